Background: an optimization exercise with open tools, aiming at a short achievable clock period and few clock cycles. Do not read the settings as production practice. RTL that was checked went through simulation tests only; none was proved equivalent to the original. Runs are listed by start time; runs that overlapped did not see each other's results, and the first one shown may already differ from the original design. Some runs may be left out. An edit can pass the tests and still lose a function that they never use. The RTL of run 1 was laid out without a check of its function. Power figures rest on the tool's default switching activity, not on a simulated workload.

==> flow/design.v <==
module riscvsingle(clk, reset,
                   PC,
                   Instr,
                   MemWrite,
                   ALUResult, WriteData,
                   ReadData);
input clk, reset;
output [63:0] PC;
input  [31:0] Instr;
output MemWrite;
output [63:0] ALUResult, WriteData;
input  [63:0] ReadData;
  wire       ALUSrc, RegWrite, Jump, Zero;
  wire [1:0] ResultSrc, ImmSrc;
  wire [2:0] ALUControl;
  controller c(Instr[6:0], Instr[14:12], Instr[30], Zero,
               ResultSrc, MemWrite, PCSrc,
               ALUSrc, RegWrite, Jump,
               ImmSrc, ALUControl);
  datapath dp(clk, reset, ResultSrc, PCSrc,
              ALUSrc, RegWrite,
              ImmSrc, ALUControl,
              Zero, PC, Instr,
              ALUResult, WriteData, ReadData);
endmodule
module controller(op,
                  funct3,
                  funct7b5,
                  Zero,
                  ResultSrc,
                  MemWrite,
                  PCSrc, ALUSrc,
                  RegWrite, Jump,
                  ImmSrc,
                  ALUControl);
  input  [6:0] op;
  input  [2:0] funct3;
  input  funct7b5;
  input  Zero;
  output [1:0] ResultSrc;
  output MemWrite;
  output PCSrc, ALUSrc;
  output RegWrite, Jump;
  output [1:0] ImmSrc;
  output [2:0] ALUControl;
  wire [1:0] ALUOp;
  wire       Branch;
  maindec md(op, ResultSrc, MemWrite, Branch,
             ALUSrc, RegWrite, Jump, ImmSrc, ALUOp);
  aludec  ad(op[5], funct3, funct7b5, ALUOp, ALUControl);
  assign PCSrc = Branch & Zero | Jump;
endmodule
module maindec(op,
               ResultSrc,
               MemWrite,
               Branch, ALUSrc,
               RegWrite, Jump,
               ImmSrc,
               ALUOp);
  input [6:0] op;
  output [1:0] ResultSrc;
  output MemWrite;
  output Branch, ALUSrc;
  output RegWrite, Jump;
  output [1:0] ImmSrc;
  output [1:0] ALUOp;
  reg [10:0] controls;
  assign {RegWrite, ImmSrc, ALUSrc, MemWrite,
          ResultSrc, Branch, ALUOp, Jump} = controls;
always @(*) begin
    case (op)
        7'b000_0011: controls = 14'b1_00_1_0_01_0_00_0;  
        7'b010_0011: controls = 14'b0_01_1_1_00_0_00_0;  
        7'b011_0011: controls = 14'b1_00_0_0_00_0_10_0;  
        7'b110_0011: controls = 14'b0_10_0_0_00_1_01_0;  
        7'b001_0011: controls = 14'b1_00_1_0_00_0_10_0;  
        7'b110_1111: controls = 14'b1_11_0_0_10_0_00_1;  
            default: controls = 14'b0_00_0_0_00_0_00_0;  
    endcase
end
endmodule
module aludec(opb5,
              funct3,
              funct7b5, 
              ALUOp,
              ALUControl);
  input  opb5;
  input  [2:0] funct3;
  input  funct7b5; 
  input  [1:0] ALUOp;
  output reg [2:0] ALUControl;
  wire  RtypeSub;
  assign RtypeSub = funct7b5 & opb5;   
  always@(*)
    case(ALUOp)
      2'b00:                ALUControl = 3'b000;  
      2'b01:                ALUControl = 3'b001;  
      default: case(funct3)  
                 3'b000:  if (RtypeSub) 
                            ALUControl = 3'b001;  
                          else          
                            ALUControl = 3'b000;  
                 3'b010:    ALUControl = 3'b101;  
                 3'b110:    ALUControl = 3'b011;  
                 3'b111:    ALUControl = 3'b010;  
                 default:   ALUControl = 3'bxxx;  
               endcase
    endcase
endmodule
module datapath(clk, reset,
                ResultSrc, 
                PCSrc, ALUSrc,
                RegWrite,
                ImmSrc,
                ALUControl,
                Zero,
                PC,
                Instr,
                ALUResult, WriteData,
                ReadData);
  input  clk, reset;
  input  [1:0] ResultSrc; 
  input  PCSrc, ALUSrc;
  input  RegWrite;
  input  [1:0] ImmSrc;
  input  [2:0]  ALUControl;
  output Zero;
  output [63:0]  PC;
  input  [31:0] Instr;
  output [63:0] ALUResult, WriteData;
  input  [63:0] ReadData;
  wire [63:0] PCNext, PCPlus4;
  wire [63:0] ImmExt;
  wire [63:0] SrcA, SrcB;
  wire [63:0] Result;
  flopr pcreg(clk, reset, PCNext, PC);	
  NextPCLogic pcNEXT(PCNext, PCPlus4, PC, ImmExt, PCSrc);
  regfile regFile(clk, RegWrite, Instr[19:15], Instr[24:20], Instr[11:7], Result, SrcA, WriteData);
  extend ext(Instr[31:7], ImmSrc, ImmExt[63:0]);
  mux2  srcbmux(WriteData, ImmExt, ALUSrc, SrcB);
  alu aluUnit(SrcA, SrcB, ALUControl, ALUResult, Zero);
  mux3  resultmux(ALUResult, ReadData, PCPlus4, ResultSrc, Result);
endmodule
module flopr  (clk, reset, d, q);
  input  clk, reset;
  input  [63:0] d; 
  output reg [63:0] q;
  always @(posedge clk, posedge reset)
    if (reset) q <= 0;
    else       q <= d;
endmodule
module mux2  (d0, d1, s, y);
	input  [63:0] d0, d1; 
        input  s; 
        output [63:0] y;
  assign y = s ? d1 : d0; 
endmodule
module mux3 (d0, d1, d2, s, y);
  input  [63:0] d0, d1, d2;
  input  [1:0] s;
  output [63:0] y;
  assign y = s[1] ? d2 : (s[0] ? d1 : d0); 
endmodule
module alu(a, b, alucontrol, result, zero);
	input signed [63:0] a, b;
	input  [2:0]  alucontrol;
	output reg [63:0] result;
	output zero;
	always @(*) begin
		case (alucontrol)
	      		3'b000:  result = a+b;          
	      		3'b001:  result = a-b;          
	      		3'b010:  result = a & b;        
	      		3'b011:  result = a | b;        
	      		3'b100:  result = a ^ b;        
	      		3'b101:  result = {63'd0,(a < b)};  
	      		3'b110:  result = a << b[4:0];  
	      		3'b111:  result = a >> b[4:0];  
	      		default: result = 32'bx;
		endcase
	end
		assign zero = (result==0)? 1 : 0;
endmodule
module extend(instr,
	        immsrc,
              immext);
  input [31:7] instr;
  input [1:0]  immsrc;
  output reg [63:0] immext;
  always @(*)
    case(immsrc)
      2'b00:   immext = {{52{instr[31]}}, instr[31:20]};  
      2'b01:   immext = {{52{instr[31]}}, instr[31:25], instr[11:7]};
      2'b10:   immext = {{52{instr[31]}}, instr[7], instr[30:25], instr[11:8], 1'b0};
      2'b11:   immext = {{44{instr[31]}}, instr[19:12], instr[20], instr[30:21], 1'b0};
      default: immext = 64'bx;  
    endcase             
endmodule
module regfile (clk, we3, r1, r2, r3, dw3, rd1, rd2);
    output [63:0] rd1;
    output [63:0] rd2;
    input [63:0] dw3;
    input [4:0] r1;
    input [4:0] r2;
    input [4:0] r3;
    input we3;
    input clk;
    reg [63:0] registers [31:1];
  always @(posedge clk)
    if (we3) registers[r3] <= dw3;	
  assign rd1 = (r1 != 0) ? registers[r1] : 0;
  assign rd2 = (r2 != 0) ? registers[r2] : 0;
endmodule
module NextPCLogic(PCNext, PCPlus4, PC, ImmExt, PCSrc);
       input [63:0] PC, ImmExt;
       input PCSrc;
       output [63:0] PCNext, PCPlus4;
	assign PCPlus4=PC+4;
        assign PCNext=(PCSrc==1)?PC+ ImmExt:PCPlus4;
endmodule
==> flow/run.sh <==
#!/bin/bash
# synth_recipe.tcl (not shown) runs the flow's synth.tcl, then flattens the netlist and writes it again
# the make line also repeats each setting of config.mk as NAME=value (left out here)
make -C /OpenROAD-flow-scripts/flow DESIGN_CONFIG=/design/flow/config.mk WORK_HOME=/design/flow/orfs CLKGATE_MAP_FILE= SYNTH_SCRIPT=/design/flow/synth_recipe.tcl finish
==> flow/config.mk <==
export PLATFORM = sky130hd
export DESIGN_NAME = riscvsingle
export DESIGN_NICKNAME = riscvsingle
export VERILOG_FILES = /design/flow/design.v
export SDC_FILE = /design/flow/constraint.sdc
export NUM_CORES = 4
export LEC_CHECK = 0
export CAP_MARGIN = 20
export CORE_MARGIN = 2
export CORE_UTILIZATION = 40
export SLEW_MARGIN = 20
==> flow/constraint.sdc <==
create_clock -name core_clock -period 13.0 [get_ports {clk}]
set_input_delay 2.6000 -clock core_clock [delete_from_list [all_inputs] [get_ports {clk}]]
set_output_delay 2.6000 -clock core_clock [all_outputs]
set_load 0.01 [all_outputs]
==> impl_metrics.ini, run 1 <==
[detailed_routing]
viasPerCell = 6.602
first_iter_violations = 11850
ant_nets = 0
drc = 0
wirelength_um = 429200
drtPass1Iterations = 6
via_count = 80750
wl_per_cell_um = 35.09

[logic_synthesis]
synth_top_area_share_pct = 52.84
netlist_top_cells_count = edfxtp_1, mux4_2, a21oi_1, nor2_1, mux2i_1
yosysUniqueCellTypes = 99
synth_ff_type = edfxtp_1
syn_area_mm2 = 0.1128
synth_edf_count = 1984
syn_area_per_cell_um2 = 14.06
synth_area_leaders = edfxtp_1, mux4_2, mux2i_1, ha_1, a21oi_1
synth_top_cell_by_area = edfxtp_1
syn_inst = 8020
ys_ff_latch = 2048
seq_area_frac_synth_pct = 54.26
yosysWarnings = 7
async_flop_share_pct = 3.125
yosysMostFrequentCell = edfxtp_1

[worst_setup_path]
criticalPathCategory = input pin to primary output
slowest_delay_ns = 1.02
slowest_stage = a2111oi_1
worst_r2r_startpoint = dp.regFile.registers[31][0]$_DFFE_PP_
path_max_fanout = 26
rr_worst_depth = 23
startpoint_type = input pin
cp.arrival_ns = 10.06
cp-end-kind = primary output
cp.depth = 22
path_buf_inv = 6
crit_path_cell_trace = buf_8 > buf_12 > buf_4 > mux2_2 > a21oi_1 > o21ai_0 > o22ai_1 > nor3b_1 > o21ai_0 > o21a_1 > ha_1 > a221o_1 > a21oi_1 > nor3_1 > buf_4 > a2111oi_1 > buf_4 > o2111ai_1 > and4_1 > o21ai_0 > nand2_1 > clkdlybuf4s50_1
critPathRequiredTime_ns = 10.40
reg2reg_to = dp.pcreg.q[36]$_DFF_PP0_
reg2reg_slack_ns = 4.31
cp_top_family = compound AO/OA/AOI/OAI gates

[cts]
ctsHtreeMaxLevel = 4
clock_latency_ns = 0.92
clockRootBuffer = clkbuf_16
cts_tree = done
post-cts-setup-buffers = 0
clock_sinks = 2048
clkTransAtPathRegs_ns = 0.07
clockBufferDepth = 4
ctsHoldBuffers = 0
numCtsBuffers = 215
cts_resized = 0

[global_routing]
track_usage_pct = 29.28
gr-total-overflow = 0
grt_start_max_net_pins = 112
grt_pass1_vias = 78150
antenna_found_initial = 27
grt_pass1_wl_um = 597100

[outcome]
outcome = complete, no violations

[floorplanning]
initial_core_util_pct = 40.29
num_rows = 194
io_pins = 291
fp.coreArea_mm2 = 0.2799
die_y_um = 534.9
die_area_mm2 = 0.2861
die_w_um = 534.9

[worst_hold_path]
holdCritStartpoint = dp.pcreg.q[0]$_DFFE_PP0P_
min_to = dp.pcreg.q[0]$_DFFE_PP0P_
min_path_cells = 1
hp-class = flip-flop to flip-flop

[sta]
max_freq_mhz = 78.97
max-slew-margin-rel_pct = 18.22
fin_crit_ns = 12.66
hold_viol = 0
worst_slew_pin_slew_ns = 1.227
finalClockSkew_ns = 0.09178
finalSetupTns_ns = 0
setup_viol = 0
rsz0062_at_grt = no
drv_slew = 0
fin_crit_sh_pct = 97.41

[power_and_ir_drop]
leakage_nw = 44.06
p_total_mw = 19.90
ir_drop_mv = 0.1097
power.density_mw_per_mm2 = 153.6

[layout]
num-nets-final = 8693
drive_gt1_share_pct = 21.15
areaGrowthSynthToFinish_pct = 14.88

[place]
hpwl_um = 270600
place_congestion = 0.9755
io_buffers = 290

[job]
maxCapViolations = 0
-- cells by family (layout without fill, tap and decap cells) --
family | count (synthesis) | in the layout | synth area share (%)
AOI/OAI and AO/OA | 1856 | 1856 | 10.46
xor gates and xnor gates | 141 | 141 | 1.095
adders and majority gates | 260 | 260 | 2.905
buffers and inverters | 852 | 1336 | 2.871
DFF | 2048 | 2048 | 54.26
muxes | 1432 | 1432 | 22.33
other | 0 | 3 | 0
and+or+nand+nor | 1431 | 1431 | 6.074
-- power breakdown --
part	internal (mW)	total (mW)	switching, mW
Combinational	1.78	5.40	3.62
Sequential	8.09	8.22	0.130
Clock	3.59	6.28	2.70
-- state kept, by name, summed over array words and instances (netlist names) --
| signal | flops |
|---|---|
| dp.regFile.registers | 1984 |
| dp.pcreg.q | 64 |
-- worst reg2reg max path: cells and delay by family, from the launching register on --
family	cells	cell delay (ns)
AND/OR/NAND/NOR	9	3.33
adder cells (fa/ha/maj)	2	0.74
flip-flops	1	0.40
buffers and inverters	2	0.34
AO/OA/AOI/OAI	6	1.96
multiplexers	4	1.82
-- area by class of cell --
type | count | area, um2
diodes | 3 | 7.507
clock buffers | 255 | 5637
clock inverters | 131 | 1349
fillers | 24350 | 150300
inverters | 286 | 1076
multi-input cells | 5120 | 49120
flip-flops and latches | 2048 | 61180
well taps | 3724 | 4659
repair buffers | 664 | 6506
-- metrics by stage --
stage               util [%]  cells  instance area, um2  hold slack [ns]  setup slack (ns)
floorplan                  -   8020              112800           0.5975             2.096
global placement       43.76  11840              122500           0.5645            0.5799
detailed placement     43.76  11840              122500           0.5985            0.5838
CTS                    46.26  12230              129500           0.6135            0.5474
global route           46.28  12230              129500           0.6231           0.03641
finish                 46.28  12230              129500           0.6287            0.3362
-- worst max-delay path by stage --
| stage | start | to | slack, ns |
|---|---|---|---|
| after floorplan | Instr[15] | ALUResult[40] | 2.10 |
| after global placement | Instr[20] | ALUResult[54] | 0.58 |
| after detailed placement | Instr[20] | ALUResult[49] | 0.58 |
| after CTS | Instr[20] | ALUResult[49] | 0.55 |
| after global routing | Instr[20] | ALUResult[49] | 0.04 |
| final | Instr[20] | ALUResult[49] | 0.34 |
-- metal layers --
layer	share of wire [%]	wire [um]	vias to the layer above	GRT usage, %
met4	4.0	16990	12	10.37
met3	11	48240	835	5.676
met5	0.017	74	-	0
met2	45	194200	5124	45.37
met1	40	169700	41900	41.14
li1	-	-	32880	-
-- cell usage in the layout, fill, tap and decap left out, types with 36 or more instances in the layout --
cell type	netlist	routed
and3_1	36	36
a21o_1	75	74
o221ai_1	131	131
nor2b_1	37	36
nor4_1	47	45
inv_1	284	283
nand4_1	50	50
dfrtp_1	64	64
a21oi_2	1	38
buf_4	0	313
nand2_1	312	308
nor2_1	538	504
clkdlybuf4s50_1	0	279
mux2_2	71	71
nand3_1	76	75
o21a_1	95	94
a21oi_1	637	580
buf_12	0	61
o22ai_1	136	136
mux4_2	859	859
o211ai_1	39	39
xnor2_1	71	71
nor3_1	73	69
nand2b_1	91	90
o21ai_0	344	327
edfxtp_1	1984	1984
nor3b_1	65	65
ha_1	257	257
mux2i_1	500	498
a211oi_1	123	122
clkbuf_16	0	220
xor2_1	70	70
clkinv_1	1	41
==> run 2, diff against run 1 <==
==> flow/design.v (replaced) <==
module riscvsingle(clk, reset,
                   PC,
                   Instr,
                   MemWrite,
                   ALUResult, WriteData,
                   ReadData);
  input clk, reset;
  output [63:0] PC;
  input  [31:0] Instr;
  output MemWrite;
  output [63:0] ALUResult, WriteData;
  input  [63:0] ReadData;
  reg [63:0] pc_f;
  reg        x_br;         
  reg        x_jal;
  reg        x_ld;
  reg        x_sd;
  reg        x_we;         
  reg [4:0]  x_rd;
  reg [31:0] x_oh1, x_oh2;   
  reg        x_wdld;       
  reg        x_bimm;
  reg [63:0] x_imm;
  reg        x_sub;
  reg        x_sand, x_sor, x_sslt, x_ssum;
  reg [63:0] x_pc4;
  reg [63:0] x_tgt;
  reg        m_we;
  reg        m_ld;
  reg [4:0]  m_rd;
  reg [63:0] m_res;
  reg [63:0] alu_q;
  reg [63:0] wd_q;
  reg        mw_q;
  reg [63:0] rf [1:31];
  assign PC        = pc_f;
  assign ALUResult = alu_q;
  assign WriteData = wd_q;
  assign MemWrite  = mw_q;
  wire [6:0] op    = Instr[6:0];
  wire [4:0] f_rs1 = Instr[19:15];
  wire [4:0] f_rs2 = Instr[24:20];
  wire [4:0] f_rd  = Instr[11:7];
  wire [2:0] f3    = Instr[14:12];
  wire f_r    = (op[6:4] == 3'b011);
  wire f_i    = (op[6:4] == 3'b001);
  wire f_ld   = (op[6:4] == 3'b000);
  wire f_sd   = (op[6:4] == 3'b010);
  wire f_b    = (op[6:4] == 3'b110) & ~op[2];
  wire f_jal  = (op[6:4] == 3'b110) &  op[2];
  wire f_same = (f_rs1 == f_rs2);
  wire f_pred = f_jal | (f_b & f_same);
  wire f_br   = f_b & ~f_same;
  wire f_use1 = f_r | f_i | f_ld | f_sd | f_br;
  wire f_use2 = f_r | f_br;
  wire f_wrd  = (f_r | f_i | f_ld | f_jal) & (f_rd != 5'd0);
  wire x_ldw  = x_ld & x_we;
  wire m1     = (f_rs1 == x_rd);
  wire m2     = (f_rs2 == x_rd);
  wire hazard = x_ldw & ((f_use1 & m1) | (f_use2 & m2));
  wire fwd1   = x_we & m1;
  wire fwd2   = x_we & m2;
  wire [20:0] imm21;
  assign imm21[0]     = 1'b0;
  assign imm21[4:1]   = op[3] ? Instr[24:21] : Instr[11:8];
  assign imm21[10:5]  = Instr[30:25];
  assign imm21[11]    = op[3] ? Instr[20] : Instr[7];
  assign imm21[19:12] = op[3] ? Instr[19:12] : {8{Instr[31]}};
  assign imm21[20]    = Instr[31];
  wire [21:0] tlo = {1'b0, pc_f[20:0]} + {1'b0, imm21};
  wire [42:0] pc_hi_inc = pc_f[63:21] + 43'd1;
  wire [42:0] pc_hi_dec = pc_f[63:21] - 43'd1;
  wire [42:0] thi = (Instr[31] == tlo[21]) ? pc_f[63:21] :
                    (tlo[21] ? pc_hi_inc : pc_hi_dec);
  wire [63:0] f_tgt = {thi, tlo[20:0]};
  wire [63:0] pc_seq = pc_f + 64'd4;
  reg [63:0] ra, rb;
  integer k;
  always @(*) begin
    ra = {64{x_oh1[0]}} & m_res;
    rb = {64{x_oh2[0]}} & m_res;
    for (k = 1; k < 32; k = k + 1) begin
      ra = ra | ({64{x_oh1[k]}} & rf[k]);
      rb = rb | ({64{x_oh2[k]}} & rf[k]);
    end
  end
  wire [63:0] opb  = x_bimm ? x_imm : rb;
  wire [63:0] opbx = x_sub ? ~opb : opb;
  wire [64:0] sum1 = {ra, 1'b1} + {opbx, x_sub};
  wire [63:0] sum  = sum1[64:1];
  wire        lt   = (ra[63] != opb[63]) ? ra[63] : sum[63];
  wire        eq   = (ra == rb);
  wire [63:0] res  = ({64{x_ssum}} & sum) |
                     ({64{x_sand}} & (ra & opb)) |
                     ({64{x_sor}}  & (ra | opb)) |
                     {63'd0, x_sslt & lt};
  wire [63:0] mres = x_jal ? x_pc4 : res;
  wire redirect = x_br & eq;
  wire [63:0] pc_next = redirect ? x_tgt :
                        hazard   ? pc_f  :
                        f_pred   ? f_tgt : pc_seq;
  wire bubble = redirect | hazard;
  always @(posedge clk or posedge reset)
    if (reset) begin
      pc_f  <= 64'd0;
      x_br  <= 1'b0;
      x_jal <= 1'b0;
      x_ld  <= 1'b0;
      x_sd  <= 1'b0;
      x_we  <= 1'b0;
      m_we  <= 1'b0;
      m_ld  <= 1'b0;
      mw_q  <= 1'b0;
    end else begin
      pc_f  <= pc_next;
      x_br  <= ~bubble & f_br;
      x_jal <= ~bubble & f_jal;
      x_ld  <= ~bubble & f_ld;
      x_sd  <= ~bubble & f_sd;
      x_we  <= ~bubble & f_wrd;
      m_we  <= x_we;
      m_ld  <= x_ld;
      mw_q  <= x_sd;
    end
  integer j;
  always @(posedge clk) begin
    x_rd   <= f_rd;
    x_oh1[0] <= fwd1;
    x_oh2[0] <= fwd2;
    for (j = 1; j < 32; j = j + 1) begin
      x_oh1[j] <= (f_rs1 == j) & ~fwd1;
      x_oh2[j] <= (f_rs2 == j) & ~fwd2;
    end
    x_wdld <= x_ldw & m2;
    x_bimm <= ~op[5] | ~op[4];           
    x_imm  <= {{53{Instr[31]}}, Instr[30:25],
               f_sd ? Instr[11:7] : Instr[24:20]};
    x_sub  <= (f_r & (f3 == 3'b000) & Instr[30]) | ((f_r | f_i) & (f3 == 3'b010));
    x_sand <= (f_r | f_i) & (f3 == 3'b111);
    x_sor  <= (f_r | f_i) & (f3 == 3'b110);
    x_sslt <= (f_r | f_i) & (f3 == 3'b010);
    x_ssum <= ~((f_r | f_i) & f3[1]);
    x_pc4  <= pc_seq;
    x_tgt  <= f_tgt;
    m_rd   <= x_rd;
    m_res  <= mres;
    alu_q  <= res;
    wd_q   <= x_wdld ? ReadData : rb;
    if (m_we) rf[m_rd] <= m_ld ? ReadData : m_res;
  end
endmodule
==> run 2 against run 1 <==
Effect of this change:
- first-iteration DRC count grew 98%
- synthesized cell count is 4.5% higher
- clock-buffer cell count is 107 higher
- global-route usage up 11 points
- fmax increased by 38%
- non-clock buffer count is 63 lower
==> impl_metrics.ini, run 2 <==
[floorplanning]
die_y_um = 526.5
fp.coreArea_mm2 = 0.2712
die_area_mm2 = 0.2772
num_rows = 191
initial_core_util_pct = 40.26
die_w_um = 526.5
io_pins = 291

[detailed_routing]
first_iter_violations = 23510
ant_nets = 0
via_count = 95960
drtPass1Iterations = 14
viasPerCell = 7.671
wirelength_um = 577100
wl_per_cell_um = 46.13
drc = 0

[power_and_ir_drop]
power.density_mw_per_mm2 = 198.8
intPower_mw = 16.81
p_sw_mw = 8.387
ir_drop_mv = 0.1271
share_comb_of_total_power_pct = 24.2
leakage_nw = 41.53
p_total_mw = 25.20
switching_share_pct = 33.29
p_clk_share_pct = 32.2
p_seq_share_pct = 43.6

[sta]
drv_slew = 0
setup_viol = 0
rsz0062_at_grt = no
fin_crit_sh_pct = 70.48
finalClockSkew_ns = 0.06648
max_freq_mhz = 109.1
holdWs_ns = 0.3575
fin_crit_ns = 9.162
worst_slew_pin_slew_ns = 1.279
hold_viol = 0
finalSetupTns_ns = 0
max-slew-margin-rel_pct = 14.51

[worst_setup_path]
path_common_cell = o2111ai_1
startpoint_type = input pin
rr_worst_depth = 19
slowest_stage = clkdlybuf4s50_1
reg2reg_to = m_res[48]$_DFF_P_
critPathRequiredTime_ns = 13.78
slowest_delay_ns = 0.84
cp-end-kind = flip-flop
cp.arrival_ns = 9.94
path_max_fanout = 44
worst_r2r_startpoint = x_oh2[28]$_DFF_P_
reg2reg_slack_ns = 4.84
criticalPathCategory = input pin to flip-flop

[worst_hold_path]
holdCritStartpoint = x_sd$_DFF_PP0_
min_path_cells = 0
hp-class = flip-flop to flip-flop
min_to = mw_q$_DFF_PP0_

[logic_synthesis]
synth_top_cell_by_area = edfxtp_1
yosysUniqueCellTypes = 97
synth_edf_count = 1984
syn_inst = 8382
ys_ff_latch = 2468
syn_area_per_cell_um2 = 13.03
seq_area_frac_synth_pct = 63.76
yosysMostFrequentCell = edfxtp_1
async_flop_share_pct = 2.917
netlist_top_cells_count = edfxtp_1, a22oi_1, nand4_1, dfxtp_1, nand2_1
synth_ff_type = edfxtp_1
yosysWarnings = 1
synth_area_leaders = edfxtp_1, a22oi_1, dfxtp_1, nand4_1, mux2_2
syn_area_mm2 = 0.1092
synth_top_area_share_pct = 54.56

[global_routing]
grt_util_met3_pct = 19.61
gr-total-overflow = 0
grt_use_met1_pct = 49.22
track_usage_pct = 40.01
grt_pass1_wl_um = 762900
antenna_found_initial = 44
grt_start_max_net_pins = 65
grt_pass1_vias = 88010
busiest_layer = met2
grt_use_met2_pct = 53.94

[cts]
clockBufferDepth = 4
clock_sinks = 2468
post-cts-setup-buffers = 0
ctsHtreeMaxLevel = 5
clock_latency_ns = 0.90
numCtsBuffers = 278
clkTransAtPathRegs_ns = 0.06
ctsHoldBuffers = 0
cts_tree = done
cts_resized = 0
clockRootBuffer = clkbuf_16

[outcome]
outcome = complete, no violations

[place]
dpl_cell_area_mm2 = 0.1173
place_congestion = 1.015
io_buffers = 288
hpwl_um = 335100
dp_cells = 11930

[layout]
areaGrowthSynthToFinish_pct = 16.05
largest-register = rf
drive_gt1_share_pct = 12.42
num-nets-final = 8864
layout_commonest_cell = edfxtp_1
final_area_mm2 = 0.1267
largest_register_ffs = 1984
finalNonFillerCells = 12510
layout_common_cells = edfxtp_1, a22oi_1, nand4_1, nand2_1, dfxtp_1

[job]
maxCapViolations = 0
==> run 2: changes by cell type in the layout (fill, tap and decap cells not counted), sizes merged, moves of 295 or more <==
cell,delta
nor2,-295
a21oi,-423
mux4,-859
a22oi,+1853
dfxtp,+412
mux2i,-428
nand4,+431
==> run 2: worst max path at each step <==
stage	startpoint	slack [ns]	depth (start not counted)	to
2_1_floorplan	Instr[21]	4.61	26	pc_f[61]$_DFFE_PP0P_
3_3_place_gp	Instr[3]	2.85	27	pc_f[61]$_DFFE_PP0P_
3_5_place_dp	Instr[3]	3.03	27	pc_f[61]$_DFFE_PP0P_
4_1_cts	Instr[3]	3.95	27	pc_f[61]$_DFFE_PP0P_
5_1_grt	Instr[3]	3.39	27	pc_f[61]$_DFFE_PP0P_
6_report	Instr[3]	3.84	27	pc_f[61]$_DFFE_PP0P_
==> run 2: cell families after synthesis <==
group | synth area share (%)
xor gates and xnor gates | 2.366
buffers and inverters | 2.949
adders and majority gates | 1.492
and+or+nand+nor | 8.109
muxes | 2.579
AOI/OAI and AO/OA | 18.74
DFF | 63.76
==> run 2: final cells by class <==
cell class                      instances  area, um2
Fill cell                           23750     144500
Timing Repair Buffer                  601       5583
Sequential cell                      2468      69890
Antenna cell                           85      212.7
Clock inverter                        135       1523
Multi-Input combinational cell       5151      36890
Clock buffer                          362       7634
Tap cell                             3570       4467
Inverter                              137      516.7
==> run 2: worst max-delay path, delay by kind of cell <==
kind	cells	cell delay, ns
mux	1	0.40
buf+inv	4	1.48
fa+ha+maj	3	0.81
simple gates	4	0.71
compound gates	15	3.89
==> run 2: metrics by stage <==
step                setup WS [ns]  utilization, %
floorplan                   4.613               -
global placement            2.849           43.18
detailed placement          3.034           43.24
CTS                         3.951           46.62
global route                3.391           46.67
finish                      3.838           46.72
==> run 2: metal layers <==
metal | wire, um | vias to the layer above
met2 | 222400 | 11400
met3 | 107100 | 3281
met1 | 191000 | 46570
li1 | - | 34680
met5 | 486 | -
met4 | 56100 | 30
==> run 2: power by group through the flow <==
stage	logic (mW)	registers [mW]	clock network, mW
finish	6.10	11.0	8.11
global route	6.44	11.0	8.38
CTS	5.89	10.9	8.06
detailed placement	5.87	11.1	0
global placement	5.83	11.1	0
floorplan	3.37	10.6	0
Testbench counts for the RTL of run 2, summed over its fixed seeds: cycles 150,831.
==> run 3, diff against run 2 <==
==> flow/design.v (replaced) <==
module riscvsingle(clk, reset,
                   PC,
                   Instr,
                   MemWrite,
                   ALUResult, WriteData,
                   ReadData);
  input clk, reset;
  output [63:0] PC;
  input  [31:0] Instr;
  output MemWrite;
  output [63:0] ALUResult, WriteData;
  input  [63:0] ReadData;
  reg [63:0] pc_f;
  reg        x_br;         
  reg        x_ld;
  reg        x_sd;
  reg        x_we;         
  reg [4:0]  x_rd;
  reg [63:0] x_a, x_b, x_imm;          
  reg        sa_m, sa_w, sa_r;         
  reg        sa_l, sd_l, sb_l;         
  reg        sb_m, sb_w, sb_r;         
  reg        sb_mn, sb_wn, sb_rn, sb_i;
  reg        sd_m, sd_w, sd_r;         
  reg        x_sub;
  reg        x_sand, x_sor, x_sslt, x_ssum;
  reg [63:0] x_tgt;
  reg        m_we;
  reg        m_ld;
  reg [4:0]  m_rd;
  reg [63:0] m_res;
  reg [63:0] alu_q;
  reg [63:0] wd_q;
  reg        mw_q;
  reg [63:0] w_res;
  reg [63:0] rf [1:31];
  assign PC        = pc_f;
  assign ALUResult = alu_q;
  assign WriteData = wd_q;
  assign MemWrite  = mw_q;
  wire [6:0] op    = Instr[6:0];
  wire [4:0] f_rs1 = Instr[19:15];
  wire [4:0] f_rs2 = Instr[24:20];
  wire [4:0] f_rd  = Instr[11:7];
  wire [2:0] f3    = Instr[14:12];
  wire f_r    = (op[6:4] == 3'b011);
  wire f_i    = (op[6:4] == 3'b001);
  wire f_ld   = (op[6:4] == 3'b000);
  wire f_sd   = (op[6:4] == 3'b010);
  wire f_b    = (op[6:4] == 3'b110) & ~op[2];
  wire f_jal  = (op[6:4] == 3'b110) &  op[2];
  wire f_same = (f_rs1 == f_rs2);
  wire f_bt   = f_b & f_same;        
  wire f_br   = f_b & ~f_same;
  wire f_logic = (f_r | f_i) & f3[2] & f3[1];
  wire f_use1 = f_ld | f_sd | f_br | ((f_r | f_i) & ~f_logic);
  wire f_use2 = f_br | (f_r & ~f_logic);
  wire f_wrd  = (f_r | f_i | f_ld | f_jal) & (f_rd != 5'd0);
  wire f_bimm = ~op[5] | ~op[4] | f_jal;    
  wire f_sub  = (f_r & (f3 == 3'b000) & Instr[30]) | ((f_r | f_i) & (f3 == 3'b010));
  wire x1 = (f_rs1 == x_rd) & x_we;
  wire x2 = (f_rs2 == x_rd) & x_we;
  wire w1 = (f_rs1 == m_rd) & m_we;
  wire w2 = (f_rs2 == m_rd) & m_we;
  wire hazard = x_ld & ((f_use1 & x1) | (f_use2 & x2));
  wire [63:0] pc_seq = pc_f + 64'd4;
  reg [63:0] rv1, rv2;
  integer k;
  always @(*) begin
    rv1 = 64'd0;
    rv2 = 64'd0;
    for (k = 1; k < 32; k = k + 1) begin
      rv1 = rv1 | ({64{f_rs1 == k}} & rf[k]);
      rv2 = rv2 | ({64{f_rs2 == k}} & rf[k]);
    end
  end
  wire [20:0] immJ = {Instr[31], Instr[19:12], Instr[20], Instr[30:21], 1'b0};
  wire [12:0] immB = {Instr[31], Instr[7], Instr[30:25], Instr[11:8], 1'b0};
  wire [20:0] tJlo;
  wire [12:0] tBlo;
  wire        cJ, cB;
  tgtadd #(21) addJ(.a(pc_f[20:0]), .b(immJ), .s(tJlo), .co(cJ));
  tgtadd #(13) addB(.a(pc_f[12:0]), .b(immB), .s(tBlo), .co(cB));
  wire [42:0] hJ_inc, hJ_dec, hJ_t;
  wire [50:0] hB_inc, hB_dec, hB_t;
  incdec #(43) idJ(.h(pc_f[63:21]), .hi(hJ_inc), .hd(hJ_dec));
  incdec #(51) idB(.h(pc_f[63:13]), .hi(hB_inc), .hd(hB_dec));
  hisel  #(43) hsJ(.h(pc_f[63:21]), .hi(hJ_inc), .hd(hJ_dec), .sign(Instr[31]), .c(cJ), .y(hJ_t));
  hisel  #(51) hsB(.h(pc_f[63:13]), .hi(hB_inc), .hd(hB_dec), .sign(Instr[31]), .c(cB), .y(hB_t));
  wire [63:0] tJ  = {hJ_t, tJlo};
  wire [63:0] tB  = {hB_t, tBlo};
  wire [63:0] a   = ({64{sa_m}} & m_res) | ({64{sa_w}} & w_res) | ({64{sa_r}} & x_a);
  wire [63:0] al  = a | ({64{sa_l}} & ReadData);
  wire [63:0] b2e = ({64{sd_m}} & m_res) | ({64{sd_w}} & w_res) | ({64{sd_r}} & x_b);
  wire [63:0] b2  = b2e | ({64{sd_l}} & ReadData);
  wire [63:0] opbx = ({64{sb_m}}  & m_res)  | ({64{sb_w}}  & w_res)  | ({64{sb_r}}  & x_b) |
                     ({64{sb_mn}} & ~m_res) | ({64{sb_wn}} & ~w_res) | ({64{sb_rn}} & ~x_b) |
                     ({64{sb_i}}  & x_imm);
  wire [64:0] sum1 = {a, 1'b1} + {opbx, x_sub};
  wire [63:0] sum  = sum1[64:1];
  wire        lt   = (a[63] == opbx[63]) ? a[63] : sum[63];
  wire [63:0] opbl = opbx | ({64{sb_l}} & ReadData);
  wire        eq   = (a == b2e);
  wire [63:0] res  = ({64{x_ssum}} & sum) |
                     ({64{x_sand}} & (al & opbl)) |
                     ({64{x_sor}}  & (al | opbl)) |
                     {63'd0, x_sslt & lt};
  wire redirect = x_br & eq;
  wire s_J    = ~redirect & f_jal;
  wire s_B    = ~redirect & f_bt;
  wire s_R    = redirect | (~f_jal & ~f_bt);
  wire s_hold = ~redirect & hazard;
  wire [63:0] pc_early = redirect ? x_tgt : pc_seq;
  wire [63:0] pc_rest, pc_next;
  lmux  #(64) mH(.s(s_hold), .a(pc_f), .b(pc_early), .y(pc_rest));
  lsel3 #(64) mT(.s1(s_J), .a1(tJ), .s2(s_B), .a2(tB), .s3(s_R), .a3(pc_rest), .y(pc_next));
  wire bubble = redirect | hazard;
  always @(posedge clk or posedge reset)
    if (reset) begin
      pc_f  <= 64'd0;
      x_br  <= 1'b0;
      x_ld  <= 1'b0;
      x_sd  <= 1'b0;
      x_we  <= 1'b0;
      m_we  <= 1'b0;
      m_ld  <= 1'b0;
      mw_q  <= 1'b0;
    end else begin
      pc_f  <= pc_next;
      x_br  <= ~bubble & f_br;
      x_ld  <= ~bubble & f_ld;
      x_sd  <= ~bubble & f_sd;
      x_we  <= ~bubble & f_wrd;
      m_we  <= x_we;
      m_ld  <= x_ld;
      mw_q  <= x_sd;
    end
  wire [63:0] wdata = m_ld ? ReadData : m_res;
  integer j;
  always @(posedge clk) begin
    x_rd   <= f_rd;
    x_a    <= rv1;
    x_b    <= rv2;
    x_imm  <= f_jal ? pc_seq :
              {64{f_sub}} ^ {{53{Instr[31]}}, Instr[30:25],
                             f_sd ? Instr[11:7] : Instr[24:20]};
    sa_m   <= ~f_jal & x1 & ~x_ld;
    sa_l   <= ~f_jal & x1 & x_ld;
    sa_w   <= ~f_jal & ~x1 & w1;
    sa_r   <= ~f_jal & ~x1 & ~w1;
    sd_m   <= x2 & ~x_ld;
    sd_l   <= x2 & x_ld;
    sd_w   <= ~x2 & w2;
    sd_r   <= ~x2 & ~w2;
    sb_i   <= f_bimm;
    sb_m   <= ~f_bimm & ~f_sub & x2 & ~x_ld;
    sb_l   <= ~f_bimm & ~f_sub & x2 & x_ld;
    sb_w   <= ~f_bimm & ~f_sub & ~x2 & w2;
    sb_r   <= ~f_bimm & ~f_sub & ~x2 & ~w2;
    sb_mn  <= ~f_bimm & f_sub & x2 & ~x_ld;
    sb_wn  <= ~f_bimm & f_sub & ~x2 & w2;
    sb_rn  <= ~f_bimm & f_sub & ~x2 & ~w2;
    x_sub  <= f_sub;
    x_sand <= (f_r | f_i) & (f3 == 3'b111);
    x_sor  <= (f_r | f_i) & (f3 == 3'b110);
    x_sslt <= (f_r | f_i) & (f3 == 3'b010);
    x_ssum <= ~((f_r | f_i) & f3[1]);
    x_tgt  <= tB;
    m_rd   <= x_rd;
    m_res  <= res;
    alu_q  <= res;
    wd_q   <= b2;
    w_res  <= wdata;
    if (m_we) rf[m_rd] <= wdata;
  end
endmodule
module tgtadd #(parameter W = 21) (a, b, s, co);
  input  [W-1:0] a, b;
  output [W-1:0] s;
  output co;
  assign {co, s} = {1'b0, a} + {1'b0, b};
endmodule
module incdec #(parameter W = 43) (h, hi, hd);
  input  [W-1:0] h;
  output [W-1:0] hi, hd;
  assign hi = h + 1'b1;
  assign hd = h - 1'b1;
endmodule
module hisel #(parameter W = 43) (h, hi, hd, sign, c, y);
  input  [W-1:0] h, hi, hd;
  input  sign, c;
  output [W-1:0] y;
  wire [W-1:0] y1 = sign ? h  : hi;
  wire [W-1:0] y0 = sign ? hd : h;
  assign y = c ? y1 : y0;
endmodule
module lmux #(parameter W = 64) (s, a, b, y);
  input  s;
  input  [W-1:0] a, b;
  output [W-1:0] y;
  assign y = s ? a : b;
endmodule
module lsel3 #(parameter W = 64) (s1, a1, s2, a2, s3, a3, y);
  input  s1, s2, s3;
  input  [W-1:0] a1, a2, a3;
  output [W-1:0] y;
  assign y = ({W{s1}} & a1) | ({W{s2}} & a2) | ({W{s3}} & a3);
endmodule
==> flow/flow/run.sh (new file) <==
#!/bin/bash
# Standard synthesis and layout; repair aims at a tighter period than the
# 13 ns constraint (SDC unchanged) by raising the setup slack margin.
set -euo pipefail
MARGIN=$(cat flow/margin.txt)
bash standard.sh synth > synth.log 2>&1
bash standard.sh SETUP_SLACK_MARGIN=$MARGIN finish > layout.log 2>&1
==> flow/flow/margin.txt (new file) <==
8.6
==> flow/standard.sh (new file) <==
#!/bin/bash
# synth_recipe.tcl (not shown) runs the flow's synth.tcl, then flattens the netlist and writes it again
# the make line also repeats each setting of config.mk as NAME=value (left out here)
make -C /OpenROAD-flow-scripts/flow DESIGN_CONFIG=/design/flow/config.mk WORK_HOME=/design/flow/orfs CLKGATE_MAP_FILE= SYNTH_SCRIPT=/design/flow/synth_recipe.tcl "${@:-finish}"
--- a/flow/config.mk
+++ b/flow/config.mk
@@ -6,6 +6,11 @@
 export NUM_CORES = 4
 export LEC_CHECK = 0
+export ABC_CLOCK_PERIOD_IN_PS = 2000
 export CAP_MARGIN = 20
+export CELL_PAD_IN_SITES_DETAIL_PLACEMENT = 1
+export CELL_PAD_IN_SITES_GLOBAL_PLACEMENT = 2
 export CORE_MARGIN = 2
-export CORE_UTILIZATION = 40
+export CORE_UTILIZATION = 35
+export PLACE_DENSITY = 0.45
 export SLEW_MARGIN = 20
+export SYNTH_HIERARCHICAL = 1
removed: flow/run.sh
==> run 3 against run 2 <==
Effect of this change:
- still clean on timing, DRC and antenna
- synthesized area is 8.7% higher
- utilization decreased by 3.6 points
- combinational power up 31%
- worst hold slack worse by 0.0064 ns
- register-to-register slack improved by 3.7 ns
- first-iteration DRC count down 10%
- critical path depth decreased by 18
- sequential power about the same
==> impl_metrics.ini, run 3 <==
[power_and_ir_drop]
p_clk_share_pct = 31.3
share_comb_of_total_power_pct = 28.9
power.density_mw_per_mm2 = 190.5
intPower_mw = 18.03
ir_drop_mv = 0.1149
p_sw_mw = 9.651
switching_share_pct = 34.87
leakage_nw = 50.76
p_seq_share_pct = 39.8

[worst_hold_path]
hp-class = flip-flop to flip-flop
holdCritStartpoint = x_sd$_DFF_PP0_

[global_routing]
antenna_found_initial = 105
grt_pass1_vias = 101200
grt_pass1_wl_um = 972900
track_usage_pct = 42.08
grt_start_max_net_pins = 73
gr-total-overflow = 0

[sta]
holdWs_ns = 0.3511
rsz0062_at_grt = yes
finalClockSkew_ns = 0.09921
fin_crit_sh_pct = 35.76
setup_viol = 0
finalSetupTns_ns = 0
drv_slew = 0
setup_ws_ns = 8.351
fin_crit_ns = 4.649
max_freq_mhz = 215.1
worst_slew_pin_slew_ns = 1.291
max-slew-margin-rel_pct = 13.95
hold_viol = 0

[job]
maxCapViolations = 0

[layout]
largest_register_ffs = 1984
num-nets-final = 10230
layout_commonest_cell = edfxtp_1
drive_gt1_share_pct = 18.02
largest-register = rf
layout_common_cells = edfxtp_1, a22oi_1, nand2_1, nand3_1, buf_4
areaGrowthSynthToFinish_pct = 22.42
finalNonFillerCells = 14880
final_core_util_pct = 43.09

[detailed_routing]
wl_per_cell_um = 51.50
first_iter_violations = 21060
wirelength_um = 766100
ant_nets = 0
drtPass1Iterations = 10
via_count = 107100
viasPerCell = 7.201
drc = 0

[logic_synthesis]
seq_area_frac_synth_pct = 59.79
synth_area_leaders = edfxtp_1, dfxtp_1, a22oi_1, mux2i_1, a221oi_1
yosysMostFrequentCell = edfxtp_1
syn_inst = 9426
syn_area_mm2 = 0.1187
synth_top_cell_by_area = edfxtp_1
synth_edf_count = 1984
async_flop_share_pct = 2.802
synth_top_area_share_pct = 50.21
yosysUniqueCellTypes = 106
synthMuxAreaShare_pct = 4.965
synth_ff_type = edfxtp_1
synth_top_family_by_area = compound AO/OA/AOI/OAI gates
yosysWarnings = 7
synth_compound_area_share_pct = 18.78
synth-adder-area-share_pct = 1.126
netlist_top_cells_count = edfxtp_1, a22oi_1, clkbuf_1, nand2_1, nand3_1
ys_ff_latch = 2534
syn_area_per_cell_um2 = 12.59
synth_simple_gate_area_share_pct = 8.945
synth-xor-area-share_pct = 2.886

[place]
hpwl_um = 416200
dp_worst_setup_slack_ns = 5.316
dp_cells = 13790
io_buffers = 287
place_congestion = 0.9112

[cts]
cts_tree = done
clockRootBuffer = clkbuf_16
clock_sinks = 2534
ctsHtreeMaxLevel = 5
ctsHoldBuffers = 0
clkTransAtPathRegs_ns = 0.06
clockBufferDepth = 4
clock_latency_ns = 0.99
numCtsBuffers = 300

[worst_setup_path]
path_common_cell = buf_4
startpoint_type = input pin
slowest_delay_ns = 0.79
cp.arrival_ns = 5.43
slowest_stage = buf_6
path_max_fanout = 29
cp-end-kind = flip-flop
worst_r2r_startpoint = pc_f[2]$_DFF_PP0_
path_buf_inv = 4
cp_top_family = simple AND/OR/NAND/NOR gates
crit_path_cell_trace = buf_12 > buf_4 > or2_4 > buf_4 > nor2_4 > buf_6 > a221oi_1 > nand3_1 > or4_1
critPathRequiredTime_ns = 13.78
cp-startpoint = Instr[16]
criticalPathCategory = input pin to flip-flop

[floorplanning]
fp.coreArea_mm2 = 0.3371
num_rows = 213
die_y_um = 586.3
io_pins = 291
initial_core_util_pct = 35.20
die_area_mm2 = 0.3437
die_w_um = 586.3

[outcome]
outcome = complete, no violations
-- run 3: repair_timing --
item                                    4_1_cts  5_1_grt
buffers inserted                            263      115
endpoints found under the setup margin      510      170
cloned                                       43       30
gates resized for setup                     938      241
pin swaps                                   120      111
-- run 3: final cells by class --
cell class / instances / area (um2)
fill: 34270 / 191900
clock inverter: 142 / 1390
tap: 4515 / 5649
antenna: 93 / 232.7
sequential: 2534 / 71200
timing repair buffer: 1024 / 11990
clock buffer: 398 / 8267
multi-input combinational: 5980 / 45820
inverter: 189 / 711.9
-- run 3: power by group through the flow --
stage | Combinational, mW | Sequential (mW) | Clock [mW]
6_report | 8.00 | 11.0 | 8.66
5_1_grt | 8.28 | 11.0 | 8.93
2_1_floorplan | 3.62 | 10.9 | 0
4_1_cts | 7.48 | 11.0 | 8.66
3_5_place_dp | 6.52 | 11.2 | 0
3_3_place_gp | 6.43 | 11.2 | 0
-- run 3: worst paths after layout --
path | end | slack, ns | depth (start not counted)
min in group asynchronous | pc_f[61]$_DFF_PP0_ | 2.07 | 2
max | x_a[2]$_DFF_P_ | 8.35 | 9
max in group asynchronous | pc_f[13]$_DFF_PP0_ | 9.52 | 3
max reg2reg | pc_f[62]$_DFF_PP0_ | 8.51 | 14
min | mw_q$_DFF_PP0_ | 0.35 | 0
min reg2reg | mw_q$_DFF_PP0_ | 0.35 | 0
-- run 3: cell families after synthesis --
| kind of cell | count (synthesis) |
|---|---|
| buffers and inverters | 916 |
| muxes | 547 |
| AOI/OAI and AO/OA | 2876 |
| xor gates and xnor gates | 391 |
| adders and majority gates | 105 |
| other | 1 |
| DFF | 2534 |
| and+or+nand+nor | 2056 |
-- run 3: routing by layer --
metal  vias to the layer above  GRT usage, %  wire length (um)
li1                      39740             -                 -
met2                      9054         64.13            331300
met3                      2222         9.132             89860
met4                        50         23.78             55450
met5                         -             0               354
met1                     56050         55.36            289100
-- run 3: stage by stage --
| step | cell area [um2] | power, mW |
|---|---|---|
| 2_1_floorplan | 119000 | 14.53 |
| 3_3_place_gp | 127400 | 17.62 |
| 3_5_place_dp | 127400 | 17.73 |
| 4_1_cts | 142400 | 27.11 |
| 5_1_grt | 145100 | 28.25 |
| 6_report | 145300 | 27.68 |
Testbench counts for the RTL of run 3, summed over its fixed seeds: cycles 150,406.
==> run 4, diff against run 3 <==
==> flow/run.sh (new file) <==
#!/bin/bash
# synth_recipe.tcl (not shown) runs the flow's synth.tcl, then flattens the netlist and writes it again
# the make line also repeats each setting of config.mk as NAME=value (left out here)
make -C /OpenROAD-flow-scripts/flow DESIGN_CONFIG=/design/flow/config.mk WORK_HOME=/design/flow/orfs CLKGATE_MAP_FILE= SYNTH_SCRIPT=/design/flow/synth_recipe.tcl finish
--- a/flow/config.mk
+++ b/flow/config.mk
@@ -13,4 +13,5 @@
 export CORE_UTILIZATION = 35
 export PLACE_DENSITY = 0.45
+export SETUP_SLACK_MARGIN = 5
 export SLEW_MARGIN = 20
 export SYNTH_HIERARCHICAL = 1
removed: flow/flow/run.sh
removed: flow/flow/margin.txt
removed: flow/standard.sh
==> run 4 against run 3 <==
Effect of this change:
- critical endpoint is now pc_f[45]$_DFF_PP0_
- die area stayed put
- critical path type unchanged
- fmax is 36% lower
- critical path depth is 5 higher
==> impl_metrics.ini, run 4 <==
[power_and_ir_drop]
leakage_nw = 47.49
ir_drop_mv = 0.1311
power.density_mw_per_mm2 = 193.8

[detailed_routing]
ant_nets = 0
drtPass1Iterations = 13
via_count = 103500
viasPerCell = 7.118
wl_per_cell_um = 49.61
drc = 0
wirelength_um = 721600
first_iter_violations = 19590

[logic_synthesis]
synth_area_leaders = edfxtp_1, dfxtp_1, a22oi_1, mux2i_1, a221oi_1
syn_area_per_cell_um2 = 12.59
yosysUniqueCellTypes = 106
yosysWarnings = 7
seq_area_frac_synth_pct = 59.79
synth_top_area_share_pct = 50.21
synth_top_cell_by_area = edfxtp_1
syn_area_mm2 = 0.1187
synth_ff_type = edfxtp_1
syn_inst = 9426
async_flop_share_pct = 2.802
synth_edf_count = 1984
netlist_top_cells_count = edfxtp_1, a22oi_1, clkbuf_1, nand2_1, nand3_1
ys_ff_latch = 2534
yosysMostFrequentCell = edfxtp_1

[cts]
clockRootBuffer = clkbuf_16
numCtsBuffers = 307
ctsHtreeMaxLevel = 5
post-cts-setup-buffers = 0
clock_sinks = 2534
cts_tree = done
cts_resized = 0
ctsHoldBuffers = 0
clkTransAtPathRegs_ns = 0.06
clock_latency_ns = 0.97
clockBufferDepth = 4

[place]
place_congestion = 0.9196
hpwl_um = 421800
dp_cells = 13850
dpl_cell_area_mm2 = 0.1276
dp_worst_setup_slack_ns = 4.920
io_buffers = 287

[worst_hold_path]
holdCritStartpoint = x_sd$_DFF_PP0_
min_to = mw_q$_DFF_PP0_
hp-class = flip-flop to flip-flop
min_path_cells = 0

[sta]
setup_viol = 0
holdWs_ns = 0.3679
fin_crit_ns = 7.249
hold_viol = 0
rsz0062_at_grt = no
finalSetupTns_ns = 0
fin_crit_sh_pct = 55.76
worst_slew_pin_slew_ns = 1.334
finalClockSkew_ns = 0.07477
max_freq_mhz = 137.9
drv_slew = 0
setup_ws_ns = 5.751
max-slew-margin-rel_pct = 10.49

[job]
maxCapViolations = 0

[global_routing]
grt_pass1_vias = 99310
antenna_found_initial = 97
gr-total-overflow = 0
grt_start_max_net_pins = 104
track_usage_pct = 40.61
grt_pass1_wl_um = 942600

[worst_setup_path]
path_max_fanout = 49
worst_r2r_startpoint = sa_m$_DFF_P_
rr_worst_depth = 13
cp-startpoint = Instr[20]
cp-end-kind = flip-flop
reg2reg_to = pc_f[58]$_DFF_PP0_
reg2reg_slack_ns = 6.00
criticalPathCategory = input pin to flip-flop
critPathRequiredTime_ns = 13.78
startpoint_type = input pin
cp.arrival_ns = 8.03

[layout]
final_area_mm2 = 0.1383
largest_register_ffs = 1984
finalNonFillerCells = 14550
fill_cells = 34870
largest-register = rf
areaGrowthSynthToFinish_pct = 16.52
layout_commonest_cell = edfxtp_1
num-nets-final = 9850
drive_gt1_share_pct = 11.63
layout_common_cells = edfxtp_1, a22oi_1, nand2_1, nand3_1, dfxtp_1

[floorplanning]
initial_core_util_pct = 35.20
io_pins = 291
die_w_um = 586.3
num_rows = 213
die_y_um = 586.3
fp.coreArea_mm2 = 0.3371
die_area_mm2 = 0.3437

[outcome]
outcome = complete, no violations
## run 4: cell count changes in the layout (fill, tap and decap cells not counted), moves of 42 or more
cell | previous run | this run
buf_6 | 64 | 2
clkdlybuf4s50_1 | 67 | 286
dlygate4sd2_1 | 150 | 0
buf_4 | 447 | 318
or4_4 | 45 | 3
or4_1 | 70 | 112
dfxtp_1 | 407 | 461
buf_12 | 118 | 26
## run 4: layout make-up
class / instances / area [um2] / area share [%]
diodes: 128 / 320.3 / 0.2317
repair buffers: 638 / 5913 / 4.277
clock buffers: 393 / 8462 / 6.120
flip-flops and latches: 2534 / 71000 / 51.36
well taps: 4515 / 5649 / 4.086
clock inverters: 172 / 1859 / 1.345
multi-input cells: 5977 / 44340 / 32.07
inverters: 189 / 710.7 / 0.5140
## run 4: through the flow
stage | power, mW | util [%]
after detailed placement | 17.70 | 37.85
after global routing | 27.46 | 40.99
after global placement | 17.58 | 37.80
after CTS | 26.66 | 40.92
after floorplan | 14.50 | -
final | 26.80 | 41.01
## run 4: report_power, final
group,total (mW),internal (mW),switching [mW]
Sequential,11.1,10.2,0.941
Clock,9.07,5.28,3.79
Combinational,6.62,2.15,4.46
Total,26.8,17.6,9.20
## run 4: logic make-up after synthesis
group	count (synthesis)	share of synthesized area (%)
compound gates	2876	18.78
xor+xnor	391	2.886
fa+ha+maj	105	1.126
buf+inv	916	3.505
flops	2534	59.79
mux	547	4.965
other cells	1	0.003160
simple gates	2056	8.945
## run 4: layer usage
metal  vias up  global-route usage, %  wire length, um
met3      1839                  10.04            86530
met4        38                  20.70            42330
met5         -                      0              271
li1      38990                      -                -
met2      8160                  60.62           309500
met1     54520                  54.59           282900
## run 4: worst max-delay path, cell delays in order
cell and delay, ns:
clkdlybuf4s50_1 1.00, ha_1 0.74, nand2_1 0.08, o21ai_0 0.28, a31oi_1 0.14, o21ai_0 0.24, nor3b_1 0.13, a221oi_4 0.31
buf_4 0.65, buf_4 0.80, mux2i_1 0.26, mux2i_1 0.16, a222oi_1 0.43, inv_1 0.07
## run 4: how the worst max path moves through the flow
stage | to | cells past startpoint
after floorplan | pc_f[62]$_DFF_PP0_ | 14
after global placement | pc_f[60]$_DFF_PP0_ | 14
after detailed placement | pc_f[60]$_DFF_PP0_ | 14
after CTS | pc_f[60]$_DFF_PP0_ | 14
after global routing | pc_f[44]$_DFF_PP0_ | 14
final | pc_f[45]$_DFF_PP0_ | 14
==> run 5, diff against run 4 <==
--- a/flow/design.v
+++ b/flow/design.v
@@ -53,7 +53,5 @@
   wire f_bt   = f_b & f_same;        
   wire f_br   = f_b & ~f_same;
-  wire f_logic = (f_r | f_i) & f3[2] & f3[1];
-  wire f_use1 = f_ld | f_sd | f_br | ((f_r | f_i) & ~f_logic);
-  wire f_use2 = f_br | (f_r & ~f_logic);
+  wire f_use2 = f_r | f_b;
   wire f_wrd  = (f_r | f_i | f_ld | f_jal) & (f_rd != 5'd0);
   wire f_bimm = ~op[5] | ~op[4] | f_jal;    
@@ -63,5 +61,5 @@
   wire w1 = (f_rs1 == m_rd) & m_we;
   wire w2 = (f_rs2 == m_rd) & m_we;
-  wire hazard = x_ld & ((f_use1 & x1) | (f_use2 & x2));
+  wire hazard = x_ld & (x1 | (f_use2 & x2));
   wire [63:0] pc_seq = pc_f + 64'd4;
   reg [63:0] rv1, rv2;
@@ -115,5 +113,5 @@
   lmux  #(64) mH(.s(s_hold), .a(pc_f), .b(pc_early), .y(pc_rest));
   lsel3 #(64) mT(.s1(s_J), .a1(tJ), .s2(s_B), .a2(tB), .s3(s_R), .a3(pc_rest), .y(pc_next));
-  wire bubble = redirect | hazard;
+  wire bubble = redirect | (hazard & ~f_jal & ~f_bt);
   always @(posedge clk or posedge reset)
     if (reset) begin
==> flow/flow/run.sh (new file) <==
#!/bin/bash
# Standard synthesis and layout; repair aims at a tighter period than the
# 13 ns constraint (SDC unchanged) by raising the setup slack margin.
set -euo pipefail
MARGIN=$(cat flow/margin.txt)
bash standard.sh synth > synth.log 2>&1
bash standard.sh SETUP_SLACK_MARGIN=$MARGIN finish > layout.log 2>&1
==> flow/flow/margin.txt (new file) <==
8.8
==> flow/standard.sh (new file) <==
#!/bin/bash
# synth_recipe.tcl (not shown) runs the flow's synth.tcl, then flattens the netlist and writes it again
# the make line also repeats each setting of config.mk as NAME=value (left out here)
make -C /OpenROAD-flow-scripts/flow DESIGN_CONFIG=/design/flow/config.mk WORK_HOME=/design/flow/orfs CLKGATE_MAP_FILE= SYNTH_SCRIPT=/design/flow/synth_recipe.tcl "${@:-finish}"
==> flow/config.mk (replaced) <==
export PLATFORM = sky130hd
export DESIGN_NAME = riscvsingle
export DESIGN_NICKNAME = riscvsingle
export VERILOG_FILES = /design/flow/design.v
export SDC_FILE = /design/flow/constraint.sdc
export NUM_CORES = 4
export LEC_CHECK = 0
export ABC_CLOCK_PERIOD_IN_PS = 2000
export CAP_MARGIN = 20
export CELL_PAD_IN_SITES_DETAIL_PLACEMENT = 2
export CELL_PAD_IN_SITES_GLOBAL_PLACEMENT = 3
export CORE_MARGIN = 2
export CORE_UTILIZATION = 28
export PLACE_DENSITY = 0.35
export SLEW_MARGIN = 20
export SYNTH_HIERARCHICAL = 1
removed: flow/run.sh
==> run 5 against run 4 <==
Effect of this change:
- largest power group unchanged
- highest routed layer unchanged
- synthesized cell count barely moved
- sequential power hardly changed
- synthesized area hardly changed
- fmax grew 56%
- final cell count up 15%
- clock skew about the same
- non-clock buffer count is 989 higher
- utilization is 3.5 points lower
==> impl_metrics.ini, run 5 <==
[cts]
ctsHtreeMaxLevel = 5
clockRootBuffer = clkbuf_16
cts_tree = done
clockBufferDepth = 4
numCtsBuffers = 319
clock_sinks = 2534
clkTransAtPathRegs_ns = 0.06
clock_latency_ns = 0.98

[worst_setup_path]
worst_r2r_startpoint = x_a[47]$_DFF_P_
slowest_stage = a222oi_1
startpoint_type = input pin
path_buf_inv = 6
cp.depth = 14
path_max_fanout = 7
cp_top_family = buffers and inverters
crit_path_cell_trace = clkdlybuf4s15_2 > ha_4 > nand4_4 > nor2_4 > nand3_4 > a221oi_4 > buf_6 > buf_12 > buf_12 > buf_8 > mux2i_1 > mux2i_1 > a222oi_1 > inv_1
cp-startpoint = Instr[13]
cp.arrival_ns = 5.44
cp-endpoint = pc_f[53]$_DFF_PP0_
reg2reg_to = pc_f[32]$_DFF_PP0_
slowest_delay_ns = 0.43
reg2reg_slack_ns = 8.57
critPathRequiredTime_ns = 13.80
criticalPathCategory = input pin to flip-flop
cp-end-kind = flip-flop
rr_worst_depth = 15

[logic_synthesis]
syn_inst = 9420
synth_top_area_share_pct = 50.23
synth_edf_count = 1984
syn_area_per_cell_um2 = 12.59
async_flop_share_pct = 2.802
yosysUniqueCellTypes = 106
ys_ff_latch = 2534
yosysWarnings = 7
yosysMostFrequentCell = edfxtp_1
synth_area_leaders = edfxtp_1, dfxtp_1, a22oi_1, mux2i_1, a221oi_1
seq_area_frac_synth_pct = 59.81
synth_top_cell_by_area = edfxtp_1
syn_area_mm2 = 0.1186
netlist_top_cells_count = edfxtp_1, a22oi_1, clkbuf_1, nand2_1, dfxtp_1
synth_ff_type = edfxtp_1

[place]
place_congestion = 0.8534
io_buffers = 287
hpwl_um = 489300

[sta]
fin_crit_sh_pct = 35.71
hold_viol = 0
finalSetupTns_ns = 0
finalClockSkew_ns = 0.07526
worst_slew_pin_slew_ns = 1.236
drv_slew = 0
fin_crit_ns = 4.642
max-slew-margin-rel_pct = 16.83
setup_viol = 0
max_freq_mhz = 215.4
rsz0062_at_grt = yes

[worst_hold_path]
hp-class = flip-flop to flip-flop

[detailed_routing]
first_iter_violations = 20010
wirelength_um = 918700
wl_per_cell_um = 54.90
drc = 0
via_count = 111500
drtPass1Iterations = 9
ant_nets = 0
viasPerCell = 6.660

[power_and_ir_drop]
switching_share_pct = 35.84
p_sw_mw = 10.63
leakage_nw = 55.91
share_comb_of_total_power_pct = 31.3
power.density_mw_per_mm2 = 186.8
p_total_mw = 29.65
ir_drop_mv = 0.1234
p_clk_share_pct = 31.4
p_seq_share_pct = 37.4
intPower_mw = 19.02

[global_routing]
antenna_found_initial = 154
grt_start_max_net_pins = 69
gr-total-overflow = 0
grt_pass1_wl_um = 1121000
grt_pass1_vias = 105800
track_usage_pct = 39.47

[layout]
num-nets-final = 10850
layout_common_cells = edfxtp_1, a22oi_1, buf_4, nand2_1, nand3_1
largest_register_ffs = 1984
final_core_util_pct = 37.54
drive_gt1_share_pct = 28.24
largest-register = rf
areaGrowthSynthToFinish_pct = 33.81
layout_commonest_cell = edfxtp_1

[floorplanning]
die_y_um = 654.9
die_w_um = 654.9
num_rows = 239
io_pins = 291
fp.coreArea_mm2 = 0.4228
die_area_mm2 = 0.4288
initial_core_util_pct = 28.05

[job]
maxCapViolations = 0

[outcome]
outcome = complete, no violations
run 5: cell types whose count changed in the layout (fill, tap and decap cells not counted), sizes merged, moves of 23 or more:
| cell | previous run | this run |
|---|---|---|
| a22oi | 1236 | 1203 |
| buf | 352 | 1384 |
| bufbuf | 0 | 46 |
| clkbuf | 393 | 485 |
| clkdlybuf4s15 | 0 | 50 |
| clkdlybuf4s50 | 286 | 65 |
| diode | 128 | 171 |
| dlygate4sd2 | 0 | 30 |
| nand3 | 481 | 458 |
run 5: cell families (layout without fill, tap and decap cells):
family	after synthesis	count (layout)	share of synthesized area [%]
compound gates	2865	2865	18.77
xor+xnor	392	392	2.894
fa+ha+maj	105	105	1.127
buf+inv	900	2378	3.417
flops	2534	2534	59.81
mux	550	550	4.973
other cells	1	173	0.003161
simple gates	2073	2075	9.005
run 5: how the worst min path moves through the flow:
| stage | cells after the start | from | slack, ns | to |
|---|---|---|---|---|
| after CTS | 0 | x_sd$_DFF_PP0_ | 0.39 | mw_q$_DFF_PP0_ |
| after floorplan | 0 | x_sd$_DFF_PP0_ | 0.33 | mw_q$_DFF_PP0_ |
| after global routing | 0 | x_sd$_DFF_PP0_ | 0.39 | mw_q$_DFF_PP0_ |
| after detailed placement | 0 | x_sd$_DFF_PP0_ | 0.36 | mw_q$_DFF_PP0_ |
| final | 0 | x_sd$_DFF_PP0_ | 0.39 | mw_q$_DFF_PP0_ |
| after global placement | 0 | x_sd$_DFF_PP0_ | 0.34 | mw_q$_DFF_PP0_ |
run 5: layout make-up:
cell class | count | area [um2]
clock buffers | 433 | 9037
flip-flops and latches | 2534 | 71310
clock inverters | 144 | 1418
fillers | 42660 | 264100
diodes | 171 | 427.9
well taps | 5663 | 7086
inverters | 174 | 659.4
repair buffers | 1627 | 19870
multi-input cells | 5989 | 48900
run 5: worst register-to-register path, cell delays in order, from the launching register on:
cell and delay (ns):
dfxtp_1 0.97, a22oi_1 0.24, nand2_2 0.34, o21ai_0 0.16
a221o_1 0.34, nor4_1 0.34, nand4_1 0.13, buf_4 0.19
buf_12 0.21, nor2b_4 0.25, buf_12 0.14, buf_12 0.13
buf_16 0.20, mux2_4 0.34, a222oi_1 0.25, inv_1 0.08
run 5: routing by layer:
layer	wire, um	track usage (%)	share of wire, %
met1	363400	52.86	40
met3	93460	7.569	10
met4	62530	19.53	6.8
met5	493	0	0.054
met2	398800	60.93	43
run 5: power by group through the flow:
stage	clock [mW]	sequential [mW]	combinational (mW)
final	9.30	11.1	9.27
after global routing	9.61	11.1	9.59
after CTS	9.33	11.0	8.67
after detailed placement	0	11.3	7.00
after global placement	0	11.3	6.89
after floorplan	0	10.9	3.71
run 5: repair_timing:
| action | CTS | global route |
|---|---|---|
| endpoints found under the setup margin | 623 | 221 |
| gates cloned | 85 | 60 |
| hold buffers | 0 | 0 |
| gates resized for setup | 1716 | 517 |
| setup buffers | 491 | 346 |
| pin swaps | 209 | 268 |
run 5: through the flow:
| step | cells | cell area (um2) | hold WS [ns] | worst slack (ns) |
|---|---|---|---|---|
| final | 16740 | 158700 | 0.3881 | 8.358 |
| after global routing | 16660 | 158500 | 0.3890 | 8.262 |
| after CTS | 16160 | 151400 | 0.3926 | 8.401 |
| after detailed placement | 15010 | 130800 | 0.3602 | 5.266 |
| after global placement | 15000 | 130700 | 0.3444 | 5.209 |
| after floorplan | 9421 | 122200 | 0.3312 | 8.054 |
Testbench counts for the RTL of run 5, summed over its fixed seeds: cycles 150,831.
==> run 6, diff against run 5 <==
==> flow/flow/margin.txt (replaced) <==
8.6
--- a/flow/config.mk
+++ b/flow/config.mk
@@ -8,9 +8,9 @@
 export ABC_CLOCK_PERIOD_IN_PS = 2000
 export CAP_MARGIN = 20
-export CELL_PAD_IN_SITES_DETAIL_PLACEMENT = 2
-export CELL_PAD_IN_SITES_GLOBAL_PLACEMENT = 3
+export CELL_PAD_IN_SITES_DETAIL_PLACEMENT = 1
+export CELL_PAD_IN_SITES_GLOBAL_PLACEMENT = 2
 export CORE_MARGIN = 2
-export CORE_UTILIZATION = 28
-export PLACE_DENSITY = 0.35
+export CORE_UTILIZATION = 35
+export PLACE_DENSITY = 0.45
 export SLEW_MARGIN = 20
 export SYNTH_HIERARCHICAL = 1
==> run 6 against run 5 <==
Effect of this change:
- utilization grew 6.7 points
- setup slack gained 0.024 ns
- critical path depth shrank 5
- fmax grew 0.53%
- power shrank 4.8%
- still clean on timing, DRC and antenna
- global-route usage grew 4.0 points
- routed wire length shrank 13%
- synthesized cell count is the same
- critical endpoint is now x_a[27]$_DFF_P_
==> impl_metrics.ini, run 6 <==
[detailed_routing]
drtPass1Iterations = 10
ant_nets = 0
via_count = 109400
wl_per_cell_um = 53.02
first_iter_violations = 22590
wirelength_um = 800800
drc = 0
viasPerCell = 7.247

[logic_synthesis]
synthMuxAreaShare_pct = 4.973
synth-xor-area-share_pct = 2.894
netlist_top_cells_count = edfxtp_1, a22oi_1, clkbuf_1, nand2_1, dfxtp_1
synth_top_area_share_pct = 50.23
synth_simple_gate_area_share_pct = 9.005
synth_top_cell_by_area = edfxtp_1
yosysMostFrequentCell = edfxtp_1
ys_ff_latch = 2534
synth_edf_count = 1984
yosysWarnings = 7
syn_area_mm2 = 0.1186
yosysUniqueCellTypes = 106
seq_area_frac_synth_pct = 59.81
async_flop_share_pct = 2.802
synth-adder-area-share_pct = 1.127
synth_top_family_by_area = compound AO/OA/AOI/OAI gates
synth_ff_type = edfxtp_1
syn_inst = 9420
synth_area_leaders = edfxtp_1, dfxtp_1, a22oi_1, mux2i_1, a221oi_1
synth_compound_area_share_pct = 18.77
syn_area_per_cell_um2 = 12.59

[global_routing]
grt_pass1_vias = 101900
track_usage_pct = 43.50
grt_start_max_net_pins = 67
antenna_found_initial = 133
grt_pass1_wl_um = 999100
gr-total-overflow = 0

[sta]
worst_slew_pin_slew_ns = 1.314
setup_viol = 0
max_freq_mhz = 216.6
max-slew-margin-rel_pct = 12.37
fin_crit_sh_pct = 35.52
finalClockSkew_ns = 0.08468
holdWs_ns = 0.3625
rsz0062_at_grt = yes
hold_viol = 0
finalSetupTns_ns = 0
setup_ws_ns = 8.382
fin_crit_ns = 4.618
drv_slew = 0

[layout]
layout_commonest_cell = edfxtp_1
final_area_mm2 = 0.1489
largest-register = rf
num-nets-final = 10360
finalNonFillerCells = 15100
areaGrowthSynthToFinish_pct = 25.51
drive_gt1_share_pct = 20.03
layout_common_cells = edfxtp_1, a22oi_1, nand2_1, buf_4, nand3_1
largest_register_ffs = 1984
fill_cells = 34300

[cts]
clockRootBuffer = clkbuf_16
numCtsBuffers = 302
clkTransAtPathRegs_ns = 0.05
clockBufferDepth = 4
clock_latency_ns = 0.99
ctsHtreeMaxLevel = 5
cts_tree = done
clock_sinks = 2534

[place]
io_buffers = 287
place_congestion = 0.8866
dp_worst_setup_slack_ns = 5.123
dp_cells = 13800
dpl_cell_area_mm2 = 0.1274
hpwl_um = 418000

[worst_setup_path]
criticalPathCategory = input pin to flip-flop
cp-end-kind = flip-flop
critPathRequiredTime_ns = 13.76
startpoint_type = input pin
cp.arrival_ns = 5.38
path_max_fanout = 55

[worst_hold_path]
hp-class = flip-flop to flip-flop

[power_and_ir_drop]
power.density_mw_per_mm2 = 189.5
leakage_nw = 52.21
ir_drop_mv = 0.1779

[floorplanning]
die_y_um = 586.2
fp.coreArea_mm2 = 0.3369
io_pins = 291
die_w_um = 586.2
initial_core_util_pct = 35.21
num_rows = 213
die_area_mm2 = 0.3436

[job]
maxCapViolations = 0

[outcome]
outcome = complete, no violations
-- run 6: cell count changes in the layout (fill, tap and decap cells not counted), moves of 96 or more --
cell | before | now
buf_4 | 811 | 477
a221oi_1 | 177 | 338
dlygate4sd2_1 | 30 | 156
buf_6 | 160 | 64
a221oi_2 | 194 | 37
-- run 6: final timing paths --
path	from	end	slack (ns)	cells past startpoint
hold reg to reg	x_sd$_DFF_PP0_	mw_q$_DFF_PP0_	0.36	0
setup / recovery	Instr[16]	x_a[27]$_DFF_P_	8.38	9
hold / removal	x_sd$_DFF_PP0_	mw_q$_DFF_PP0_	0.36	0
min in group asynchronous	reset	pc_f[63]$_DFF_PP0_	1.99	2
max in group asynchronous	reset	pc_f[15]$_DFF_PP0_	9.50	3
setup reg to reg	sd_m$_DFF_P_	pc_f[6]$_DFF_PP0_	8.47	15
-- run 6: logic make-up (layout without fill, tap and decap cells) --
logic type,count (synthesis),count (layout)
AOI/OAI and AO/OA,2865,2866
xor gates and xnor gates,392,392
adders and majority gates,105,105
buffers and inverters,900,1885
DFF,2534,2534
muxes,550,550
other,1,183
and+or+nand+nor,2073,2073
-- run 6: worst max-delay path, stage by stage --
cell,delay (ns)
clkbuf_4,0.23
nand2b_4,0.22
buf_4,0.19
nor2_4,0.05
buf_12,0.17
a22o_1,0.42
a221oi_1,0.29
nand3_1,0.18
or4_4,0.61
-- run 6: cell type report --
type,instances,area (um2),share of cell area (%)
antenna,181,452.9,0.3042
clock buffer,405,8488,5.701
clock inverter,149,1593,1.070
inverter,174,655.6,0.4404
multi-input combinational,5988,46180,31.02
sequential,2534,71230,47.84
tap,4515,5649,3.794
timing repair buffer,1157,14630,9.829
-- run 6: per-layer routing --
| layer | share of wire (%) | wire length (um) | GRT usage [%] | vias to the layer above |
|---|---|---|---|---|
| met2 | 42 | 340200 | 65.15 | 9799 |
| met3 | 13 | 103700 | 11.71 | 2455 |
| met4 | 7.5 | 60160 | 25.74 | 52 |
| li1 | - | - | - | 40170 |
| met5 | 0.050 | 403 | 0.05604 | - |
| met1 | 37 | 296200 | 56.29 | 56970 |
-- run 6: what timing repair did --
item / CTS / global route
resized for setup: 1065 / 261
hold endpoints to repair: 0 / 0
gates cloned: 69 / 46
hold buffers: 0 / 0
setup endpoints to repair: 500 / 191
pin swaps: 155 / 141
buffers inserted: 319 / 135
-- run 6: metrics by stage --
| step | util [%] | power (mW) |
|---|---|---|
| floorplan | - | 14.57 |
| finish | 44.20 | 28.22 |
| global placement | 37.81 | 17.70 |
| CTS | 43.07 | 27.69 |
| global route | 44.13 | 28.75 |
| detailed placement | 37.83 | 17.83 |
-- run 6: power breakdown --
| group | total [mW] | switching [mW] | internal [mW] |
|---|---|---|---|
| sequential | 11.0 | 0.756 | 10.2 |
| combinational | 8.28 | 5.27 | 3.01 |
| clock | 8.94 | 3.80 | 5.14 |
==> run 7, diff against run 6 <==
--- a/flow/design.v
+++ b/flow/design.v
@@ -63,14 +63,17 @@
   wire hazard = x_ld & (x1 | (f_use2 & x2));
   wire [63:0] pc_seq = pc_f + 64'd4;
-  reg [63:0] rv1, rv2;
-  integer k;
-  always @(*) begin
-    rv1 = 64'd0;
-    rv2 = 64'd0;
-    for (k = 1; k < 32; k = k + 1) begin
-      rv1 = rv1 | ({64{f_rs1 == k}} & rf[k]);
-      rv2 = rv2 | ({64{f_rs2 == k}} & rf[k]);
+  wire [31*32-1:0] rf_lo, rf_hi;
+  genvar g;
+  generate
+    for (g = 1; g < 32; g = g + 1) begin : rfh
+      assign rf_lo[(g-1)*32 +: 32] = rf[g][31:0];
+      assign rf_hi[(g-1)*32 +: 32] = rf[g][63:32];
     end
-  end
+  endgenerate
+  wire [63:0] rv1, rv2;
+  rdhalf r1l(.rs(f_rs1), .regs(rf_lo), .y(rv1[31:0]));
+  rdhalf r1h(.rs(f_rs1), .regs(rf_hi), .y(rv1[63:32]));
+  rdhalf r2l(.rs(f_rs2), .regs(rf_lo), .y(rv2[31:0]));
+  rdhalf r2h(.rs(f_rs2), .regs(rf_hi), .y(rv2[63:32]));
   wire [20:0] immJ = {Instr[31], Instr[19:12], Instr[20], Instr[30:21], 1'b0};
   wire [12:0] immB = {Instr[31], Instr[7], Instr[30:25], Instr[11:8], 1'b0};
@@ -79,4 +82,7 @@
   wire        cJ, cB;
   tgtadd #(21) addJ(.a(pc_f[20:0]), .b(immJ), .s(tJlo), .co(cJ));
+  wire [20:0] tJlo2_unused;
+  wire        cJ2;
+  tgtadd #(21) addJ2(.a(pc_f[20:0]), .b(immJ), .s(tJlo2_unused), .co(cJ2));
   tgtadd #(13) addB(.a(pc_f[12:0]), .b(immB), .s(tBlo), .co(cB));
   wire [42:0] hJ_inc, hJ_dec, hJ_t;
@@ -84,5 +90,6 @@
   incdec #(43) idJ(.h(pc_f[63:21]), .hi(hJ_inc), .hd(hJ_dec));
   incdec #(51) idB(.h(pc_f[63:13]), .hi(hB_inc), .hd(hB_dec));
-  hisel  #(43) hsJ(.h(pc_f[63:21]), .hi(hJ_inc), .hd(hJ_dec), .sign(Instr[31]), .c(cJ), .y(hJ_t));
+  hisel  #(22) hsJ(.h(pc_f[42:21]), .hi(hJ_inc[21:0]), .hd(hJ_dec[21:0]), .sign(Instr[31]), .c(cJ), .y(hJ_t[21:0]));
+  hisel  #(21) hsJ2(.h(pc_f[63:43]), .hi(hJ_inc[42:22]), .hd(hJ_dec[42:22]), .sign(Instr[31]), .c(cJ2), .y(hJ_t[42:22]));
   hisel  #(51) hsB(.h(pc_f[63:13]), .hi(hB_inc), .hd(hB_dec), .sign(Instr[31]), .c(cB), .y(hB_t));
   wire [63:0] tJ  = {hJ_t, tJlo};
@@ -205,2 +212,13 @@
   assign y = ({W{s1}} & a1) | ({W{s2}} & a2) | ({W{s3}} & a3);
 endmodule
+module rdhalf (rs, regs, y);
+  input  [4:0] rs;
+  input  [31*32-1:0] regs;      
+  output reg [31:0] y;
+  integer k;
+  always @(*) begin
+    y = 32'd0;
+    for (k = 1; k < 32; k = k + 1)
+      y = y | ({32{rs == k}} & regs[(k-1)*32 +: 32]);
+  end
+endmodule
==> run 7 against run 6 <==
Effect of this change:
- register-to-register slack got worse by 0.04 ns
- synthesized area up 8.1%
- clock power fell by 3.8%
- non-clock buffer count increased by 114
- still clean on timing, DRC and antenna
- critical path type unchanged
- final cell count rose by 8.6%
- combinational power grew 4.6%
- global-route usage shrank 7.1 points
- via count decreased by 1.7%
- largest power group unchanged
- synthesized cell count grew 12%
==> impl_metrics.ini, run 7 <==
[logic_synthesis]
syn_inst = 10510
yosysWarnings = 8
syn_area_per_cell_um2 = 12.19
syn_area_mm2 = 0.1282

[cts]
ctsHtreeMaxLevel = 5
clock_latency_ns = 0.95
clockRootBuffer = clkbuf_16
numCtsBuffers = 306
clockBufferDepth = 4
clock_sinks = 2534
ctsHoldBuffers = 0
cts_tree = done
clkTransAtPathRegs_ns = 0.06

[layout]
largest-register = rf
largest_register_ffs = 1984
layout_commonest_cell = edfxtp_1
final_area_mm2 = 0.1586
num-nets-final = 11510
areaGrowthSynthToFinish_pct = 23.73
drive_gt1_share_pct = 20.71
layout_common_cells = edfxtp_1, mux2i_1, a22oi_1, buf_4, nand2_1
finalNonFillerCells = 16400

[place]
place_congestion = 0.8732
dp_worst_setup_slack_ns = 5.749
io_buffers = 287
hpwl_um = 425700
dpl_cell_area_mm2 = 0.1363
dp_cells = 15130

[power_and_ir_drop]
power.density_mw_per_mm2 = 177.4
p_seq_share_pct = 38.6
p_clk_share_pct = 30.6
leakage_nw = 58.37
ir_drop_mv = 0.1002
share_comb_of_total_power_pct = 30.8
p_total_mw = 28.13
intPower_mw = 18.26
switching_share_pct = 35.08
p_sw_mw = 9.868

[detailed_routing]
wirelength_um = 713100
ant_nets = 0
via_count = 107600
drc = 0
wl_per_cell_um = 43.50
first_iter_violations = 15240
drtPass1Iterations = 10
viasPerCell = 6.564

[sta]
hold_viol = 0
rsz0062_at_grt = yes
setup_viol = 0
max-slew-margin-rel_pct = 9.740
max_freq_mhz = 215.5
finalSetupTns_ns = 0
fin_crit_ns = 4.640
setup_ws_ns = 8.360
finalClockSkew_ns = 0.05318
fin_crit_sh_pct = 35.69
worst_slew_pin_slew_ns = 1.349
drv_slew = 0

[worst_setup_path]
cp.arrival_ns = 5.17
criticalPathCategory = input pin to flip-flop
reg2reg_slack_ns = 8.43
path_max_fanout = 11
startpoint_type = input pin
critPathRequiredTime_ns = 13.53
cp-end-kind = flip-flop

[global_routing]
grt_pass1_wl_um = 931200
grt_start_max_net_pins = 68
gr-total-overflow = 0
track_usage_pct = 36.36
grt_pass1_vias = 106200
antenna_found_initial = 116

[floorplanning]
fp.coreArea_mm2 = 0.3650
initial_core_util_pct = 35.12
die_w_um = 609.2
num_rows = 222
io_pins = 291
die_y_um = 609.2
die_area_mm2 = 0.3711

[worst_hold_path]
hp-class = flip-flop to flip-flop

[outcome]
outcome = complete, no violations

[job]
maxCapViolations = 0
[run 7: cell types whose count changed in the layout (fill, tap and decap cells not counted), moves of 167 or more]
cell / before / now
a22oi_1: 1199 / 681
nand3_1: 445 / 278
a221oi_1: 338 / 65
mux2i_1: 409 / 1094
a22o_1: 310 / 138
o22ai_1: 10 / 237
[run 7: per-layer routing]
layer / GRT usage [%] / wire length [um] / vias to the layer above / part of all wire (%)
met5: 0 / 369 / - / 0.052
met4: 14.25 / 32540 / 56 / 4.6
met3: 7.555 / 68950 / 1341 / 9.7
met2: 57.73 / 323100 / 6196 / 45
met1: 48.49 / 288200 / 56590 / 40
li1: - / - / 43440 / -
[run 7: power groups by stage]
stage	clock (mW)	sequential, mW	combinational (mW)
after floorplan	0	10.9	4.05
after global placement	0	11.1	6.79
after detailed placement	0	11.2	6.92
after CTS	8.69	10.8	8.09
after global routing	9.00	10.9	9.03
final	8.60	10.9	8.66
[run 7: area by class of cell]
| cell class | count | area (um2) |
|---|---|---|
| fillers | 37390 | 206400 |
| flip-flops and latches | 2534 | 71190 |
| multi-input cells | 6924 | 55600 |
| repair buffers | 1271 | 15040 |
| clock buffers | 427 | 8571 |
| well taps | 4816 | 6026 |
| clock inverters | 136 | 1140 |
| inverters | 244 | 918.4 |
| diodes | 43 | 107.6 |
[run 7: path summary, 6_finish.rpt]
check,end,depth (start not counted),startpoint
setup / recovery,x_b[28]$_DFF_P_,10,Instr[20]
hold / removal,mw_q$_DFF_PP0_,0,x_sd$_DFF_PP0_
setup reg to reg,pc_f[48]$_DFF_PP0_,16,sa_r$_DFF_P_
hold reg to reg,mw_q$_DFF_PP0_,0,x_sd$_DFF_PP0_
max in group asynchronous,pc_f[18]$_DFF_PP0_,3,reset
min in group asynchronous,pc_f[8]$_DFF_PP0_,2,reset
[run 7: stage by stage]
step | utilization, % | hold WS (ns)
detailed placement | 37.35 | 0.3464
finish | 43.45 | 0.3569
floorplan | - | 0.3312
global route | 43.43 | 0.3916
CTS | 42.36 | 0.3604
global placement | 37.33 | 0.3381
[run 7: what timing repair did]
item,in CTS,in global routing
cloned,74,33
pin swaps,136,171
endpoints found under the setup margin,480,180
setup buffers,367,182
hold endpoints to repair,0,0
gates resized for setup,1155,336
[run 7: critical path: stages]
cell,delay [ns]
buf_16,0.14
buf_16,0.21
buf_12,0.17
buf_16,0.13
buf_4,0.13
or4bb_4,0.37
o32ai_1,0.18
nor3b_4,0.30
and4_1,0.26
nand4_1,0.60
Testbench counts for the RTL of run 7, summed over its fixed seeds: cycles 150,831.

-- what the ideal ports hide --
The flow's constraints put no driver on any port. The routed layouts listed below were extracted and timed again, unchanged, in two steps.
Step 1: set_driving_cell puts a clkbuf_16 on clk and a buf_2 on each other input, an assumption about the parent block.
Step 2 moves the port delays by t, midway between the first and last clock arrival at a register: inputs arrive t later, outputs are due t later. That takes back most of the time a late clock gives input paths.
Three values: no drivers, after step 1, after step 2; two values: the first two.
run	t, ns	setup WS [ns]	worst setup path after step 2
run 1	0.977	0.336 / 0.285 / 0.285	input to output
run 2	0.966	3.838 / 3.914 / 2.948	input to register
run 3	1.070	8.351 / 8.320 / 7.251	input to register
run 4	1.051	5.751 / 5.839 / 4.787	input to register
run 5	1.085	8.358 / 8.465 / 7.380	input to register
run 6	1.066	8.382 / 8.285 / 7.219	input to register
run 7	1.029	8.360 / 8.000 / 6.971	input to register
After both steps every run listed still meets setup and hold. The setup slack of run 7, which loses most, moves by -0.360 ns with the drivers and by -1.389 ns with both steps.
